Context: an optimization exercise on an open-source flow, tuned for small area, a short achievable clock period and few clock cycles per item. The choices shown serve that exercise and are no tape-out recipe. The RTL was checked by simulation tests, not by an equivalence proof against the original design. The runs stand in the order in which they began. Some may have run side by side, so a run need not build on the results above it, and the first need not be the original design. Not every run is shown, and edits may drop behaviour that the tests do not exercise. No activity file was given, so power comes from the tool's default toggle rates.

## design/flow/run.sh

```bash
#!/bin/bash
# synth_recipe.tcl (not shown) runs the flow's synth.tcl, then flattens the netlist and writes it again
# the make line also repeats each setting of config.mk as NAME=value (left out here)
make -C /OpenROAD-flow-scripts/flow DESIGN_CONFIG=/design/flow/config.mk WORK_HOME=/design/flow/orfs CLKGATE_MAP_FILE= SYNTH_SCRIPT=/design/flow/synth_recipe.tcl finish
```

## design/flow/config.mk

```make
export PLATFORM = sky130hd
export DESIGN_NAME = matrix_multiplier
export DESIGN_NICKNAME = matrix_multiplier
export VERILOG_FILES = /design/flow/design.v
export SDC_FILE = /design/flow/constraint.sdc
export NUM_CORES = 4
export LEC_CHECK = 0
export CAP_MARGIN = 20
export CORE_MARGIN = 2
export CORE_UTILIZATION = 40
export SLEW_MARGIN = 20
```

## design/flow/constraint.sdc

```tcl
create_clock -name core_clock -period 8.0 [get_ports {clk}]
set_input_delay 1.6000 -clock core_clock [delete_from_list [all_inputs] [get_ports {clk}]]
set_output_delay 1.6000 -clock core_clock [all_outputs]
set_load 0.01 [all_outputs]
```

## design/flow/design.v

```verilog
module matrix_multiplier(
    input logic clk,
    input logic NRST,
    input logic start,
    input logic [7:0] A,
    input logic [7:0 ]B,
    output logic [16:0] out,
    output logic out_strobe
);
   logic [16:0] temp_mul;
   logic [16:0] accumlator;
   logic [1:0] state,next_state; 
   logic [7:0] x0,x1,y0,y1;
always_ff @(posedge clk or negedge NRST) begin 
    if(NRST == 0) begin 
        state <= 0;
        out <= 0;
        out_strobe <= 0;
        x0 <= 0;
        x1 <= 0;
        y0 <= 0;
        y1 <= 0;
        temp_mul <= 0;
        accumlator <= 0;
        next_state <= 0;
    end else begin
            if  (start == 1) begin 
                if (state == 0) begin 
                    out_strobe <= 0;
                    x0 <= A;
                    y0 <= B; 
                    temp_mul <=  $signed(A) * $signed(B);
                    accumlator <=  $signed(A) * $signed(B);
                    state <= 1;
                end else if (state == 1) begin 
                    x1 <= A;
                    y1 <= B;
                    temp_mul <=  $signed(A) * $signed(B);
                    accumlator <= $signed(accumlator) + $signed(A) * $signed(B);
                    state <= 2;
                end else if(state == 2) begin 
                    out <= accumlator;
                    out_strobe <= 1;
                    state <= 0;
                end 
            end
        end
    end 
endmodule
```

==> impl_metrics.ini, run 1 <==
[clock_tree]
root_buffer = clkbuf_16
cts_buffer_depth = 2
cts.sinks = 37
ctsHoldBuffers = 0
clkTransAtPathRegs_ns = 0.05
post_cts_buffers = 0
htree_levels = 2
cts_tree = done
insertion_delay_ns = 0.27
numCtsBuffers = 5
cts_resized = 0

[placement]
io_buffers = 36
hpwl_um = 8030
gp_congestion = 0.901

[layout]
drive_gt1_frac = 0.0664
final_common_cell = inv_1
antenna_cells = 0
fin_util = 0.465
syn_to_final_growth_pct = 14.8
layout_common_cells = inv_1, fa_1, ha_1
final_nets = 677

[routing]
drtPass1Iterations = 4
wire_per_inst_um = 13.2
antenna_left = 0
vias = 3457
vias_per_cell = 4.91
wirelength_um = 9320
first_iter_violations = 124
drc_errors = 0

[global_routing]
grt_pass1_wl_um = 16200
antenna_found_initial = 0
grt_util_all_layers = 0.152
grt.overflow.total = 0
grt_max_degree = 38
grt_pass1_vias = 3496

[logic_synthesis]
syn-cell-area_sq_um = 4830
synth_edf_count = 0
async_reset_ff_frac = 1.00
avgSynthCellArea_sq_um = 9.30
netlist_instances = 519
ys.flop_type = dfrtp_1
ys_seq_area_frac = 0.192
synth_nets = 640
ys_types = 45
ys_ff_latch = 37
yosys_warnings = 1

[floorplan]
start_util = 0.405
dieArea_sq_um = 13000
fp-row-count = 40
die_y_um = 114
ios = 37
coreArea_sq_um = 11900
die_w_um = 114

[critical_path]
cp.required_ns = 8.14
crit_path_cell_trace = clkdlybuf4s50_1 -> and2_1 -> fa_1 -> inv_1 -> fa_1 -> inv_1 -> fa_1 -> inv_1 -> fa_1 -> inv_1 -> ha_1 -> a21o_1 -> a221oi_2 -> xnor2_1 -> ha_1 -> o21ai_0 -> o21ai_1 -> a21o_1 -> a221oi_4 -> o211ai_2 -> a221oi_2 -> mux2i_1
slowest_delay_ns = 0.53
arrival_ns = 7.54
end_kind = flop
cp_max_fo = 8
critPathLaunch = B[4]
endpoint = accumlator[16]
rr_startpoint = accumlator[0]
r2r_cells = 9
r2r_setup_slack_ns = 5.26
crit_type = input pin to flop
cp-start-kind = input pin
timing.rr.end = accumlator[16]
slowest_stage = clkdlybuf4s50_1

[sta]
rsz0062_at_grt = no
hold_viol_final = 0
fin_tns_setup_ns = 0
worst_pin_slew_ns = 0.874
slew_headroom = 0.416
fin_skew_ns = 0.00384
finalMaxSlewViolations = 0
post-route-period-util = 0.926
worst_hold_slack_ns = 0.479
min_period_ns = 7.40
clock.fmax_mhz = 135
setup_viol = 0

[run]
maxCapViolCount = 0

[outcome]
outcome = finished clean

[worst_hold_path]
hold_class = flop to flop
==> worst max-delay path, delay by kind of cell <==
| family | cells | cell delay, ns |
|---|---|---|
| adders and majority gates | 6 | 2.73 |
| AOI/OAI and AO/OA | 8 | 1.92 |
| buffers and inverters | 5 | 0.72 |
| and+or+nand+nor | 1 | 0.24 |
| xor gates and xnor gates | 1 | 0.21 |
| muxes | 1 | 0.11 |
==> layer usage <==
layer / share of wire / global-route usage
met1: 0.51 / 0.216
met2: 0.46 / 0.254
met3: 0.019 / 0.00903
met4: 0.011 / 0.0415
met5: 0 / 0
==> synth_stat cells (2+ instances only) <==
cell | instances | area share
o22ai_1 | 4 | 0.0052
clkbuf_1 | 7 | 0.0054
o21a_1 | 6 | 0.0093
inv_1 | 100 | 0.078
nand3_1 | 7 | 0.0073
fa_1 | 56 | 0.23
a211oi_1 | 3 | 0.0047
xnor2_1 | 25 | 0.045
a21o_1 | 11 | 0.017
o21bai_1 | 5 | 0.0078
a21oi_1 | 17 | 0.018
ha_1 | 46 | 0.12
nand2_1 | 40 | 0.031
o21ai_0 | 23 | 0.024
mux2_2 | 18 | 0.042
nor3_1 | 6 | 0.0062
nand4_1 | 3 | 0.0039
and3_1 | 3 | 0.0039
nor2b_1 | 7 | 0.0091
a31oi_1 | 4 | 0.0052
a221oi_2 | 2 | 0.0062
dfrtp_1 | 37 | 0.19
nor2_1 | 14 | 0.011
mux2i_1 | 5 | 0.010
xor2_1 | 5 | 0.0091
nand2b_1 | 3 | 0.0039
and2_1 | 44 | 0.057
==> worst min-delay path by stage <==
stage | slack [ns] | start | cells past startpoint | endpoint
floorplan | 0.47 | accumlator[11] | 2 | accumlator[11]
global placement | 0.47 | out[16] | 2 | out[16]
detailed placement | 0.47 | out[16] | 2 | out[16]
CTS | 0.48 | out[16] | 2 | out[16]
global route | 0.51 | out[10] | 1 | out[10]
finish | 0.48 | out[16] | 2 | out[16]
==> through the flow <==
| stage | std cells | setup WS [ns] | instance area (sq um) |
|---|---|---|---|
| 6_report | 704 | 0.596 | 5540 |
| 5_1_grt | 704 | 0.190 | 5540 |
| 4_1_cts | 704 | 0.552 | 5540 |
| 3_5_place_dp | 696 | 0.268 | 5350 |
| 3_3_place_gp | 696 | 0.402 | 5350 |
| 2_1_floorplan | 519 | 1.27 | 4830 |
==> state kept, by name, summed over array words and instances (netlist names) <==
register and count:
accumlator 17, out 17, out_strobe 1, state 2
==> cell families after synthesis <==
kind of cell | after synthesis | synth area share
xor+xnor | 30 | 0.0544
simple gates | 134 | 0.145
buf+inv | 108 | 0.0843
flops | 37 | 0.192
mux | 23 | 0.0524
fa+ha+maj | 102 | 0.352
compound gates | 85 | 0.120
==> final cells by class <==
type,count,area (sq um)
clock buffers,5,125
well taps,147,184
clock inverters,3,65.1
fillers,1116,6370
inverters,100,375
flip-flops and latches,37,926
multi-input cells,374,3490
repair buffers,38,370
Testbench counts, summed over its fixed seeds: cycles 4,800, items 1,600.
Power of run 1 is not shown: the default activity estimate is doubtful for this run.
==> run 2, diff against run 1 <==
==> design/flow/design.v (replaced) <==
module matrix_multiplier(
    input logic clk,
    input logic NRST,
    input logic start,
    input logic [7:0] A,
    input logic [7:0 ]B,
    output logic [16:0] out,
    output logic out_strobe
);
   logic busy;
   logic [16:0] s_q, s_d;
   logic [16:1] c_q, c_d;
   logic go, keep;
   wire one1, two2, neg3, bp4, bp5, bp6, bp7, bp8, bp9, bp10, bp11, bp12, one13, two14, neg15, bp16, bp17, bp18, bp19, bp20, bp21, bp22, bp23, bp24, one25, two26, neg27, bp28, bp29, bp30, bp31, bp32, bp33, bp34, bp35, bp36, one37, two38, neg39, bp40, bp41, bp42, bp43, bp44, bp45, bp46, bp47, bp48, m49, sx50, sa51, m52, mc53, sx54, sa55, m56, mc57, sx58, sa59, m60, mc61, sx62, sa63, m64, mc65, sx66, sa67, m68, mc69, sx70, sa71, m72, mc73, sx74, sa75, m76, mc77, sx78, sa79, m80, mc81, sx82, sa83, m84, mc85, sx86, sa87, m88, mc89, sx90, sa91, m92, mc93, sx94, sa95, m96, mc97, sx98, sa99, m100, mc101, sx102, sa103, m104, mc105, sx106, sa107, m108, mc109, sx110, sa111, m112, mc113, s114, c115, s116, c117, s118, c119, s120, c121, s122, c123, s124, c125, s126, c127, s128, c129, s130, c131, s132, c133, s134, c135, s136, c137, s138, c139, s140, c141, s142, c143, s144, c145, s146, c147, s148, c149, s150, c151, s152, c153, s154, c155, s156, c157, s158, c159, s160, c161, s162, c163, s164, c165, s166, c167, s168, c169, s170, c171, s172, c173, s174, c175, s176, c177, s178, c179, s180, c181;
   assign go = start;
   assign keep = busy | ~start;
   assign one1 = go & (B[0] ^ 1'b0);
   assign two2 = go & ((B[1] & ~B[0] & ~1'b0) | (~B[1] & B[0] & 1'b0));
   assign neg3 = go & B[1] & ~(B[0] & 1'b0);
   assign bp4 = ((one1 & A[0]) | (two2 & 1'b0)) ^ neg3;
   assign bp5 = ((one1 & A[1]) | (two2 & A[0])) ^ neg3;
   assign bp6 = ((one1 & A[2]) | (two2 & A[1])) ^ neg3;
   assign bp7 = ((one1 & A[3]) | (two2 & A[2])) ^ neg3;
   assign bp8 = ((one1 & A[4]) | (two2 & A[3])) ^ neg3;
   assign bp9 = ((one1 & A[5]) | (two2 & A[4])) ^ neg3;
   assign bp10 = ((one1 & A[6]) | (two2 & A[5])) ^ neg3;
   assign bp11 = ((one1 & A[7]) | (two2 & A[6])) ^ neg3;
   assign bp12 = go & ~(((one1 & A[7]) | (two2 & A[7])) ^ neg3);
   assign one13 = go & (B[2] ^ B[1]);
   assign two14 = go & ((B[3] & ~B[2] & ~B[1]) | (~B[3] & B[2] & B[1]));
   assign neg15 = go & B[3] & ~(B[2] & B[1]);
   assign bp16 = ((one13 & A[0]) | (two14 & 1'b0)) ^ neg15;
   assign bp17 = ((one13 & A[1]) | (two14 & A[0])) ^ neg15;
   assign bp18 = ((one13 & A[2]) | (two14 & A[1])) ^ neg15;
   assign bp19 = ((one13 & A[3]) | (two14 & A[2])) ^ neg15;
   assign bp20 = ((one13 & A[4]) | (two14 & A[3])) ^ neg15;
   assign bp21 = ((one13 & A[5]) | (two14 & A[4])) ^ neg15;
   assign bp22 = ((one13 & A[6]) | (two14 & A[5])) ^ neg15;
   assign bp23 = ((one13 & A[7]) | (two14 & A[6])) ^ neg15;
   assign bp24 = go & ~(((one13 & A[7]) | (two14 & A[7])) ^ neg15);
   assign one25 = go & (B[4] ^ B[3]);
   assign two26 = go & ((B[5] & ~B[4] & ~B[3]) | (~B[5] & B[4] & B[3]));
   assign neg27 = go & B[5] & ~(B[4] & B[3]);
   assign bp28 = ((one25 & A[0]) | (two26 & 1'b0)) ^ neg27;
   assign bp29 = ((one25 & A[1]) | (two26 & A[0])) ^ neg27;
   assign bp30 = ((one25 & A[2]) | (two26 & A[1])) ^ neg27;
   assign bp31 = ((one25 & A[3]) | (two26 & A[2])) ^ neg27;
   assign bp32 = ((one25 & A[4]) | (two26 & A[3])) ^ neg27;
   assign bp33 = ((one25 & A[5]) | (two26 & A[4])) ^ neg27;
   assign bp34 = ((one25 & A[6]) | (two26 & A[5])) ^ neg27;
   assign bp35 = ((one25 & A[7]) | (two26 & A[6])) ^ neg27;
   assign bp36 = go & ~(((one25 & A[7]) | (two26 & A[7])) ^ neg27);
   assign one37 = go & (B[6] ^ B[5]);
   assign two38 = go & ((B[7] & ~B[6] & ~B[5]) | (~B[7] & B[6] & B[5]));
   assign neg39 = go & B[7] & ~(B[6] & B[5]);
   assign bp40 = ((one37 & A[0]) | (two38 & 1'b0)) ^ neg39;
   assign bp41 = ((one37 & A[1]) | (two38 & A[0])) ^ neg39;
   assign bp42 = ((one37 & A[2]) | (two38 & A[1])) ^ neg39;
   assign bp43 = ((one37 & A[3]) | (two38 & A[2])) ^ neg39;
   assign bp44 = ((one37 & A[4]) | (two38 & A[3])) ^ neg39;
   assign bp45 = ((one37 & A[5]) | (two38 & A[4])) ^ neg39;
   assign bp46 = ((one37 & A[6]) | (two38 & A[5])) ^ neg39;
   assign bp47 = ((one37 & A[7]) | (two38 & A[6])) ^ neg39;
   assign bp48 = go & ~(((one37 & A[7]) | (two38 & A[7])) ^ neg39);
   assign m49 = keep & s_q[0];
   assign sx50 = s_q[1] ^ c_q[1];
   assign sa51 = s_q[1] & c_q[1];
   assign m52 = bp5 ^ (keep & sx50);
   assign mc53 = keep & (sa51 | (bp5 & sx50));
   assign sx54 = s_q[2] ^ c_q[2];
   assign sa55 = s_q[2] & c_q[2];
   assign m56 = neg15 ^ (keep & sx54);
   assign mc57 = keep & (sa55 | (neg15 & sx54));
   assign sx58 = s_q[3] ^ c_q[3];
   assign sa59 = s_q[3] & c_q[3];
   assign m60 = bp7 ^ (keep & sx58);
   assign mc61 = keep & (sa59 | (bp7 & sx58));
   assign sx62 = s_q[4] ^ c_q[4];
   assign sa63 = s_q[4] & c_q[4];
   assign m64 = neg27 ^ (keep & sx62);
   assign mc65 = keep & (sa63 | (neg27 & sx62));
   assign sx66 = s_q[5] ^ c_q[5];
   assign sa67 = s_q[5] & c_q[5];
   assign m68 = bp9 ^ (keep & sx66);
   assign mc69 = keep & (sa67 | (bp9 & sx66));
   assign sx70 = s_q[6] ^ c_q[6];
   assign sa71 = s_q[6] & c_q[6];
   assign m72 = neg39 ^ (keep & sx70);
   assign mc73 = keep & (sa71 | (neg39 & sx70));
   assign sx74 = s_q[7] ^ c_q[7];
   assign sa75 = s_q[7] & c_q[7];
   assign m76 = bp11 ^ (keep & sx74);
   assign mc77 = keep & (sa75 | (bp11 & sx74));
   assign sx78 = s_q[8] ^ c_q[8];
   assign sa79 = s_q[8] & c_q[8];
   assign m80 = go ^ (keep & sx78);
   assign mc81 = keep & (sa79 | (go & sx78));
   assign sx82 = s_q[9] ^ c_q[9];
   assign sa83 = s_q[9] & c_q[9];
   assign m84 = go ^ (keep & sx82);
   assign mc85 = keep & (sa83 | (go & sx82));
   assign sx86 = s_q[10] ^ c_q[10];
   assign sa87 = s_q[10] & c_q[10];
   assign m88 = mc85 ^ (keep & sx86);
   assign mc89 = keep & (sa87 | (mc85 & sx86));
   assign sx90 = s_q[11] ^ c_q[11];
   assign sa91 = s_q[11] & c_q[11];
   assign m92 = go ^ (keep & sx90);
   assign mc93 = keep & (sa91 | (go & sx90));
   assign sx94 = s_q[12] ^ c_q[12];
   assign sa95 = s_q[12] & c_q[12];
   assign m96 = mc93 ^ (keep & sx94);
   assign mc97 = keep & (sa95 | (mc93 & sx94));
   assign sx98 = s_q[13] ^ c_q[13];
   assign sa99 = s_q[13] & c_q[13];
   assign m100 = go ^ (keep & sx98);
   assign mc101 = keep & (sa99 | (go & sx98));
   assign sx102 = s_q[14] ^ c_q[14];
   assign sa103 = s_q[14] & c_q[14];
   assign m104 = mc101 ^ (keep & sx102);
   assign mc105 = keep & (sa103 | (mc101 & sx102));
   assign sx106 = s_q[15] ^ c_q[15];
   assign sa107 = s_q[15] & c_q[15];
   assign m108 = go ^ (keep & sx106);
   assign mc109 = keep & (sa107 | (go & sx106));
   assign sx110 = s_q[16] ^ c_q[16];
   assign sa111 = s_q[16] & c_q[16];
   assign m112 = go ^ (keep & sx110);
   assign mc113 = keep & (sa111 | (go & sx110));
   assign s114 = m49 ^ neg3 ^ bp4;
   assign c115 = (m49 & neg3) | (m49 & bp4) | (neg3 & bp4);
   assign s116 = bp6 ^ bp16 ^ m56;
   assign c117 = (bp6 & bp16) | (bp6 & m56) | (bp16 & m56);
   assign s118 = bp17 ^ mc57 ^ m60;
   assign c119 = (bp17 & mc57) | (bp17 & m60) | (mc57 & m60);
   assign s120 = bp8 ^ bp18 ^ bp28;
   assign c121 = (bp8 & bp18) | (bp8 & bp28) | (bp18 & bp28);
   assign s122 = m64 ^ mc61 ^ s120;
   assign c123 = (m64 & mc61) | (m64 & s120) | (mc61 & s120);
   assign s124 = bp19 ^ bp29 ^ mc65;
   assign c125 = (bp19 & bp29) | (bp19 & mc65) | (bp29 & mc65);
   assign s126 = m68 ^ c121 ^ s124;
   assign c127 = (m68 & c121) | (m68 & s124) | (c121 & s124);
   assign s128 = bp10 ^ bp20 ^ bp30;
   assign c129 = (bp10 & bp20) | (bp10 & bp30) | (bp20 & bp30);
   assign s130 = bp40 ^ m72 ^ mc69;
   assign c131 = (bp40 & m72) | (bp40 & mc69) | (m72 & mc69);
   assign s132 = s128 ^ c125 ^ s130;
   assign c133 = (s128 & c125) | (s128 & s130) | (c125 & s130);
   assign s134 = bp21 ^ bp31 ^ bp41;
   assign c135 = (bp21 & bp31) | (bp21 & bp41) | (bp31 & bp41);
   assign s136 = mc73 ^ m76 ^ c129;
   assign c137 = (mc73 & m76) | (mc73 & c129) | (m76 & c129);
   assign s138 = s134 ^ c131 ^ s136;
   assign c139 = (s134 & c131) | (s134 & s136) | (c131 & s136);
   assign s140 = m80 ^ bp22 ^ bp32;
   assign c141 = (m80 & bp22) | (m80 & bp32) | (bp22 & bp32);
   assign s142 = bp42 ^ bp12 ^ mc77;
   assign c143 = (bp42 & bp12) | (bp42 & mc77) | (bp12 & mc77);
   assign s144 = c135 ^ s140 ^ s142;
   assign c145 = (c135 & s140) | (c135 & s142) | (s140 & s142);
   assign s146 = c137 ^ s144;
   assign c147 = c137 & s144;
   assign s148 = mc81 ^ m84 ^ bp23;
   assign c149 = (mc81 & m84) | (mc81 & bp23) | (m84 & bp23);
   assign s150 = bp33 ^ bp43 ^ c141;
   assign c151 = (bp33 & bp43) | (bp33 & c141) | (bp43 & c141);
   assign s152 = s148 ^ c143 ^ s150;
   assign c153 = (s148 & c143) | (s148 & s150) | (c143 & s150);
   assign s154 = c145 ^ s152;
   assign c155 = c145 & s152;
   assign s156 = bp34 ^ bp44 ^ bp24;
   assign c157 = (bp34 & bp44) | (bp34 & bp24) | (bp44 & bp24);
   assign s158 = m88 ^ c149 ^ s156;
   assign c159 = (m88 & c149) | (m88 & s156) | (c149 & s156);
   assign s160 = c151 ^ s158 ^ c153;
   assign c161 = (c151 & s158) | (c151 & c153) | (s158 & c153);
   assign s162 = m92 ^ bp35 ^ bp45;
   assign c163 = (m92 & bp35) | (m92 & bp45) | (bp35 & bp45);
   assign s164 = mc89 ^ c157 ^ s162;
   assign c165 = (mc89 & c157) | (mc89 & s162) | (c157 & s162);
   assign s166 = c159 ^ s164;
   assign c167 = c159 & s164;
   assign s168 = bp46 ^ bp36 ^ m96;
   assign c169 = (bp46 & bp36) | (bp46 & m96) | (bp36 & m96);
   assign s170 = c163 ^ s168 ^ c165;
   assign c171 = (c163 & s168) | (c163 & c165) | (s168 & c165);
   assign s172 = m100 ^ bp47 ^ mc97;
   assign c173 = (m100 & bp47) | (m100 & mc97) | (bp47 & mc97);
   assign s174 = c169 ^ s172;
   assign c175 = c169 & s172;
   assign s176 = bp48 ^ m104 ^ c173;
   assign c177 = (bp48 & m104) | (bp48 & c173) | (m104 & c173);
   assign s178 = m108 ^ mc105;
   assign c179 = m108 & mc105;
   assign s180 = mc109 ^ m112;
   assign c181 = mc109 & m112;
   assign s_d[0] = s114;
   assign s_d[1] = m52;
   assign c_d[1] = c115;
   assign s_d[2] = mc53;
   assign c_d[2] = s116;
   assign s_d[3] = c117;
   assign c_d[3] = s118;
   assign s_d[4] = c119;
   assign c_d[4] = s122;
   assign s_d[5] = c123;
   assign c_d[5] = s126;
   assign s_d[6] = c127;
   assign c_d[6] = s132;
   assign s_d[7] = c133;
   assign c_d[7] = s138;
   assign s_d[8] = c139;
   assign c_d[8] = s146;
   assign s_d[9] = c147;
   assign c_d[9] = s154;
   assign s_d[10] = c155;
   assign c_d[10] = s160;
   assign s_d[11] = s166;
   assign c_d[11] = c161;
   assign s_d[12] = c167;
   assign c_d[12] = s170;
   assign s_d[13] = s174;
   assign c_d[13] = c171;
   assign s_d[14] = c175;
   assign c_d[14] = s176;
   assign s_d[15] = s178;
   assign c_d[15] = c177;
   assign s_d[16] = s180;
   assign c_d[16] = c179;
always_ff @(posedge clk or negedge NRST) begin
    if (NRST == 0) begin
        busy <= 0;
        out_strobe <= 0;
    end else if (start == 1) begin
        busy <= !busy;
        out_strobe <= busy;
    end
end
always_ff @(posedge clk) begin
    s_q <= s_d;
    c_q <= c_d;
end
   assign out = s_q + {c_q, 1'b0};
endmodule
==> design/flow/flow/run.sh (new file) <==
#!/bin/bash
# Own flow: the standard layout (standard.sh, standard synthesis unchanged), with the
# port buffers that buffer_ports inserts made sky130_fd_sc_hd__buf_2 instead of the
# default (a slow delay cell), so every input and output port still gets its buffer.
set -euo pipefail
export BUFFER_PORTS_ARGS="-buffer_cell sky130_fd_sc_hd__buf_2"
bash standard.sh finish > standard_flow.log 2>&1
==> design/flow/standard.sh (new file) <==
#!/bin/bash
# synth_recipe.tcl (not shown) runs the flow's synth.tcl, then flattens the netlist and writes it again
# the make line also repeats each setting of config.mk as NAME=value (left out here)
make -C /OpenROAD-flow-scripts/flow DESIGN_CONFIG=/design/flow/config.mk WORK_HOME=/design/flow/orfs CLKGATE_MAP_FILE= SYNTH_SCRIPT=/design/flow/synth_recipe.tcl "${@:-finish}"
--- a/design/flow/config.mk
+++ b/design/flow/config.mk
@@ -9,3 +9,4 @@
 export CORE_MARGIN = 2
 export CORE_UTILIZATION = 40
+export SETUP_SLACK_MARGIN = 4
 export SLEW_MARGIN = 20
removed: design/flow/run.sh
==> run 2 against run 1 <==
  * Non-clock buffer count increased by 12
  * Count of clock-buffer cells in the layout increased by 1
  * Critical path depth decreased by 10
  * Worst hold slack improved by 0.034 ns
  * Global-route usage increased by 3.2 points
  * Critical path type unchanged
==> impl_metrics.ini, run 2 <==
[outcome]
outcome = finished clean

[layout]
layout_common_cells = xnor2_1, dfxtp_1, nand2_1, buf_2, a21oi_1
largest-register = s_q
final_nets = 492
final_common_cell = xnor2_1
drive_gt1_frac = 0.225
final_cell_area_sq_um = 4020
antenna_cells = 0
reg.largest.list = s_q (17), c_q (16)
syn_to_final_growth_pct = 15.5
largest_reg_flops = 17

[routing]
wirelength_um = 8230
antenna_left = 0
first_iter_violations = 135
vias_per_cell = 5.23
drc_errors = 0
wire_per_inst_um = 15.5
drtPass1Iterations = 4
vias = 2777

[sta]
fin_skew_ns = 0.00698
fin_tns_setup_ns = 0
min_period_ns = 4.02
finalMaxSlewViolations = 0
setup_viol = 0
hold_viol_final = 0
finalWorstSetupSlack_ns = 3.98
post-route-period-util = 0.502
rsz0062_at_grt = yes
clock.fmax_mhz = 249
slew_headroom = 0.683
worst_pin_slew_ns = 0.476

[critical_path]
r2r_cells = 10
r2r_setup_slack_ns = 5.13
cp-start-kind = input pin
timing.rr.end = c_q[10]
cp_max_fo = 6
crit_type = input pin to flop
end_kind = flop
cp.required_ns = 8.17
arrival_ns = 4.18
rr_startpoint = busy

[clock_tree]
clkTransAtPathRegs_ns = 0.07
cts.sinks = 35
cts_tree = done
root_buffer = clkbuf_8
htree_levels = 2
numCtsBuffers = 5
cts_buffer_depth = 2
insertion_delay_ns = 0.29

[run]
maxCapViolCount = 0

[power_and_ir_drop]
p_per_area_nw_per_um2 = 423
p_leak_nw = 1.76
ir_worst_vdd_mv = 0.127

[global_routing]
grt_max_degree = 44
antenna_found_initial = 0
grt.overflow.total = 0
grt_pass1_vias = 2929
grt_util_all_layers = 0.184
grt_pass1_wl_um = 14100

[logic_synthesis]
ys_ff_latch = 35
synthMostInstantiatedCell = xnor2_1
ys_types = 46
synth_top_area_cell = dfxtp_1
synth_nets = 466
synth_edf_count = 0
synth_top_area_share = 0.190
ys.flop_type = dfxtp_1
syn-cell-area_sq_um = 3480
avgSynthCellArea_sq_um = 8.79
ys_seq_area_frac = 0.204
netlist_instances = 396
async_reset_ff_frac = 0.0571
ys_top_cells_by_count = xnor2_1, dfxtp_1, nand2_1, a21oi_1, fa_1
yosys_warnings = 1
synth.area.top_cells = dfxtp_1, fa_1, xnor2_1, ha_1, a22oi_1

[worst_hold_path]
min_to = out_strobe
hp-start = out_strobe
hold_class = flop to flop
hold_depth = 1

[floorplan]
start_util = 0.405
dieArea_sq_um = 9460
fp-row-count = 34
ios = 37
die_w_um = 97.3
coreArea_sq_um = 8590
die_y_um = 97.3

[placement]
gp_congestion = 0.860
placed_cell_area_sq_um = 3700
io_buffers = 36
preCtsSetupSlack_ns = 3.28
hpwl_um = 6310
==> run 2: cell types whose count changed in the layout (fill, tap and decap cells not counted), sizes merged, moves of 21 or more <==
cell           before  now
inv               100   26
clkdlybuf4s50      35    0
and2               44   13
fa                 56   28
buf                 3   50
dfxtp               0   33
a22oi               0   21
dfrtp              37    2
ha                 46   23
==> run 2: kinds of logic (layout without fill, tap and decap cells) <==
family	Yosys count	in the layout	synth area share
AOI/OAI and AO/OA	98	98	0.195
and+or+nand+nor	94	94	0.139
xor gates and xnor gates	59	59	0.148
buffers and inverters	58	85	0.0669
adders and majority gates	51	51	0.244
DFF	35	35	0.204
muxes	1	1	0.00323
==> run 2: power by group <==
part           internal [mW]  switching, mW
combinational          0.518          0.710
clock                  0.101         0.0672
sequential             0.269         0.0344
==> run 2: area by class of cell <==
cell class                      count  area (sq um)
Fill cell                         849          4570
Multi-Input combinational cell    303          2650
Sequential cell                    35           711
Timing Repair Buffer               50           309
Tap cell                          108           135
Inverter                           27           101
Clock buffer                        6          82.6
Clock inverter                      2          35.0
==> run 2: per-layer routing <==
| layer | vias up | share of wire | GRT usage |
|---|---|---|---|
| li1 | 1380 | - | - |
| met3 | 9 | 0.024 | 0.0266 |
| met1 | 1349 | 0.45 | 0.243 |
| met5 | - | 0 | 0 |
| met4 | 0 | 0.017 | 0.0524 |
| met2 | 39 | 0.51 | 0.314 |
==> run 2: repair_timing <==
item | 4_1_cts | 5_1_grt
pin swaps | 7 | 10
hold buffers | 0 | 0
endpoints found under the setup margin | 16 | 12
buffers inserted | 8 | 6
gates resized for setup | 13 | 15
==> run 2: worst max path at each step <==
stage	from	to	slack [ns]	cells past startpoint
finish	B[3]	c_q[10]	3.98	12
global route	B[3]	c_q[10]	3.86	10
detailed placement	start	c_q[10]	3.28	9
CTS	B[3]	c_q[10]	3.95	12
global placement	start	c_q[10]	3.36	9
floorplan	B[1]	c_q[10]	3.84	12
==> run 2: worst max-delay path: stages <==
cell,delay (ns)
buf_4,0.13
or3b_4,0.38
a21boi_4,0.19
a22oi_2,0.10
xnor2_2,0.21
fa_2,0.23
inv_2,0.03
fa_1,0.48
inv_2,0.04
fa_2,0.32
inv_1,0.07
fa_1,0.39
==> run 2: through the flow <==
stage	utilization	hold slack, ns	total power [mW]	std cells
global placement	0.431	0.498	1.46	509
CTS	0.456	0.522	1.68	525
finish	0.468	0.513	1.70	531
floorplan	-	0.488	1.18	396
detailed placement	0.431	0.505	1.50	509
global route	0.468	0.545	1.90	531
Testbench counts for the RTL of run 2, summed over its fixed seeds: cycles 3,200, items 1,600.
==> run 3, diff against run 2 <==
==> design/flow/design.v (replaced) <==
module matrix_multiplier(
    input logic clk,
    input logic NRST,
    input logic start,
    input logic [7:0] A,
    input logic [7:0 ]B,
    output logic [16:0] out,
    output logic out_strobe
);
   logic busy;
   logic [16:0] s_q, s_d;
   logic [15:5] c_q, c_d;
   logic go, keep;
   wire one1, two2, neg3, bp4, bp5, bp6, bp7, bp8, bp9, bp10, bp11, bp12, one13, two14, neg15, bp16, bp17, bp18, bp19, bp20, bp21, bp22, bp23, bp24, one25, two26, neg27, bp28, bp29, bp30, bp31, bp32, bp33, bp34, bp35, bp36, one37, two38, neg39, bp40, bp41, bp42, bp43, bp44, bp45, bp46, bp47, bp48, m49, m50, m51, m52, m53, sx54, sa55, m56, mc57, sx58, sa59, m60, mc61, sx62, sa63, m64, mc65, sx66, sa67, m68, mc69, sx70, sa71, m72, mc73, sx74, sa75, m76, mc77, sx78, sa79, m80, mc81, sx82, sa83, m84, mc85, sx86, sa87, m88, mc89, sx90, sa91, m92, mc93, sx94, sa95, m96, mc97, m98, s99, c100, s101, c102, s103, c104, s105, c106, s107, c108, s109, c110, s111, c112, s113, c114, s115, c116, s117, c118, s119, c120, s121, c122, s123, c124, s125, c126, s127, c128, s129, c130, s131, c132, s133, c134, s135, c136, s137, c138, s139, c140, s141, c142, s143, c144, s145, c146, s147, c148, s149, c150, s151, c152, s153, c154, s155, c156, s157, c158, s159, c160, s161, c162, s163, c164, s165, c166, s167, c168, s169, c170, s171, c172, s173, c174, s175, c176;
   assign go = start;
   assign keep = busy | ~start;
   assign one1 = go & (B[0] ^ 1'b0);
   assign two2 = go & ((B[1] & ~B[0] & ~1'b0) | (~B[1] & B[0] & 1'b0));
   assign neg3 = go & B[1] & ~(B[0] & 1'b0);
   assign bp4 = ((one1 & A[0]) | (two2 & 1'b0)) ^ neg3;
   assign bp5 = ((one1 & A[1]) | (two2 & A[0])) ^ neg3;
   assign bp6 = ((one1 & A[2]) | (two2 & A[1])) ^ neg3;
   assign bp7 = ((one1 & A[3]) | (two2 & A[2])) ^ neg3;
   assign bp8 = ((one1 & A[4]) | (two2 & A[3])) ^ neg3;
   assign bp9 = ((one1 & A[5]) | (two2 & A[4])) ^ neg3;
   assign bp10 = ((one1 & A[6]) | (two2 & A[5])) ^ neg3;
   assign bp11 = ((one1 & A[7]) | (two2 & A[6])) ^ neg3;
   assign bp12 = go & ~(((one1 & A[7]) | (two2 & A[7])) ^ neg3);
   assign one13 = go & (B[2] ^ B[1]);
   assign two14 = go & ((B[3] & ~B[2] & ~B[1]) | (~B[3] & B[2] & B[1]));
   assign neg15 = go & B[3] & ~(B[2] & B[1]);
   assign bp16 = ((one13 & A[0]) | (two14 & 1'b0)) ^ neg15;
   assign bp17 = ((one13 & A[1]) | (two14 & A[0])) ^ neg15;
   assign bp18 = ((one13 & A[2]) | (two14 & A[1])) ^ neg15;
   assign bp19 = ((one13 & A[3]) | (two14 & A[2])) ^ neg15;
   assign bp20 = ((one13 & A[4]) | (two14 & A[3])) ^ neg15;
   assign bp21 = ((one13 & A[5]) | (two14 & A[4])) ^ neg15;
   assign bp22 = ((one13 & A[6]) | (two14 & A[5])) ^ neg15;
   assign bp23 = ((one13 & A[7]) | (two14 & A[6])) ^ neg15;
   assign bp24 = go & ~(((one13 & A[7]) | (two14 & A[7])) ^ neg15);
   assign one25 = go & (B[4] ^ B[3]);
   assign two26 = go & ((B[5] & ~B[4] & ~B[3]) | (~B[5] & B[4] & B[3]));
   assign neg27 = go & B[5] & ~(B[4] & B[3]);
   assign bp28 = ((one25 & A[0]) | (two26 & 1'b0)) ^ neg27;
   assign bp29 = ((one25 & A[1]) | (two26 & A[0])) ^ neg27;
   assign bp30 = ((one25 & A[2]) | (two26 & A[1])) ^ neg27;
   assign bp31 = ((one25 & A[3]) | (two26 & A[2])) ^ neg27;
   assign bp32 = ((one25 & A[4]) | (two26 & A[3])) ^ neg27;
   assign bp33 = ((one25 & A[5]) | (two26 & A[4])) ^ neg27;
   assign bp34 = ((one25 & A[6]) | (two26 & A[5])) ^ neg27;
   assign bp35 = ((one25 & A[7]) | (two26 & A[6])) ^ neg27;
   assign bp36 = go & ~(((one25 & A[7]) | (two26 & A[7])) ^ neg27);
   assign one37 = go & (B[6] ^ B[5]);
   assign two38 = go & ((B[7] & ~B[6] & ~B[5]) | (~B[7] & B[6] & B[5]));
   assign neg39 = go & B[7] & ~(B[6] & B[5]);
   assign bp40 = ((one37 & A[0]) | (two38 & 1'b0)) ^ neg39;
   assign bp41 = ((one37 & A[1]) | (two38 & A[0])) ^ neg39;
   assign bp42 = ((one37 & A[2]) | (two38 & A[1])) ^ neg39;
   assign bp43 = ((one37 & A[3]) | (two38 & A[2])) ^ neg39;
   assign bp44 = ((one37 & A[4]) | (two38 & A[3])) ^ neg39;
   assign bp45 = ((one37 & A[5]) | (two38 & A[4])) ^ neg39;
   assign bp46 = ((one37 & A[6]) | (two38 & A[5])) ^ neg39;
   assign bp47 = ((one37 & A[7]) | (two38 & A[6])) ^ neg39;
   assign bp48 = go & ~(((one37 & A[7]) | (two38 & A[7])) ^ neg39);
   assign m49 = keep & s_q[0];
   assign m50 = keep & s_q[1];
   assign m51 = keep & s_q[2];
   assign m52 = keep & s_q[3];
   assign m53 = keep & s_q[4];
   assign sx54 = s_q[5] ^ c_q[5];
   assign sa55 = s_q[5] & c_q[5];
   assign m56 = bp9 ^ (keep & sx54);
   assign mc57 = keep & (sa55 | (bp9 & sx54));
   assign sx58 = s_q[6] ^ c_q[6];
   assign sa59 = s_q[6] & c_q[6];
   assign m60 = neg39 ^ (keep & sx58);
   assign mc61 = keep & (sa59 | (neg39 & sx58));
   assign sx62 = s_q[7] ^ c_q[7];
   assign sa63 = s_q[7] & c_q[7];
   assign m64 = mc61 ^ (keep & sx62);
   assign mc65 = keep & (sa63 | (mc61 & sx62));
   assign sx66 = s_q[8] ^ c_q[8];
   assign sa67 = s_q[8] & c_q[8];
   assign m68 = go ^ (keep & sx66);
   assign mc69 = keep & (sa67 | (go & sx66));
   assign sx70 = s_q[9] ^ c_q[9];
   assign sa71 = s_q[9] & c_q[9];
   assign m72 = go ^ (keep & sx70);
   assign mc73 = keep & (sa71 | (go & sx70));
   assign sx74 = s_q[10] ^ c_q[10];
   assign sa75 = s_q[10] & c_q[10];
   assign m76 = mc73 ^ (keep & sx74);
   assign mc77 = keep & (sa75 | (mc73 & sx74));
   assign sx78 = s_q[11] ^ c_q[11];
   assign sa79 = s_q[11] & c_q[11];
   assign m80 = go ^ (keep & sx78);
   assign mc81 = keep & (sa79 | (go & sx78));
   assign sx82 = s_q[12] ^ c_q[12];
   assign sa83 = s_q[12] & c_q[12];
   assign m84 = mc81 ^ (keep & sx82);
   assign mc85 = keep & (sa83 | (mc81 & sx82));
   assign sx86 = s_q[13] ^ c_q[13];
   assign sa87 = s_q[13] & c_q[13];
   assign m88 = go ^ (keep & sx86);
   assign mc89 = keep & (sa87 | (go & sx86));
   assign sx90 = s_q[14] ^ c_q[14];
   assign sa91 = s_q[14] & c_q[14];
   assign m92 = mc89 ^ (keep & sx90);
   assign mc93 = keep & (sa91 | (mc89 & sx90));
   assign sx94 = s_q[15] ^ c_q[15];
   assign sa95 = s_q[15] & c_q[15];
   assign m96 = go ^ (keep & sx94);
   assign mc97 = keep & (sa95 | (go & sx94));
   assign m98 = keep & s_q[16];
   assign s99 = m49 ^ neg3 ^ bp4;
   assign c100 = (m49 & neg3) | (m49 & bp4) | (neg3 & bp4);
   assign s101 = m50 ^ bp5 ^ c100;
   assign c102 = (m50 & bp5) | (m50 & c100) | (bp5 & c100);
   assign s103 = m51 ^ neg15 ^ bp6;
   assign c104 = (m51 & neg15) | (m51 & bp6) | (neg15 & bp6);
   assign s105 = bp16 ^ s103 ^ c102;
   assign c106 = (bp16 & s103) | (bp16 & c102) | (s103 & c102);
   assign s107 = m52 ^ bp7 ^ bp17;
   assign c108 = (m52 & bp7) | (m52 & bp17) | (bp7 & bp17);
   assign s109 = c104 ^ s107 ^ c106;
   assign c110 = (c104 & s107) | (c104 & c106) | (s107 & c106);
   assign s111 = m53 ^ neg27 ^ bp8;
   assign c112 = (m53 & neg27) | (m53 & bp8) | (neg27 & bp8);
   assign s113 = bp18 ^ bp28 ^ c108;
   assign c114 = (bp18 & bp28) | (bp18 & c108) | (bp28 & c108);
   assign s115 = s111 ^ s113 ^ c110;
   assign c116 = (s111 & s113) | (s111 & c110) | (s113 & c110);
   assign s117 = bp19 ^ bp29 ^ m56;
   assign c118 = (bp19 & bp29) | (bp19 & m56) | (bp29 & m56);
   assign s119 = c112 ^ s117 ^ c114;
   assign c120 = (c112 & s117) | (c112 & c114) | (s117 & c114);
   assign s121 = m60 ^ bp10 ^ bp20;
   assign c122 = (m60 & bp10) | (m60 & bp20) | (bp10 & bp20);
   assign s123 = bp30 ^ bp40 ^ mc57;
   assign c124 = (bp30 & bp40) | (bp30 & mc57) | (bp40 & mc57);
   assign s125 = s121 ^ c118 ^ s123;
   assign c126 = (s121 & c118) | (s121 & s123) | (c118 & s123);
   assign s127 = bp11 ^ bp21 ^ bp31;
   assign c128 = (bp11 & bp21) | (bp11 & bp31) | (bp21 & bp31);
   assign s129 = bp41 ^ m64 ^ c122;
   assign c130 = (bp41 & m64) | (bp41 & c122) | (m64 & c122);
   assign s131 = s127 ^ c124 ^ s129;
   assign c132 = (s127 & c124) | (s127 & s129) | (c124 & s129);
   assign s133 = m68 ^ bp22 ^ bp32;
   assign c134 = (m68 & bp22) | (m68 & bp32) | (bp22 & bp32);
   assign s135 = bp42 ^ bp12 ^ mc65;
   assign c136 = (bp42 & bp12) | (bp42 & mc65) | (bp12 & mc65);
   assign s137 = c128 ^ s133 ^ s135;
   assign c138 = (c128 & s133) | (c128 & s135) | (s133 & s135);
   assign s139 = c130 ^ s137;
   assign c140 = c130 & s137;
   assign s141 = mc69 ^ m72 ^ bp23;
   assign c142 = (mc69 & m72) | (mc69 & bp23) | (m72 & bp23);
   assign s143 = bp33 ^ bp43 ^ c134;
   assign c144 = (bp33 & bp43) | (bp33 & c134) | (bp43 & c134);
   assign s145 = s141 ^ c136 ^ s143;
   assign c146 = (s141 & c136) | (s141 & s143) | (c136 & s143);
   assign s147 = c138 ^ s145;
   assign c148 = c138 & s145;
   assign s149 = m76 ^ bp34 ^ bp44;
   assign c150 = (m76 & bp34) | (m76 & bp44) | (bp34 & bp44);
   assign s151 = bp24 ^ c142 ^ s149;
   assign c152 = (bp24 & c142) | (bp24 & s149) | (c142 & s149);
   assign s153 = c144 ^ s151 ^ c146;
   assign c154 = (c144 & s151) | (c144 & c146) | (s151 & c146);
   assign s155 = m80 ^ mc77 ^ bp35;
   assign c156 = (m80 & mc77) | (m80 & bp35) | (mc77 & bp35);
   assign s157 = bp45 ^ c150 ^ s155;
   assign c158 = (bp45 & c150) | (bp45 & s155) | (c150 & s155);
   assign s159 = c152 ^ s157;
   assign c160 = c152 & s157;
   assign s161 = m84 ^ bp46 ^ bp36;
   assign c162 = (m84 & bp46) | (m84 & bp36) | (bp46 & bp36);
   assign s163 = c156 ^ s161 ^ c158;
   assign c164 = (c156 & s161) | (c156 & c158) | (s161 & c158);
   assign s165 = m88 ^ mc85 ^ bp47;
   assign c166 = (m88 & mc85) | (m88 & bp47) | (mc85 & bp47);
   assign s167 = c162 ^ s165;
   assign c168 = c162 & s165;
   assign s169 = m92 ^ bp48 ^ c166;
   assign c170 = (m92 & bp48) | (m92 & c166) | (bp48 & c166);
   assign s171 = m96 ^ mc93;
   assign c172 = m96 & mc93;
   assign s173 = go ^ mc97 ^ m98;
   assign c174 = (go & mc97) | (go & m98) | (mc97 & m98);
   assign s175 = s173 ^ c172;
   assign c176 = s173 & c172;
   assign s_d[0] = s99;
   assign s_d[1] = s101;
   assign s_d[2] = s105;
   assign s_d[3] = s109;
   assign s_d[4] = s115;
   assign s_d[5] = s119;
   assign c_d[5] = c116;
   assign s_d[6] = c120;
   assign c_d[6] = s125;
   assign s_d[7] = c126;
   assign c_d[7] = s131;
   assign s_d[8] = c132;
   assign c_d[8] = s139;
   assign s_d[9] = c140;
   assign c_d[9] = s147;
   assign s_d[10] = c148;
   assign c_d[10] = s153;
   assign s_d[11] = s159;
   assign c_d[11] = c154;
   assign s_d[12] = c160;
   assign c_d[12] = s163;
   assign s_d[13] = s167;
   assign c_d[13] = c164;
   assign s_d[14] = c168;
   assign c_d[14] = s169;
   assign s_d[15] = s171;
   assign c_d[15] = c170;
   assign s_d[16] = s175;
always_ff @(posedge clk or negedge NRST) begin
    if (NRST == 0) begin
        busy <= 0;
        out_strobe <= 0;
    end else if (start == 1) begin
        busy <= !busy;
        out_strobe <= busy;
    end
end
always_ff @(posedge clk) begin
    s_q <= s_d;
    c_q <= c_d;
end
   assign out = s_q + {1'b0, c_q, 5'b0};
endmodule
==> run 3 against run 2 <==
  * Still clean
  * Synthesized area down 5.9%
  * Via count down 9.2%
  * Sequential power decreased by 9.2%
  * Power decreased by 13%
  * Sequential share of layout area decreased by 1.2 points
  * Critical path depth unchanged
  * Count of clock-buffer cells in the layout stayed put
  * Worst setup slack improved by 0.10 ns
  * Wire length fell by 17%
  * Register-to-register slack worse by 0.13 ns
  * Flip-flop and latch count shrank 5
==> impl_metrics.ini, run 3 <==
[outcome]
outcome = finished clean

[logic_synthesis]
synth_nets = 446
avgSynthCellArea_sq_um = 8.71
synth_edf_count = 0
ys_seq_area_frac = 0.186
yosys_warnings = 1
synth.area.top_cells = fa_1, dfxtp_1, xnor2_1, ha_1, a22oi_1
synth_top_area_share = 0.196
netlist_instances = 376
ys.flop_type = dfxtp_1
synthMostInstantiatedCell = inv_1
ys_top_cells_by_count = inv_1, nand2_1, fa_1, xnor2_1, dfxtp_1
ys_types = 44
async_reset_ff_frac = 0.0667
synth_top_area_cell = fa_1
syn-cell-area_sq_um = 3280
ys_ff_latch = 30

[sta]
setup_viol = 0
clock.fmax_mhz = 255
worst_pin_slew_ns = 0.466
finalMaxSlewViolations = 0
fin_skew_ns = 0.00618
slew_headroom = 0.690
rsz0062_at_grt = yes
worst_hold_slack_ns = 0.515
post-route-period-util = 0.490
hold_viol_final = 0
min_period_ns = 3.92
fin_tns_setup_ns = 0

[critical_path]
rr_startpoint = busy
cp.depth = 12
crit_family = adder cells
arrival_ns = 4.09
cpMostUsedCell = inv_2
r2r_setup_slack_ns = 5.00
critPathLaunch = B[3]
crit_type = input pin to flop
timing.rr.end = s_q[4]
end_kind = flop
r2r_cells = 9
cp-start-kind = input pin
slowest_stage = fa_1
cp.required_ns = 8.17
slowest_delay_ns = 0.49
crit_buf_inv = 4
crit_path_cell_trace = buf_8 -> ha_1 -> and2_4 -> a22oi_2 -> xnor2_2 -> fa_2 -> inv_2 -> fa_1 -> inv_2 -> fa_2 -> inv_2 -> fa_1
cp_max_fo = 5
endpoint = c_q[10]

[routing]
top_layer = met4
vias = 2522
drtPass1Iterations = 4
drc_errors = 0
wl_met1_um = 3530
wirelength_um = 6800
first_iter_violations = 91
vias_per_cell = 5.00
antenna_left = 0
wl_met2_um = 2980
met3WireLength_um = 221
wire_per_inst_um = 13.5

[power_and_ir_drop]
power_frac_clock = 0.088
p_sw_mw = 0.703
p_leak_nw = 1.66
internal_power_mw = 0.782
p_seq_frac = 0.185
ir_worst_vdd_mv = 0.105
p_per_area_nw_per_um2 = 400
switching_share = 0.473
combPwrFrac = 0.727
finalPower_mw = 1.48

[floorplan]
fp-row-count = 33
die_y_um = 94.5
coreArea_sq_um = 8090
die_w_um = 94.5
start_util = 0.405
dieArea_sq_um = 8930
ios = 37

[global_routing]
grt_util_all_layers = 0.161
grt.overflow.total = 0
grt_pass1_wl_um = 11300
grt_pass1_vias = 2365
antenna_found_initial = 0
grt_max_degree = 45

[layout]
drive_gt1_frac = 0.218
largest_reg_flops = 17
layout_common_cells = inv_1, nand2_1, buf_2
stdcell_count = 504
final_nets = 468
antenna_cells = 0
reg.largest.list = s_q (17), c_q (11)
syn_to_final_growth_pct = 13.3
largest-register = s_q
final_common_cell = inv_1

[clock_tree]
htree_levels = 2
cts.sinks = 30
ctsHoldBuffers = 0
cts_tree = done
cts_buffer_depth = 2
clkTransAtPathRegs_ns = 0.07
insertion_delay_ns = 0.29
root_buffer = clkbuf_8
numCtsBuffers = 5

[run]
maxCapViolCount = 0

[worst_hold_path]
hold_class = flop to flop

[placement]
gp_congestion = 0.777
hpwl_um = 5420
io_buffers = 36
dp_cells = 483
## run 3: worst min-delay path by stage
stage | start | end | slack, ns | cells past startpoint
2_1_floorplan | s_q[0] | s_q[0] | 0.49 | 2
3_3_place_gp | out_strobe | out_strobe | 0.52 | 2
3_5_place_dp | out_strobe | out_strobe | 0.51 | 2
4_1_cts | out_strobe | out_strobe | 0.52 | 2
5_1_grt | out_strobe | out_strobe | 0.54 | 2
6_report | out_strobe | out_strobe | 0.52 | 2
## run 3: timing repair
item	CTS	global route
gates cloned	0	0
pin swaps	10	3
resized for setup	13	13
buffers inserted	9	4
setup endpoints to repair	17	9
## run 3: routing by layer
layer  global-route usage  up-vias
met3               0.0223        6
met5                    0        -
met4               0.0507        0
met2                0.247       49
met1                0.235     1199
li1                     -     1268
## run 3: logic make-up (layout without fill, tap and decap cells)
group,Yosys count,count (layout),share of synthesized area
XOR/XNOR,42,42,0.112
multiplexers,3,3,0.00917
adder cells (fa/ha/maj),51,51,0.268
flip-flops,30,30,0.186
AO/OA/AOI/OAI,76,76,0.162
AND/OR/NAND/NOR,101,101,0.159
buffers and inverters,73,96,0.103
## run 3: stage by stage
stage | worst slack (ns) | area (sq um) | utilization
final | 4.08 | 3710 | 0.459
after global routing | 3.94 | 3710 | 0.459
after CTS | 4.01 | 3640 | 0.450
after detailed placement | 3.05 | 3420 | 0.423
after global placement | 3.16 | 3420 | 0.423
after floorplan | 3.80 | 3300 | -
## run 3: cell type report
type,instances,area [sq um]
fillers,815,4380
multi-input cells,273,2420
flip-flops and latches,30,611
repair buffers,49,310
inverters,39,146
well taps,105,131
clock buffers,6,82.6
clock inverters,2,12.5
## run 3: power groups by stage
stage	registers [mW]	logic, mW	clock network, mW
after floorplan	0.263	0.840	0
after global placement	0.277	1.02	0
after detailed placement	0.279	1.06	0
after CTS	0.276	1.07	0.134
after global routing	0.284	1.25	0.140
final	0.275	1.08	0.130
## run 3: worst register-to-register path, delay by kind of cell (launching register included)
kind                       cells  cell delay (ns)
DFF                            1             0.63
and+or+nand+nor                2             0.58
adders and majority gates      4             1.50
buffers and inverters          3             0.17
Testbench counts for the RTL of run 3, summed over its fixed seeds: cycles 3,200, items 1,600.
==> run 4, diff against run 3 <==
--- a/design/flow/design.v
+++ b/design/flow/design.v
@@ -113,82 +113,43 @@
    assign mc97 = keep & (sa95 | (go & sx94));
    assign m98 = keep & s_q[16];
-   assign s99 = m49 ^ neg3 ^ bp4;
-   assign c100 = (m49 & neg3) | (m49 & bp4) | (neg3 & bp4);
-   assign s101 = m50 ^ bp5 ^ c100;
-   assign c102 = (m50 & bp5) | (m50 & c100) | (bp5 & c100);
-   assign s103 = m51 ^ neg15 ^ bp6;
-   assign c104 = (m51 & neg15) | (m51 & bp6) | (neg15 & bp6);
-   assign s105 = bp16 ^ s103 ^ c102;
-   assign c106 = (bp16 & s103) | (bp16 & c102) | (s103 & c102);
-   assign s107 = m52 ^ bp7 ^ bp17;
-   assign c108 = (m52 & bp7) | (m52 & bp17) | (bp7 & bp17);
-   assign s109 = c104 ^ s107 ^ c106;
-   assign c110 = (c104 & s107) | (c104 & c106) | (s107 & c106);
-   assign s111 = m53 ^ neg27 ^ bp8;
-   assign c112 = (m53 & neg27) | (m53 & bp8) | (neg27 & bp8);
-   assign s113 = bp18 ^ bp28 ^ c108;
-   assign c114 = (bp18 & bp28) | (bp18 & c108) | (bp28 & c108);
-   assign s115 = s111 ^ s113 ^ c110;
-   assign c116 = (s111 & s113) | (s111 & c110) | (s113 & c110);
-   assign s117 = bp19 ^ bp29 ^ m56;
-   assign c118 = (bp19 & bp29) | (bp19 & m56) | (bp29 & m56);
-   assign s119 = c112 ^ s117 ^ c114;
-   assign c120 = (c112 & s117) | (c112 & c114) | (s117 & c114);
-   assign s121 = m60 ^ bp10 ^ bp20;
-   assign c122 = (m60 & bp10) | (m60 & bp20) | (bp10 & bp20);
-   assign s123 = bp30 ^ bp40 ^ mc57;
-   assign c124 = (bp30 & bp40) | (bp30 & mc57) | (bp40 & mc57);
-   assign s125 = s121 ^ c118 ^ s123;
-   assign c126 = (s121 & c118) | (s121 & s123) | (c118 & s123);
-   assign s127 = bp11 ^ bp21 ^ bp31;
-   assign c128 = (bp11 & bp21) | (bp11 & bp31) | (bp21 & bp31);
-   assign s129 = bp41 ^ m64 ^ c122;
-   assign c130 = (bp41 & m64) | (bp41 & c122) | (m64 & c122);
-   assign s131 = s127 ^ c124 ^ s129;
-   assign c132 = (s127 & c124) | (s127 & s129) | (c124 & s129);
-   assign s133 = m68 ^ bp22 ^ bp32;
-   assign c134 = (m68 & bp22) | (m68 & bp32) | (bp22 & bp32);
-   assign s135 = bp42 ^ bp12 ^ mc65;
-   assign c136 = (bp42 & bp12) | (bp42 & mc65) | (bp12 & mc65);
-   assign s137 = c128 ^ s133 ^ s135;
-   assign c138 = (c128 & s133) | (c128 & s135) | (s133 & s135);
-   assign s139 = c130 ^ s137;
-   assign c140 = c130 & s137;
-   assign s141 = mc69 ^ m72 ^ bp23;
-   assign c142 = (mc69 & m72) | (mc69 & bp23) | (m72 & bp23);
-   assign s143 = bp33 ^ bp43 ^ c134;
-   assign c144 = (bp33 & bp43) | (bp33 & c134) | (bp43 & c134);
-   assign s145 = s141 ^ c136 ^ s143;
-   assign c146 = (s141 & c136) | (s141 & s143) | (c136 & s143);
-   assign s147 = c138 ^ s145;
-   assign c148 = c138 & s145;
-   assign s149 = m76 ^ bp34 ^ bp44;
-   assign c150 = (m76 & bp34) | (m76 & bp44) | (bp34 & bp44);
-   assign s151 = bp24 ^ c142 ^ s149;
-   assign c152 = (bp24 & c142) | (bp24 & s149) | (c142 & s149);
-   assign s153 = c144 ^ s151 ^ c146;
-   assign c154 = (c144 & s151) | (c144 & c146) | (s151 & c146);
-   assign s155 = m80 ^ mc77 ^ bp35;
-   assign c156 = (m80 & mc77) | (m80 & bp35) | (mc77 & bp35);
-   assign s157 = bp45 ^ c150 ^ s155;
-   assign c158 = (bp45 & c150) | (bp45 & s155) | (c150 & s155);
-   assign s159 = c152 ^ s157;
-   assign c160 = c152 & s157;
-   assign s161 = m84 ^ bp46 ^ bp36;
-   assign c162 = (m84 & bp46) | (m84 & bp36) | (bp46 & bp36);
-   assign s163 = c156 ^ s161 ^ c158;
-   assign c164 = (c156 & s161) | (c156 & c158) | (s161 & c158);
-   assign s165 = m88 ^ mc85 ^ bp47;
-   assign c166 = (m88 & mc85) | (m88 & bp47) | (mc85 & bp47);
-   assign s167 = c162 ^ s165;
-   assign c168 = c162 & s165;
-   assign s169 = m92 ^ bp48 ^ c166;
-   assign c170 = (m92 & bp48) | (m92 & c166) | (bp48 & c166);
-   assign s171 = m96 ^ mc93;
-   assign c172 = m96 & mc93;
-   assign s173 = go ^ mc97 ^ m98;
-   assign c174 = (go & mc97) | (go & m98) | (mc97 & m98);
-   assign s175 = s173 ^ c172;
-   assign c176 = s173 & c172;
+   mm_fa u_s99 (.a(m49), .b(neg3), .c(bp4), .s(s99), .co(c100));
+   mm_fa u_s101 (.a(m50), .b(bp5), .c(c100), .s(s101), .co(c102));
+   mm_fa u_s103 (.a(m51), .b(neg15), .c(bp6), .s(s103), .co(c104));
+   mm_fa u_s105 (.a(bp16), .b(s103), .c(c102), .s(s105), .co(c106));
+   mm_fa u_s107 (.a(m52), .b(bp7), .c(bp17), .s(s107), .co(c108));
+   mm_fa u_s109 (.a(c104), .b(s107), .c(c106), .s(s109), .co(c110));
+   mm_fa u_s111 (.a(m53), .b(neg27), .c(bp8), .s(s111), .co(c112));
+   mm_fa u_s113 (.a(bp18), .b(bp28), .c(c108), .s(s113), .co(c114));
+   mm_fa u_s115 (.a(s111), .b(s113), .c(c110), .s(s115), .co(c116));
+   mm_fa u_s117 (.a(bp19), .b(bp29), .c(m56), .s(s117), .co(c118));
+   mm_fa u_s119 (.a(c112), .b(s117), .c(c114), .s(s119), .co(c120));
+   mm_fa u_s121 (.a(m60), .b(bp10), .c(bp20), .s(s121), .co(c122));
+   mm_fa u_s123 (.a(bp30), .b(bp40), .c(mc57), .s(s123), .co(c124));
+   mm_fa u_s125 (.a(s121), .b(c118), .c(s123), .s(s125), .co(c126));
+   mm_fa u_s127 (.a(bp11), .b(bp21), .c(bp31), .s(s127), .co(c128));
+   mm_fa u_s129 (.a(bp41), .b(m64), .c(c122), .s(s129), .co(c130));
+   mm_fa u_s131 (.a(s127), .b(c124), .c(s129), .s(s131), .co(c132));
+   mm_fa u_s133 (.a(m68), .b(bp22), .c(bp32), .s(s133), .co(c134));
+   mm_fa u_s135 (.a(bp42), .b(bp12), .c(mc65), .s(s135), .co(c136));
+   mm_fa u_s137 (.a(c128), .b(s133), .c(s135), .s(s137), .co(c138));
+   mm_ha u_s139 (.a(c130), .b(s137), .s(s139), .co(c140));
+   mm_fa u_s141 (.a(mc69), .b(m72), .c(bp23), .s(s141), .co(c142));
+   mm_fa u_s143 (.a(bp33), .b(bp43), .c(c134), .s(s143), .co(c144));
+   mm_fa u_s145 (.a(s141), .b(c136), .c(s143), .s(s145), .co(c146));
+   mm_ha u_s147 (.a(c138), .b(s145), .s(s147), .co(c148));
+   mm_fa u_s149 (.a(m76), .b(bp34), .c(bp44), .s(s149), .co(c150));
+   mm_fa u_s151 (.a(bp24), .b(c142), .c(s149), .s(s151), .co(c152));
+   mm_fa u_s153 (.a(c144), .b(s151), .c(c146), .s(s153), .co(c154));
+   mm_fa u_s155 (.a(m80), .b(mc77), .c(bp35), .s(s155), .co(c156));
+   mm_fa u_s157 (.a(bp45), .b(c150), .c(s155), .s(s157), .co(c158));
+   mm_ha u_s159 (.a(c152), .b(s157), .s(s159), .co(c160));
+   mm_fa u_s161 (.a(m84), .b(bp46), .c(bp36), .s(s161), .co(c162));
+   mm_fa u_s163 (.a(c156), .b(s161), .c(c158), .s(s163), .co(c164));
+   mm_fa u_s165 (.a(m88), .b(mc85), .c(bp47), .s(s165), .co(c166));
+   mm_ha u_s167 (.a(c162), .b(s165), .s(s167), .co(c168));
+   mm_fa u_s169 (.a(m92), .b(bp48), .c(c166), .s(s169), .co(c170));
+   mm_ha u_s171 (.a(m96), .b(mc93), .s(s171), .co(c172));
+   mm_fa u_s173 (.a(go), .b(mc97), .c(m98), .s(s173), .co(c174));
+   mm_ha u_s175 (.a(s173), .b(c172), .s(s175), .co(c176));
    assign s_d[0] = s99;
    assign s_d[1] = s101;
@@ -234,2 +195,25 @@
    assign out = s_q + {1'b0, c_q, 5'b0};
 endmodule
+module mm_x3(input logic a, input logic b, input logic c, output logic y);
+   assign y = a ^ b ^ c;
+endmodule
+module mm_mj(input logic a, input logic b, input logic c, output logic y);
+   assign y = (a & b) | (a & c) | (b & c);
+endmodule
+module mm_ao21(input logic a, input logic b, input logic c, output logic y);
+   assign y = a | (b & c);
+endmodule
+module mm_and2(input logic a, input logic b, output logic y);
+   assign y = a & b;
+endmodule
+module mm_xor2(input logic a, input logic b, output logic y);
+   assign y = a ^ b;
+endmodule
+module mm_fa(input logic a, input logic b, input logic c, output logic s, output logic co);
+   assign s = a ^ b ^ c;
+   assign co = (a & b) | (a & c) | (b & c);
+endmodule
+module mm_ha(input logic a, input logic b, output logic s, output logic co);
+   assign s = a ^ b;
+   assign co = a & b;
+endmodule
--- a/design/flow/config.mk
+++ b/design/flow/config.mk
@@ -11,2 +11,4 @@
 export SETUP_SLACK_MARGIN = 4
 export SLEW_MARGIN = 20
+export SYNTH_HIERARCHICAL = 1
+export SYNTH_MINIMUM_KEEP_SIZE = 0
==> run 4 against run 3 <==
  * Highest routed layer unchanged
  * Critical path type unchanged
  * Register-to-register slack gained 0.17 ns
  * Sequential share of layout area grew 0.76 points
  * Largest power group unchanged
  * Non-clock buffer count shrank 4
  * Worst hold slack lost 0.0090 ns
  * Largest cell class unchanged
  * Synthesized cell count shrank 13%
  * Worst setup slack lost 0.073 ns
  * Power shrank 2.7%
  * Fmax shrank 1.8%
  * Critical endpoint unchanged
  * Combinational power shrank 4%
  * Still clean on timing, DRC and antenna
==> impl_metrics.ini, run 4 <==
[outcome]
outcome = finished clean

[worst_hold_path]
hold_depth = 1
hold_class = flop to flop
hp-start = out_strobe
min_to = out_strobe

[critical_path]
slowest_stage = fa_1
r2r_setup_slack_ns = 5.17
crit_type = input pin to flop
critPathLaunch = B[5]
rr_startpoint = busy
arrival_ns = 4.15
slowest_delay_ns = 0.49
r2r_cells = 7
cp-start-kind = input pin
crit_buf_inv = 1
crit_family = adder cells
end_kind = flop
timing.rr.end = s_q[4]
cp.required_ns = 8.16
cp_max_fo = 6
crit_path_cell_trace = buf_2 -> nand3b_1 -> a21boi_4 -> a22oi_2 -> xnor2_1 -> fa_2 -> fa_1 -> fa_2 -> fa_1
cp.depth = 9

[logic_synthesis]
ys_types = 44
netlist_instances = 326
async_reset_ff_frac = 0.0667
synth_top_area_cell = fa_1
yosys_warnings = 7
synthMostInstantiatedCell = xnor2_1
synth_top_area_share = 0.220
avgSynthCellArea_sq_um = 9.51
synth_nets = 399
ys_top_cells_by_count = xnor2_1, fa_1, dfxtp_1, a22oi_1, nor2_1
synth_edf_count = 0
ys_ff_latch = 30
ys_seq_area_frac = 0.197
syn-cell-area_sq_um = 3100
synth.area.top_cells = fa_1, dfxtp_1, xnor2_1, ha_1, a22oi_1
ys.flop_type = dfxtp_1

[sta]
clock.fmax_mhz = 251
rsz0062_at_grt = yes
worst_pin_slew_ns = 0.459
post-route-period-util = 0.499
min_period_ns = 3.99
setup_viol = 0
finalMaxSlewViolations = 0
hold_viol_final = 0
finalWorstSetupSlack_ns = 4.01
worst_hold_slack_ns = 0.506
slew_headroom = 0.693
fin_skew_ns = 0.00718
fin_tns_setup_ns = 0

[placement]
preCtsSetupSlack_ns = 3.27
gp_congestion = 0.780
hpwl_um = 4970
io_buffers = 36

[floorplan]
fp-row-count = 32
dieArea_sq_um = 8470
ios = 37
die_y_um = 92.0
coreArea_sq_um = 7610
start_util = 0.407
die_w_um = 92.0

[layout]
n_fill_cell = 758
final_common_cell = xnor2_1
antenna_cells = 0
largest_reg_flops = 17
final_nets = 419
syn_to_final_growth_pct = 15.0
fin_util = 0.468
reg.largest.list = s_q (17), c_q (11)
largest-register = s_q
layout_common_cells = xnor2_1, buf_2, fa_1
drive_gt1_frac = 0.256

[power_and_ir_drop]
ir_worst_vdd_mv = 0.137
p_leak_nw = 1.51
p_per_area_nw_per_um2 = 406

[routing]
first_iter_violations = 147
drc_errors = 0
drtPass1Iterations = 4
vias_per_cell = 5.17
wire_per_inst_um = 14.2
wirelength_um = 6390
vias = 2323
antenna_left = 0

[clock_tree]
root_buffer = clkbuf_8
ctsHoldBuffers = 0
insertion_delay_ns = 0.28
cts_buffer_depth = 2
cts.sinks = 30
clkTransAtPathRegs_ns = 0.07
htree_levels = 2
numCtsBuffers = 5
cts_tree = done

[global_routing]
grt_pass1_vias = 2238
antenna_found_initial = 0
grt.overflow.total = 0
grt_util_all_layers = 0.161
grt_pass1_wl_um = 10900
grt_max_degree = 40

[run]
maxCapViolCount = 0
-- run 4: cell types whose count changed after synthesis, moves of 6 or more --
cell / before / now
xor2_1: 12 / 5
nor2_1: 15 / 21
o21ai_0: 20 / 8
inv_1: 39 / 2
nand2b_1: 10 / 3
and2_1: 9 / 15
xnor2_1: 30 / 36
nand3_1: 10 / 3
nand2_1: 34 / 18
-- run 4: modules after synthesis (local to each module, per instance) --
module	cells	copies in the design
matrix_multiplier	287	1
mm_fa	1	33
mm_ha	1	6
-- run 4: metrics by stage --
stage	power, mW	instance area (sq um)	cells
6_report	1.45	3560	449
5_1_grt	1.62	3560	449
4_1_cts	1.44	3460	440
3_5_place_dp	1.30	3320	432
3_3_place_gp	1.28	3320	432
2_1_floorplan	1.06	3220	326
-- run 4: worst max path at each step --
| stage | endpoint | slack [ns] |
|---|---|---|
| 2_1_floorplan | c_q[10] | 3.90 |
| 3_3_place_gp | c_q[10] | 3.31 |
| 3_5_place_dp | c_q[10] | 3.27 |
| 4_1_cts | c_q[10] | 3.99 |
| 5_1_grt | c_q[10] | 3.93 |
| 6_report | c_q[10] | 4.01 |
-- run 4: cell families after synthesis --
family,share of synthesized area
flip-flops,0.197
XOR/XNOR,0.116
adder cells (fa/ha/maj),0.300
buffers and inverters,0.0549
AND/OR/NAND/NOR,0.136
multiplexers,0.0295
AO/OA/AOI/OAI,0.167
-- run 4: worst register-to-register path: stages (launching register included) --
cell and delay [ns]:
dfrtp_1 0.43, nand2b_4 0.21, and2_1 0.20, fa_2 0.38, fa_2 0.34, fa_2 0.34, fa_2 0.37, fa_1 0.43
-- run 4: per-layer routing --
layer / global-route usage / share of wire
met1: 0.237 / 0.50
met5: 0 / 0
met3: 0.0205 / 0.038
met2: 0.245 / 0.45
met4: 0.0485 / 0.013
-- run 4: power by group --
part / internal, mW / switching (mW) / leakage [nW] / total [mW]
combinational: 0.478 / 0.565 / 1.21 / 1.04
sequential: 0.240 / 0.0320 / 0.258 / 0.272
clock: 0.0691 / 0.0617 / 0.0472 / 0.131
total: 0.787 / 0.658 / 1.51 / 1.45
-- run 4: timing repair --
action                                  CTS  global route
gates resized for setup                  12             8
endpoints found under the setup margin   16             8
buffers inserted                          0             9
pin swaps                                 2             7
-- run 4: area by class of cell --
| cell class | instances | area, sq um | area share |
|---|---|---|---|
| Timing Repair Buffer | 45 | 260 | 0.0730 |
| Sequential cell | 30 | 613 | 0.172 |
| Inverter | 4 | 17.5 | 0.00492 |
| Tap cell | 102 | 128 | 0.0358 |
| Multi-Input combinational cell | 260 | 2450 | 0.687 |
| Clock inverter | 2 | 12.5 | 0.00351 |
| Clock buffer | 6 | 82.6 | 0.0232 |
Testbench counts for the RTL of run 4, summed over its fixed seeds: cycles 3,200, items 1,600.
==> run 5, diff against run 4 <==
--- a/design/flow/design.v
+++ b/design/flow/design.v
@@ -12,5 +12,5 @@
    logic [15:5] c_q, c_d;
    logic go, keep;
-   wire one1, two2, neg3, bp4, bp5, bp6, bp7, bp8, bp9, bp10, bp11, bp12, one13, two14, neg15, bp16, bp17, bp18, bp19, bp20, bp21, bp22, bp23, bp24, one25, two26, neg27, bp28, bp29, bp30, bp31, bp32, bp33, bp34, bp35, bp36, one37, two38, neg39, bp40, bp41, bp42, bp43, bp44, bp45, bp46, bp47, bp48, m49, m50, m51, m52, m53, sx54, sa55, m56, mc57, sx58, sa59, m60, mc61, sx62, sa63, m64, mc65, sx66, sa67, m68, mc69, sx70, sa71, m72, mc73, sx74, sa75, m76, mc77, sx78, sa79, m80, mc81, sx82, sa83, m84, mc85, sx86, sa87, m88, mc89, sx90, sa91, m92, mc93, sx94, sa95, m96, mc97, m98, s99, c100, s101, c102, s103, c104, s105, c106, s107, c108, s109, c110, s111, c112, s113, c114, s115, c116, s117, c118, s119, c120, s121, c122, s123, c124, s125, c126, s127, c128, s129, c130, s131, c132, s133, c134, s135, c136, s137, c138, s139, c140, s141, c142, s143, c144, s145, c146, s147, c148, s149, c150, s151, c152, s153, c154, s155, c156, s157, c158, s159, c160, s161, c162, s163, c164, s165, c166, s167, c168, s169, c170, s171, c172, s173, c174, s175, c176;
+   wire one1, two2, neg3, bp4, bp5, bp6, bp7, bp8, bp9, bp10, bp11, bp12, one13, two14, neg15, bp16, bp17, bp18, bp19, bp20, bp21, bp22, bp23, bp24, one25, two26, neg27, bp28, bp29, bp30, bp31, bp32, bp33, bp34, bp35, bp36, one37, two38, neg39, bp40, bp41, bp42, bp43, bp44, bp45, bp46, bp47, bp48, m49, m50, m51, m52, m53, sx54, sa55, m56, mc57, sx58, sa59, m60, mc61, sx62, sa63, m64, mc65, sx66, sa67, m68, mc69, sx70, sa71, m72, mc73, sx74, sa75, m76, mc77, sx78, sa79, m80, mc81, sx82, sa83, m84, mc85, sx86, sa87, m88, mc89, sx90, sa91, m92, mc93, sx94, sa95, m96, mc97, m98, s99, c100, s101, c102, s103, c104, s105, c106, s107, c108, s109, c110, s111, c112, s113, c114, s115, c116, s117, c118, s119, c120, s121, c122, s123, c124, s125, c126, s127, c128, s129, c130, s131, c132, s133, c134, s135, c136, s137, c138, s139, c140, s141, c142, s143, c144, s145, c146, s147, c148, s149, c150, s151, c152, s153, c154, s155, c156, s157, c158, s159, c160, s161, c162, s163, c164;
    assign go = start;
    assign keep = busy | ~start;
@@ -82,35 +82,35 @@
    assign sx66 = s_q[8] ^ c_q[8];
    assign sa67 = s_q[8] & c_q[8];
-   assign m68 = go ^ (keep & sx66);
-   assign mc69 = keep & (sa67 | (go & sx66));
+   assign m68 = bp22 ^ (keep & sx66);
+   assign mc69 = keep & (sa67 | (bp22 & sx66));
    assign sx70 = s_q[9] ^ c_q[9];
    assign sa71 = s_q[9] & c_q[9];
-   assign m72 = go ^ (keep & sx70);
-   assign mc73 = keep & (sa71 | (go & sx70));
+   assign m72 = bp23 ^ (~keep | sx70);
+   assign mc73 = (keep & sa71) | (bp23 & (~keep | sx70));
    assign sx74 = s_q[10] ^ c_q[10];
    assign sa75 = s_q[10] & c_q[10];
-   assign m76 = mc73 ^ (keep & sx74);
-   assign mc77 = keep & (sa75 | (mc73 & sx74));
+   assign m76 = bp34 ^ (~keep | sx74);
+   assign mc77 = (keep & sa75) | (bp34 & (~keep | sx74));
    assign sx78 = s_q[11] ^ c_q[11];
    assign sa79 = s_q[11] & c_q[11];
-   assign m80 = go ^ (keep & sx78);
-   assign mc81 = keep & (sa79 | (go & sx78));
+   assign m80 = bp35 ^ (keep & sx78);
+   assign mc81 = keep & (sa79 | (bp35 & sx78));
    assign sx82 = s_q[12] ^ c_q[12];
    assign sa83 = s_q[12] & c_q[12];
-   assign m84 = mc81 ^ (keep & sx82);
-   assign mc85 = keep & (sa83 | (mc81 & sx82));
+   assign m84 = bp46 ^ (~keep | sx82);
+   assign mc85 = (keep & sa83) | (bp46 & (~keep | sx82));
    assign sx86 = s_q[13] ^ c_q[13];
    assign sa87 = s_q[13] & c_q[13];
-   assign m88 = go ^ (keep & sx86);
-   assign mc89 = keep & (sa87 | (go & sx86));
+   assign m88 = bp47 ^ (keep & sx86);
+   assign mc89 = keep & (sa87 | (bp47 & sx86));
    assign sx90 = s_q[14] ^ c_q[14];
    assign sa91 = s_q[14] & c_q[14];
-   assign m92 = mc89 ^ (keep & sx90);
-   assign mc93 = keep & (sa91 | (mc89 & sx90));
+   assign m92 = bp48 ^ (~keep | sx90);
+   assign mc93 = (keep & sa91) | (bp48 & (~keep | sx90));
    assign sx94 = s_q[15] ^ c_q[15];
    assign sa95 = s_q[15] & c_q[15];
-   assign m96 = go ^ (keep & sx94);
-   assign mc97 = keep & (sa95 | (go & sx94));
-   assign m98 = keep & s_q[16];
+   assign m96 = mc93 ^ (keep & sx94);
+   assign mc97 = keep & (sa95 | (mc93 & sx94));
+   assign m98 = ~keep | s_q[16];
    mm_fa u_s99 (.a(m49), .b(neg3), .c(bp4), .s(s99), .co(c100));
    mm_fa u_s101 (.a(m50), .b(bp5), .c(c100), .s(s101), .co(c102));
@@ -130,26 +130,20 @@
    mm_fa u_s129 (.a(bp41), .b(m64), .c(c122), .s(s129), .co(c130));
    mm_fa u_s131 (.a(s127), .b(c124), .c(s129), .s(s131), .co(c132));
-   mm_fa u_s133 (.a(m68), .b(bp22), .c(bp32), .s(s133), .co(c134));
-   mm_fa u_s135 (.a(bp42), .b(bp12), .c(mc65), .s(s135), .co(c136));
-   mm_fa u_s137 (.a(c128), .b(s133), .c(s135), .s(s137), .co(c138));
-   mm_ha u_s139 (.a(c130), .b(s137), .s(s139), .co(c140));
-   mm_fa u_s141 (.a(mc69), .b(m72), .c(bp23), .s(s141), .co(c142));
-   mm_fa u_s143 (.a(bp33), .b(bp43), .c(c134), .s(s143), .co(c144));
-   mm_fa u_s145 (.a(s141), .b(c136), .c(s143), .s(s145), .co(c146));
-   mm_ha u_s147 (.a(c138), .b(s145), .s(s147), .co(c148));
-   mm_fa u_s149 (.a(m76), .b(bp34), .c(bp44), .s(s149), .co(c150));
-   mm_fa u_s151 (.a(bp24), .b(c142), .c(s149), .s(s151), .co(c152));
-   mm_fa u_s153 (.a(c144), .b(s151), .c(c146), .s(s153), .co(c154));
-   mm_fa u_s155 (.a(m80), .b(mc77), .c(bp35), .s(s155), .co(c156));
-   mm_fa u_s157 (.a(bp45), .b(c150), .c(s155), .s(s157), .co(c158));
-   mm_ha u_s159 (.a(c152), .b(s157), .s(s159), .co(c160));
-   mm_fa u_s161 (.a(m84), .b(bp46), .c(bp36), .s(s161), .co(c162));
-   mm_fa u_s163 (.a(c156), .b(s161), .c(c158), .s(s163), .co(c164));
-   mm_fa u_s165 (.a(m88), .b(mc85), .c(bp47), .s(s165), .co(c166));
-   mm_ha u_s167 (.a(c162), .b(s165), .s(s167), .co(c168));
-   mm_fa u_s169 (.a(m92), .b(bp48), .c(c166), .s(s169), .co(c170));
-   mm_ha u_s171 (.a(m96), .b(mc93), .s(s171), .co(c172));
-   mm_fa u_s173 (.a(go), .b(mc97), .c(m98), .s(s173), .co(c174));
-   mm_ha u_s175 (.a(s173), .b(c172), .s(s175), .co(c176));
+   mm_fa u_s133 (.a(bp32), .b(bp42), .c(bp12), .s(s133), .co(c134));
+   mm_fa u_s135 (.a(mc65), .b(m68), .c(c128), .s(s135), .co(c136));
+   mm_fa u_s137 (.a(s133), .b(c130), .c(s135), .s(s137), .co(c138));
+   mm_fa u_s139 (.a(bp33), .b(bp43), .c(m72), .s(s139), .co(c140));
+   mm_fa u_s141 (.a(mc69), .b(c134), .c(s139), .s(s141), .co(c142));
+   mm_ha u_s143 (.a(c136), .b(s141), .s(s143), .co(c144));
+   mm_fa u_s145 (.a(bp44), .b(bp24), .c(m76), .s(s145), .co(c146));
+   mm_fa u_s147 (.a(mc73), .b(c140), .c(s145), .s(s147), .co(c148));
+   mm_ha u_s149 (.a(c142), .b(s147), .s(s149), .co(c150));
+   mm_fa u_s151 (.a(bp45), .b(m80), .c(mc77), .s(s151), .co(c152));
+   mm_fa u_s153 (.a(c146), .b(s151), .c(c148), .s(s153), .co(c154));
+   mm_fa u_s155 (.a(bp36), .b(m84), .c(mc81), .s(s155), .co(c156));
+   mm_ha u_s157 (.a(c152), .b(s155), .s(s157), .co(c158));
+   mm_fa u_s159 (.a(m88), .b(mc85), .c(c156), .s(s159), .co(c160));
+   mm_ha u_s161 (.a(mc89), .b(m92), .s(s161), .co(c162));
+   mm_ha u_s163 (.a(m98), .b(mc97), .s(s163), .co(c164));
    assign s_d[0] = s99;
    assign s_d[1] = s101;
@@ -164,20 +158,20 @@
    assign c_d[7] = s131;
    assign s_d[8] = c132;
-   assign c_d[8] = s139;
-   assign s_d[9] = c140;
-   assign c_d[9] = s147;
-   assign s_d[10] = c148;
-   assign c_d[10] = s153;
-   assign s_d[11] = s159;
-   assign c_d[11] = c154;
-   assign s_d[12] = c160;
-   assign c_d[12] = s163;
-   assign s_d[13] = s167;
-   assign c_d[13] = c164;
-   assign s_d[14] = c168;
-   assign c_d[14] = s169;
-   assign s_d[15] = s171;
-   assign c_d[15] = c170;
-   assign s_d[16] = s175;
+   assign c_d[8] = s137;
+   assign s_d[9] = c138;
+   assign c_d[9] = s143;
+   assign s_d[10] = c144;
+   assign c_d[10] = s149;
+   assign s_d[11] = c150;
+   assign c_d[11] = s153;
+   assign s_d[12] = s157;
+   assign c_d[12] = c154;
+   assign s_d[13] = c158;
+   assign c_d[13] = s159;
+   assign s_d[14] = s161;
+   assign c_d[14] = c160;
+   assign s_d[15] = c162;
+   assign c_d[15] = m96;
+   assign s_d[16] = s163;
 always_ff @(posedge clk or negedge NRST) begin
     if (NRST == 0) begin
@@ -195,4 +189,14 @@
    assign out = s_q + {1'b0, c_q, 5'b0};
 endmodule
+module mm_benc(input logic go, input logic b1, input logic b0, input logic bm,
+               output logic one, output logic two, output logic neg);
+   assign one = go & (b0 ^ bm);
+   assign two = go & ((b1 & ~b0 & ~bm) | (~b1 & b0 & bm));
+   assign neg = go & b1 & ~(b0 & bm);
+endmodule
+module mm_bsel(input logic one, input logic two, input logic neg, input logic a, input logic am,
+               output logic pp);
+   assign pp = ((one & a) | (two & am)) ^ neg;
+endmodule
 module mm_x3(input logic a, input logic b, input logic c, output logic y);
    assign y = a ^ b ^ c;
==> design/flow/flow/run.sh (replaced) <==
#!/bin/bash
# Own flow: the standard layout (standard.sh; the standard synthesis unchanged) with two
# changes, both passed to ORFS through its own variables:
#  - buffer_ports makes every port buffer a sky130_fd_sc_hd__buf_2 (instead of the default,
#    a slow delay cell); every input and output port still gets its buffer;
#  - after the global-route stage's own repairs, flow/post_grt.tcl runs an area recovery
#    (flow/area_recover.tcl) that downsizes logic cells whose smaller size leaves the worst
#    setup and hold slack and the slew/capacitance checks no worse.
# Each ORFS step writes its full log under orfs/logs/; make's own output goes to
# standard_flow.log here.
set -euo pipefail
here=$(pwd)
export BUFFER_PORTS_ARGS="-buffer_cell sky130_fd_sc_hd__buf_2"
export POST_GLOBAL_ROUTE_TCL="$here/flow/post_grt.tcl"
bash standard.sh finish > standard_flow.log 2>&1
==> design/flow/flow/area_recover.tcl (new file) <==
# Area recovery after global-route repair: try each logic cell (not registers, not the
# clock tree) at smaller drive strengths of the same cell family, and keep the smaller one
# only when the worst setup slack, the worst hold slack and the slew and capacitance
# checks do not get worse. Parasitics are estimated again after every swap.
proc ar_ws {} { return [sta::worst_slack_cmd max] }
proc ar_hs {} { return [sta::worst_slack_cmd min] }
proc ar_viol {} {
  return [expr {[sta::max_slew_violation_count] + [sta::max_capacitance_violation_count]}]
}
set ar_lib [lindex [get_libs *] 0]
set ar_names {}
foreach lc [get_lib_cells *] { lappend ar_names [get_name $lc] }
set ar_dont_use [expr {[info exists ::env(DONT_USE_CELLS)] ? $::env(DONT_USE_CELLS) : {}}]
if {![info exists ::ar_mode]} { set ::ar_mode -global_routing }
log_cmd estimate_parasitics $::ar_mode
set ws0 [ar_ws]
set hs0 [ar_hs]
set v0 [ar_viol]
puts "area recovery: start ws [format %.4f [expr {$ws0 * 1e9}]] hs [format %.4f [expr {$hs0 * 1e9}]] violations $v0"
set saved 0.0
set changed 0
foreach inst [get_cells *] {
  set ref [get_property $inst ref_name]
  if {[regexp {dfxtp|dfrtp|dfstp|edfxtp|clkbuf|clkinv|clkdly|tapvpwr|fill|decap|conb|dlygate} $ref]} { continue }
  if {![regexp {^(.*)_([0-9]+)$} $ref -> base drv]} { continue }
  set cands {}
  foreach n $ar_names {
    if {[regexp "^${base}_(\[0-9\]+)\$" $n -> d] && $d < $drv && [lsearch -exact $ar_dont_use $n] < 0} {
      lappend cands [list $d $n]
    }
  }
  if {$cands eq {}} { continue }
  set cur $ref
  foreach c [lsort -integer -index 0 $cands] {
    set n [lindex $c 1]
    set lc [get_lib_cells */$n]
    replace_cell $inst $lc
    estimate_parasitics $::ar_mode
    if {[ar_ws] >= $ws0 - 1e-13 && [ar_hs] >= [expr {min($hs0, 0.05e-9)}] && [ar_viol] <= $v0} {
      set a0 [get_property [get_lib_cells */$cur] area]
      set a1 [get_property $lc area]
      set saved [expr {$saved + $a0 - $a1}]
      incr changed
      set cur $n
      break
    }
    replace_cell $inst [get_lib_cells */$cur]
    estimate_parasitics $::ar_mode
  }
}
puts "area recovery: $changed cells downsized, [format %.1f $saved] um2 saved, ws [format %.4f [expr {[ar_ws] * 1e9}]]"
==> design/flow/flow/post_grt.tcl (new file) <==
# POST_GLOBAL_ROUTE hook: area recovery (area_recover.tcl), followed by detailed placement
# and an incremental global route in the same way global_route.tcl does it after its own
# repairs.
source [file join [file dirname [info script]] area_recover.tcl]
log_cmd global_route -start_incremental
log_cmd detailed_placement
log_cmd global_route -end_incremental
log_cmd estimate_parasitics -global_routing
report_worst_slack -max -digits 4
write_guides $::env(RESULTS_DIR)/route.guide
--- a/design/flow/config.mk
+++ b/design/flow/config.mk
@@ -9,4 +9,5 @@
 export CORE_MARGIN = 2
 export CORE_UTILIZATION = 40
+export CTS_BUF_LIST = sky130_fd_sc_hd__clkbuf_4
 export SETUP_SLACK_MARGIN = 4
 export SLEW_MARGIN = 20
==> run 5 against run 4 <==
  * Non-clock buffer count is 6 lower
  * Critical endpoint is now s_q[4]
  * Final cell count rose by 4.0%
  * Via count rose by 7.7%
  * Die area increased by 7.3%
  * Critical path depth decreased by 1
  * Largest cell class unchanged
  * Still clean
  * Cell area decreased by 2.7%
  * Fmax grew 1.6%
  * Clock power is 31% lower
  * Worst hold slack worse by 0.0058 ns
  * Worst setup slack better by 0.063 ns
  * First-iteration DRC count decreased by 51%
  * Synthesized area grew 7.6%
==> impl_metrics.ini, run 5 <==
[outcome]
outcome = finished clean

[sta]
clock.fmax_mhz = 255
finalWorstSetupSlack_ns = 4.07
min_period_ns = 3.93
post-route-period-util = 0.491
fin_skew_ns = 0.00470
worst_pin_slew_ns = 0.621
setup_viol = 0
finalMaxSlewViolations = 0
fin_tns_setup_ns = 0
slew_headroom = 0.586
worst_hold_slack_ns = 0.500
hold_viol_final = 0

[critical_path]
rr_startpoint = busy
slowest_delay_ns = 0.42
cp-start-kind = input pin
r2r_cells = 7
arrival_ns = 4.14
cpMostUsedCell = fa_2
cp_max_fo = 23
cp.required_ns = 8.21
crit_path_cell_trace = buf_4 -> nand2b_4 -> and2_1 -> fa_2 -> fa_2 -> fa_2 -> fa_2 -> fa_1
timing.rr.end = s_q[4]
end_kind = flop
critPathLaunch = start
r2r_setup_slack_ns = 5.07
crit_type = input pin to flop
crit_buf_inv = 1
slowest_stage = fa_1
crit_family = adder cells

[layout]
layout_common_cells = xnor2_1, buf_1, dfxtp_1
reg.largest.list = s_q (17), c_q (11)
largest-register = s_q
final_nets = 432
drive_gt1_frac = 0.102
final_common_cell = xnor2_1
stdcell_count = 467
syn_to_final_growth_pct = 3.98
antenna_cells = 0
largest_reg_flops = 17
final_cell_area_sq_um = 3470
fin_util = 0.426

[power_and_ir_drop]
p_sw_mw = 0.643
finalPower_mw = 1.33
switching_share = 0.482
power_frac_clock = 0.068
p_leak_nw = 1.43
internal_power_mw = 0.690
p_per_area_nw_per_um2 = 384
ir_worst_vdd_mv = 0.131
p_seq_frac = 0.200
combPwrFrac = 0.732

[clock_tree]
cts.sinks = 30
cts_tree = done
htree_levels = 2
post_cts_buffers = 0
cts_resized = 3
numCtsBuffers = 5
cts_buffer_depth = 2
ctsHoldBuffers = 0
root_buffer = clkbuf_4
clkTransAtPathRegs_ns = 0.10
insertion_delay_ns = 0.33

[worst_hold_path]
min_to = out_strobe
hold_depth = 1
hold_class = flop to flop
hp-start = out_strobe

[global_routing]
grt.overflow.total = 0
grt_pass1_wl_um = 12300
antenna_found_initial = 0
grt_max_degree = 24
grt_util_all_layers = 0.175
grt_pass1_vias = 2509

[placement]
preCtsSetupSlack_ns = 3.49
placed_cell_area_sq_um = 3470
dp_cells = 456
gp_congestion = 0.913
io_buffers = 36
hpwl_um = 5760

[floorplan]
ios = 37
die_y_um = 95.3
die_w_um = 95.3
coreArea_sq_um = 8130
dieArea_sq_um = 9090
start_util = 0.410
fp-row-count = 33

[routing]
antenna_left = 0
first_iter_violations = 72
drtPass1Iterations = 4
vias = 2503
drc_errors = 0
wire_per_inst_um = 15.4
vias_per_cell = 5.36
wirelength_um = 7210

[logic_synthesis]
synth_top_area_share = 0.174
synthMostInstantiatedCell = xnor2_1
synth.area.top_cells = fa_1, dfxtp_1, xnor2_1, ha_1, a22oi_2
syn-cell-area_sq_um = 3340
ys_seq_area_frac = 0.183
ys_top_cells_by_count = xnor2_1, fa_1, dfxtp_1, nand2_1, ha_1
ys_ff_latch = 30
synth_edf_count = 0
ys_types = 59
netlist_instances = 347
ys.flop_type = dfxtp_1
synth_top_area_cell = fa_1
yosys_warnings = 7
avgSynthCellArea_sq_um = 9.61
async_reset_ff_frac = 0.0667
synth_nets = 418

[run]
maxCapViolCount = 0
-- run 5: power by group through the flow --
stage	clock, mW	sequential [mW]	combinational, mW
final	0.0907	0.267	0.976
after floorplan	0	0.263	0.772
after CTS	0.0954	0.267	1.01
after global placement	0	0.267	0.989
after detailed placement	0	0.270	1.00
-- run 5: routing by layer --
metal / part of all wire / GRT usage
met5: 0 / 0
met1: 0.52 / 0.260
met2: 0.43 / 0.265
met4: 0.012 / 0.0459
met3: 0.040 / 0.0237
-- run 5: kinds of logic (layout without fill, tap and decap cells) --
kind of cell | count (synthesis) | count (layout) | synth area share
multiplexers | 7 | 7 | 0.0218
AND/OR/NAND/NOR | 96 | 96 | 0.158
adder cells (fa/ha/maj) | 52 | 52 | 0.260
AO/OA/AOI/OAI | 80 | 80 | 0.189
buffers and inverters | 42 | 57 | 0.0701
XOR/XNOR | 40 | 40 | 0.117
flip-flops | 30 | 30 | 0.183
-- run 5: worst max-delay path by stage --
stage / endpoint / depth (start not counted)
after floorplan: c_q[11] / 10
after global placement: c_q[11] / 9
after detailed placement: c_q[11] / 9
after CTS: c_q[11] / 9
final: s_q[4] / 8
-- run 5: final cells by class --
type                            instances  area (sq um)
Tap cell                              105           131
Sequential cell                        30           611
Fill cell                             825          4670
Multi-Input combinational cell        275          2470
Clock inverter                          2          8.76
Clock buffer                            6          45.0
Timing Repair Buffer                   39           160
Inverter                               10          46.3
-- run 5: worst register-to-register path, delay by kind of cell, from the launching register on --
kind                       cells  cell delay, ns
DFF                            1            0.43
and+or+nand+nor                2            0.52
adders and majority gates      5            1.86
-- run 5: modules after synthesis (local to each module, per instance) --
| module | flops+latches | cells | times used |
|---|---|---|---|
| mm_ha | 0 | 1 | 5 |
| mm_fa | 0 | 1 | 28 |
| matrix_multiplier | 30 | 314 | 1 |
Testbench counts for the RTL of run 5, summed over its fixed seeds: cycles 3,200, items 1,600.
==> run 6, diff against run 5 <==
--- a/design/flow/design.v
+++ b/design/flow/design.v
@@ -10,7 +10,7 @@
    logic busy;
    logic [16:0] s_q, s_d;
-   logic [15:5] c_q, c_d;
+   logic [13:5] c_q, c_d;
    logic go, keep;
-   wire one1, two2, neg3, bp4, bp5, bp6, bp7, bp8, bp9, bp10, bp11, bp12, one13, two14, neg15, bp16, bp17, bp18, bp19, bp20, bp21, bp22, bp23, bp24, one25, two26, neg27, bp28, bp29, bp30, bp31, bp32, bp33, bp34, bp35, bp36, one37, two38, neg39, bp40, bp41, bp42, bp43, bp44, bp45, bp46, bp47, bp48, m49, m50, m51, m52, m53, sx54, sa55, m56, mc57, sx58, sa59, m60, mc61, sx62, sa63, m64, mc65, sx66, sa67, m68, mc69, sx70, sa71, m72, mc73, sx74, sa75, m76, mc77, sx78, sa79, m80, mc81, sx82, sa83, m84, mc85, sx86, sa87, m88, mc89, sx90, sa91, m92, mc93, sx94, sa95, m96, mc97, m98, s99, c100, s101, c102, s103, c104, s105, c106, s107, c108, s109, c110, s111, c112, s113, c114, s115, c116, s117, c118, s119, c120, s121, c122, s123, c124, s125, c126, s127, c128, s129, c130, s131, c132, s133, c134, s135, c136, s137, c138, s139, c140, s141, c142, s143, c144, s145, c146, s147, c148, s149, c150, s151, c152, s153, c154, s155, c156, s157, c158, s159, c160, s161, c162, s163, c164;
+   wire one1, two2, neg3, bp4, bp5, bp6, bp7, bp8, bp9, bp10, bp11, bp12, one13, two14, neg15, bp16, bp17, bp18, bp19, bp20, bp21, bp22, bp23, bp24, one25, two26, neg27, bp28, bp29, bp30, bp31, bp32, bp33, bp34, bp35, bp36, one37, two38, neg39, bp40, bp41, bp42, bp43, bp44, bp45, bp46, bp47, bp48, m49, m50, m51, m52, m53, sx54, sa55, m56, mc57, sx58, sa59, m60, mc61, sx62, sa63, m64, mc65, sx66, sa67, m68, mc69, sx70, sa71, m72, mc73, sx74, sa75, m76, mc77, sx78, sa79, m80, mc81, sx82, sa83, m84, mc85, sx86, sa87, m88, mc89, m90, m91, m92, s93, c94, s95, c96, s97, c98, s99, c100, s101, c102, s103, c104, s105, c106, s107, c108, s109, c110, s111, c112, s113, c114, s115, c116, s117, c118, s119, c120, s121, c122, s123, c124, s125, c126, s127, c128, s129, c130, s131, c132, s133, c134, s135, c136, s137, c138, s139, c140, s141, c142, s143, c144, s145, c146, s147, c148, s149, c150, s151, c152, s153, c154, s155, c156, s157, c158, s159, c160, s161, c162;
    assign go = start;
    assign keep = busy | ~start;
@@ -104,74 +104,68 @@
    assign m88 = bp47 ^ (keep & sx86);
    assign mc89 = keep & (sa87 | (bp47 & sx86));
-   assign sx90 = s_q[14] ^ c_q[14];
-   assign sa91 = s_q[14] & c_q[14];
-   assign m92 = bp48 ^ (~keep | sx90);
-   assign mc93 = (keep & sa91) | (bp48 & (~keep | sx90));
-   assign sx94 = s_q[15] ^ c_q[15];
-   assign sa95 = s_q[15] & c_q[15];
-   assign m96 = mc93 ^ (keep & sx94);
-   assign mc97 = keep & (sa95 | (mc93 & sx94));
-   assign m98 = ~keep | s_q[16];
-   mm_fa u_s99 (.a(m49), .b(neg3), .c(bp4), .s(s99), .co(c100));
-   mm_fa u_s101 (.a(m50), .b(bp5), .c(c100), .s(s101), .co(c102));
-   mm_fa u_s103 (.a(m51), .b(neg15), .c(bp6), .s(s103), .co(c104));
-   mm_fa u_s105 (.a(bp16), .b(s103), .c(c102), .s(s105), .co(c106));
-   mm_fa u_s107 (.a(m52), .b(bp7), .c(bp17), .s(s107), .co(c108));
-   mm_fa u_s109 (.a(c104), .b(s107), .c(c106), .s(s109), .co(c110));
-   mm_fa u_s111 (.a(m53), .b(neg27), .c(bp8), .s(s111), .co(c112));
-   mm_fa u_s113 (.a(bp18), .b(bp28), .c(c108), .s(s113), .co(c114));
-   mm_fa u_s115 (.a(s111), .b(s113), .c(c110), .s(s115), .co(c116));
-   mm_fa u_s117 (.a(bp19), .b(bp29), .c(m56), .s(s117), .co(c118));
-   mm_fa u_s119 (.a(c112), .b(s117), .c(c114), .s(s119), .co(c120));
-   mm_fa u_s121 (.a(m60), .b(bp10), .c(bp20), .s(s121), .co(c122));
-   mm_fa u_s123 (.a(bp30), .b(bp40), .c(mc57), .s(s123), .co(c124));
+   assign m90 = ~keep | s_q[14];
+   assign m91 = keep & s_q[15];
+   assign m92 = ~keep | s_q[16];
+   mm_fa u_s93 (.a(m49), .b(neg3), .c(bp4), .s(s93), .co(c94));
+   mm_fa u_s95 (.a(m50), .b(bp5), .c(c94), .s(s95), .co(c96));
+   mm_fa u_s97 (.a(m51), .b(neg15), .c(bp6), .s(s97), .co(c98));
+   mm_fa u_s99 (.a(bp16), .b(s97), .c(c96), .s(s99), .co(c100));
+   mm_fa u_s101 (.a(m52), .b(bp7), .c(bp17), .s(s101), .co(c102));
+   mm_fa u_s103 (.a(c98), .b(s101), .c(c100), .s(s103), .co(c104));
+   mm_fa u_s105 (.a(m53), .b(neg27), .c(bp8), .s(s105), .co(c106));
+   mm_fa u_s107 (.a(bp18), .b(bp28), .c(c102), .s(s107), .co(c108));
+   mm_fa u_s109 (.a(s105), .b(s107), .c(c104), .s(s109), .co(c110));
+   mm_fa u_s111 (.a(bp19), .b(bp29), .c(m56), .s(s111), .co(c112));
+   mm_fa u_s113 (.a(c106), .b(s111), .c(c108), .s(s113), .co(c114));
+   mm_fa u_s115 (.a(m60), .b(bp10), .c(bp20), .s(s115), .co(c116));
+   mm_fa u_s117 (.a(bp30), .b(bp40), .c(mc57), .s(s117), .co(c118));
+   mm_fa u_s119 (.a(s115), .b(c112), .c(s117), .s(s119), .co(c120));
+   mm_fa u_s121 (.a(bp11), .b(bp21), .c(bp31), .s(s121), .co(c122));
+   mm_fa u_s123 (.a(bp41), .b(m64), .c(c116), .s(s123), .co(c124));
    mm_fa u_s125 (.a(s121), .b(c118), .c(s123), .s(s125), .co(c126));
-   mm_fa u_s127 (.a(bp11), .b(bp21), .c(bp31), .s(s127), .co(c128));
-   mm_fa u_s129 (.a(bp41), .b(m64), .c(c122), .s(s129), .co(c130));
+   mm_fa u_s127 (.a(bp32), .b(bp42), .c(bp12), .s(s127), .co(c128));
+   mm_fa u_s129 (.a(mc65), .b(m68), .c(c122), .s(s129), .co(c130));
    mm_fa u_s131 (.a(s127), .b(c124), .c(s129), .s(s131), .co(c132));
-   mm_fa u_s133 (.a(bp32), .b(bp42), .c(bp12), .s(s133), .co(c134));
-   mm_fa u_s135 (.a(mc65), .b(m68), .c(c128), .s(s135), .co(c136));
-   mm_fa u_s137 (.a(s133), .b(c130), .c(s135), .s(s137), .co(c138));
-   mm_fa u_s139 (.a(bp33), .b(bp43), .c(m72), .s(s139), .co(c140));
-   mm_fa u_s141 (.a(mc69), .b(c134), .c(s139), .s(s141), .co(c142));
+   mm_fa u_s133 (.a(bp33), .b(bp43), .c(m72), .s(s133), .co(c134));
+   mm_fa u_s135 (.a(mc69), .b(c128), .c(s133), .s(s135), .co(c136));
+   mm_ha u_s137 (.a(c130), .b(s135), .s(s137), .co(c138));
+   mm_fa u_s139 (.a(bp44), .b(bp24), .c(m76), .s(s139), .co(c140));
+   mm_fa u_s141 (.a(mc73), .b(c134), .c(s139), .s(s141), .co(c142));
    mm_ha u_s143 (.a(c136), .b(s141), .s(s143), .co(c144));
-   mm_fa u_s145 (.a(bp44), .b(bp24), .c(m76), .s(s145), .co(c146));
-   mm_fa u_s147 (.a(mc73), .b(c140), .c(s145), .s(s147), .co(c148));
-   mm_ha u_s149 (.a(c142), .b(s147), .s(s149), .co(c150));
-   mm_fa u_s151 (.a(bp45), .b(m80), .c(mc77), .s(s151), .co(c152));
-   mm_fa u_s153 (.a(c146), .b(s151), .c(c148), .s(s153), .co(c154));
-   mm_fa u_s155 (.a(bp36), .b(m84), .c(mc81), .s(s155), .co(c156));
-   mm_ha u_s157 (.a(c152), .b(s155), .s(s157), .co(c158));
-   mm_fa u_s159 (.a(m88), .b(mc85), .c(c156), .s(s159), .co(c160));
-   mm_ha u_s161 (.a(mc89), .b(m92), .s(s161), .co(c162));
-   mm_ha u_s163 (.a(m98), .b(mc97), .s(s163), .co(c164));
-   assign s_d[0] = s99;
-   assign s_d[1] = s101;
-   assign s_d[2] = s105;
-   assign s_d[3] = s109;
-   assign s_d[4] = s115;
-   assign s_d[5] = s119;
-   assign c_d[5] = c116;
-   assign s_d[6] = c120;
-   assign c_d[6] = s125;
-   assign s_d[7] = c126;
-   assign c_d[7] = s131;
-   assign s_d[8] = c132;
-   assign c_d[8] = s137;
-   assign s_d[9] = c138;
-   assign c_d[9] = s143;
-   assign s_d[10] = c144;
-   assign c_d[10] = s149;
-   assign s_d[11] = c150;
-   assign c_d[11] = s153;
-   assign s_d[12] = s157;
-   assign c_d[12] = c154;
-   assign s_d[13] = c158;
-   assign c_d[13] = s159;
-   assign s_d[14] = s161;
-   assign c_d[14] = c160;
-   assign s_d[15] = c162;
-   assign c_d[15] = m96;
-   assign s_d[16] = s163;
+   mm_fa u_s145 (.a(bp45), .b(m80), .c(mc77), .s(s145), .co(c146));
+   mm_fa u_s147 (.a(c140), .b(s145), .c(c142), .s(s147), .co(c148));
+   mm_fa u_s149 (.a(bp36), .b(m84), .c(mc81), .s(s149), .co(c150));
+   mm_ha u_s151 (.a(c146), .b(s149), .s(s151), .co(c152));
+   mm_fa u_s153 (.a(m88), .b(mc85), .c(c150), .s(s153), .co(c154));
+   mm_fa u_s155 (.a(m90), .b(bp48), .c(mc89), .s(s155), .co(c156));
+   mm_ha u_s157 (.a(s155), .b(c154), .s(s157), .co(c158));
+   mm_fa u_s159 (.a(m91), .b(c156), .c(c158), .s(s159), .co(c160));
+   mm_ha u_s161 (.a(m92), .b(c160), .s(s161), .co(c162));
+   assign s_d[0] = s93;
+   assign s_d[1] = s95;
+   assign s_d[2] = s99;
+   assign s_d[3] = s103;
+   assign s_d[4] = s109;
+   assign s_d[5] = s113;
+   assign c_d[5] = c110;
+   assign s_d[6] = c114;
+   assign c_d[6] = s119;
+   assign s_d[7] = c120;
+   assign c_d[7] = s125;
+   assign s_d[8] = c126;
+   assign c_d[8] = s131;
+   assign s_d[9] = c132;
+   assign c_d[9] = s137;
+   assign s_d[10] = c138;
+   assign c_d[10] = s143;
+   assign s_d[11] = c144;
+   assign c_d[11] = s147;
+   assign s_d[12] = s151;
+   assign c_d[12] = c148;
+   assign s_d[13] = c152;
+   assign c_d[13] = s153;
+   assign s_d[14] = s157;
+   assign s_d[15] = s159;
+   assign s_d[16] = s161;
 always_ff @(posedge clk or negedge NRST) begin
     if (NRST == 0) begin
@@ -187,5 +181,5 @@
     c_q <= c_d;
 end
-   assign out = s_q + {1'b0, c_q, 5'b0};
+   assign out = s_q + {3'b0, c_q, 5'b0};
 endmodule
 module mm_benc(input logic go, input logic b1, input logic b0, input logic bm,
--- a/design/flow/config.mk
+++ b/design/flow/config.mk
@@ -9,5 +9,4 @@
 export CORE_MARGIN = 2
 export CORE_UTILIZATION = 40
-export CTS_BUF_LIST = sky130_fd_sc_hd__clkbuf_4
 export SETUP_SLACK_MARGIN = 4
 export SLEW_MARGIN = 20
==> run 6 against run 5 <==
  * Still clean
  * Count of clock-buffer cells in the layout decreased by 3
  * Wire length is 13% lower
  * First-iteration DRC count is 97% higher
  * Non-clock buffer count is 3 higher
  * Cell area shrank 6.0%
  * Highest routed layer unchanged
  * Worst setup slack worse by 0.059 ns
  * Global-route usage grew 0.17 points
  * Synthesized cell count shrank 15%
  * Via count is 16% lower
==> impl_metrics.ini, run 6 <==
[logic_synthesis]
synth.mux.area_fraction = 0.0177
ys_types = 38
ys_top_cells_by_count = fa_1, xnor2_1, dfxtp_1, a22oi_1, ha_1
synth_top_area_share = 0.214
avgSynthCellArea_sq_um = 9.79
synth_top_area_cell = fa_1
syn-cell-area_sq_um = 2900
ys_seq_area_frac = 0.197
synth_top_family_by_area = adder cells
netlist_instances = 296
synth.area.top_cells = fa_1, dfxtp_1, xnor2_1, ha_1, a22oi_1
ys_ff_latch = 28
synth_xor_area_frac = 0.136
async_reset_ff_frac = 0.0714
yosys_warnings = 7
synth_nets = 366
synthSimpleGateAreaFrac = 0.138
synth_edf_count = 0
synthAdderAreaFrac = 0.301
synth-compound-area-share = 0.158
ys.flop_type = dfxtp_1

[power_and_ir_drop]
switching_share = 0.459
power_frac_clock = 0.082
p_per_area_nw_per_um2 = 363
combPwrFrac = 0.703
ir_worst_vdd_mv = 0.145
p_sw_mw = 0.544
p_seq_frac = 0.215
internal_power_mw = 0.641
p_leak_nw = 1.33

[sta]
slew_headroom = 0.689
post-route-period-util = 0.498
clock.fmax_mhz = 251
finalMaxSlewViolations = 0
setup_viol = 0
hold_viol_final = 0
worst_pin_slew_ns = 0.466
finalWorstSetupSlack_ns = 4.01
min_period_ns = 3.99
fin_skew_ns = 0.00347
fin_tns_setup_ns = 0

[critical_path]
arrival_ns = 4.15
cp_max_fo = 29
end_kind = flop
cp-start-kind = input pin
cp.required_ns = 8.17
crit_type = input pin to flop

[clock_tree]
post_cts_buffers = 4
htree_levels = 1
cts_tree = done
insertion_delay_ns = 0.28
cts_resized = 17
numCtsBuffers = 3
clkTransAtPathRegs_ns = 0.10
ctsHoldBuffers = 0
cts_buffer_depth = 2
cts.sinks = 28
root_buffer = clkbuf_8

[run]
maxCapViolCount = 0

[layout]
largest_reg_flops = 17
layout_common_cells = xnor2_1, buf_1, dfxtp_1
n_fill_cell = 710
seq_area_sq_um = 571
fin_util = 0.457
multi_input_area_sq_um = 2290
largest-register = s_q
drive_gt1_frac = 0.161
stdcell_count = 415
final_nets = 387
reg.largest.list = s_q (17), c_q (9)
final_common_cell = xnor2_1
antenna_cells = 0
syn_to_final_growth_pct = 12.5

[global_routing]
gr-usage-met3 = 0.0249
met2_usage = 0.278
grt_pass1_wl_um = 10900
globalRouteMet1Util = 0.251
grt_max_degree = 30
antenna_found_initial = 0
busiest_layer = met2
grt_util_all_layers = 0.176
grt.overflow.total = 0
grt_pass1_vias = 2183

[floorplan]
coreArea_sq_um = 7140
start_util = 0.406
fp-row-count = 31
die_w_um = 89.1
die_y_um = 89.1
dieArea_sq_um = 7940
ios = 37

[placement]
dp_cells = 405
io_buffers = 36
preCtsSetupSlack_ns = 3.25
gp_congestion = 0.820
hpwl_um = 4830

[routing]
drtPass1Iterations = 4
vias = 2099
wirelength_um = 6250
first_iter_violations = 142
vias_per_cell = 5.06
antenna_left = 0
drc_errors = 0
wire_per_inst_um = 15.1

[worst_hold_path]
hold_class = flop to flop

[outcome]
outcome = finished clean
==> run 6: cell type report <==
class,instances,area share
Inverter,5,0.00652
Tap cell,99,0.0380
Clock inverter,1,0.00537
Sequential cell,28,0.175
Timing Repair Buffer,42,0.0610
Multi-Input combinational cell,237,0.701
Clock buffer,3,0.0127
==> run 6: worst paths after layout <==
kind | start | endpoint | slack (ns) | depth (start not counted)
worst max-delay path | start | c_q[11] | 4.01 | 10
worst min-delay path | out_strobe | out_strobe | 0.50 | 1
worst max register to register | busy | s_q[4] | 5.03 | 7
worst min register to register | out_strobe | out_strobe | 0.50 | 1
max in group asynchronous | NRST | out_strobe | 6.78 | 1
min in group asynchronous | NRST | busy | 1.09 | 1
==> run 6: cell families (layout without fill, tap and decap cells) <==
family                     after synthesis  in the layout
and+or+nand+nor                         72             72
AOI/OAI and AO/OA                       64             64
adders and majority gates               51             51
xor gates and xnor gates                45             45
buffers and inverters                   31             51
DFF                                     28             28
muxes                                    5              5
==> run 6: power by group through the flow <==
stage	combinational, mW	sequential [mW]	clock, mW
final	0.833	0.255	0.0970
after CTS	0.878	0.256	0.118
after detailed placement	0.862	0.258	0
after global placement	0.846	0.255	0
after floorplan	0.653	0.251	0
==> run 6: critical path, stage by stage <==
cell	delay [ns]
buf_8	0.17
nand2_1	0.11
o31ai_4	0.24
buf_2	0.22
a22oi_1	0.09
xnor2_1	0.15
ha_1	0.30
fa_1	0.45
fa_1	0.39
fa_1	0.43
==> run 6: Yosys stat by module, one instance, submodules excluded <==
module | flops+latches | times used
mm_ha | 0 | 5
mm_fa | 0 | 30
matrix_multiplier | 28 | 1
==> run 6: metrics by stage <==
stage	hold WS [ns]	area (sq um)	power [mW]
after floorplan	0.476	3020	0.904
after global placement	0.493	3140	1.10
after detailed placement	0.497	3140	1.12
after CTS	0.529	3290	1.25
final	0.504	3260	1.19
==> run 6: layer usage <==
layer	part of all wire	wire (um)	up-vias
met1	0.48	3010	1004
met5	0	0	-
met4	0.014	88	0
met3	0.036	226	6
met2	0.47	2920	47
li1	-	-	1042
Testbench counts for the RTL of run 6, summed over its fixed seeds: cycles 3,200, items 1,600.

## port drivers added, routing unchanged
How much do the figures lean on ideal ports? The routed layouts below were timed once more, with nothing changed but the port constraints.
Step 1, drivers: a clkbuf_16 drives clk and a buf_2 each remaining input, both assumed.
Step 2 moves the port delays by t, midway between the first and last clock arrival at a register: inputs arrive t later, outputs are due t later. That takes back most of the time a late clock gives input paths.
a / b / c = ideal / step 1 / step 2; a / b = the first two.
run | t, ns | slack for setup (ns) | latest minus earliest clock arrival (ns) | worst slew at a driven data input, ns
run 1 | 0.303 | 0.596 / 0.604 / 0.301 | 0.005 / 0.004 | 0.04
run 2 | 0.317 | 3.984 / 3.993 / 3.677 | 0.007 / 0.007 | 0.04
run 3 | 0.312 | 4.084 / 4.071 / 3.761 | 0.007 / 0.007 | 0.05
run 4 | 0.311 | 4.011 / 4.013 / 3.702 | 0.007 / 0.008 | 0.04
run 5 | 0.353 | 4.074 / 4.079 / 3.725 | 0.004 / 0.005 | 0.03
run 6 | 0.308 | 4.015 / 3.997 / 3.689 | 0.004 / 0.004 | 0.05
After both steps setup and hold are still met in every run listed. For run 5, which loses most, drivers alone change the setup slack by +0.005 ns; drivers and shift together by -0.349 ns.
